What follows belongs to an exercise in optimizing a design on an open flow for small area; a production flow would make more cautious choices. In this exercise RTL edits were held to simulation tests only and were not proved equivalent to the original. The runs stand in the order in which they began. Some may have run side by side, so a run need not build on the results above it, and the first need not be the original design. Not every run is shown, and edits may drop behaviour that the tests do not exercise. Power is estimated from default activity; no workload was simulated.

==> design/flow/design.v <==
module Keyboard (
    input [2:0] kb_lang,
    input [10:0] ps2_key,
    input pulse,
    input reset,
    output reg caps_lock,
    output [7:0] ascii_code
);
    localparam kb_US = 3'd0;
    localparam kb_GB = 3'd1;
    localparam kb_DE = 3'd2;
    localparam kb_FR = 3'd3;
    localparam kb_IT = 3'd4;
    localparam kb_ES = 3'd5;
    localparam k_F0 = 8'd192;
    localparam NONE = 8'hFF;
    wire [2:0] lang = kb_lang;
    wire ps2_pressed = ps2_key[9];
    wire ps2_released = ~ps2_pressed;
    reg old_ps2_stb;
    reg SHIFT_L;
    reg SHIFT_R;
    reg CTRL_L;
    reg CTRL_R;
    reg ALT_L;
    reg ALT_R;
    reg [7:0] joy_key;
    reg [7:0] ascii_key;
    wire SHIFT = SHIFT_L | SHIFT_R;
    wire CTRL = CTRL_L | CTRL_R;
    wire ALT = ALT_L | ALT_R;
    wire ps2_changed = (old_ps2_stb ^ ps2_key[10]);
    wire [7:0] CAPSTOGGLE = (SHIFT ^ caps_lock) ? 8'h00 : 8'h20;
    wire [7:0] CTRLMASK = CTRL ? 8'h1f : 8'hff;
    wire [8:0] keycode = ps2_key[8:0];
    assign ascii_code = ascii_key & joy_key;
    always @(posedge pulse) begin
        old_ps2_stb <= ps2_key[10];
        if (reset) begin
            caps_lock <= 0;
            SHIFT_L <= 0;
            SHIFT_R <= 0;
            CTRL_L <= 0;
            CTRL_R <= 0;
            ALT_L <= 0;
            ALT_R <= 0;
            joy_key <= 8'hff;
            ascii_key <= 8'hff;
        end else if (ps2_changed) begin
            case (keycode)
                9'h012: begin ascii_key <= NONE; SHIFT_L <= ps2_pressed; end
                9'h059: begin ascii_key <= NONE; SHIFT_R <= ps2_pressed; end
                9'h014: begin ascii_key <= NONE; CTRL_L  <= ps2_pressed; end
                9'h114: begin ascii_key <= NONE; CTRL_R  <= ps2_pressed; end
                9'h011: begin ascii_key <= NONE; ALT_L   <= ps2_pressed; end
                9'h111: begin ascii_key <= NONE; ALT_R   <= ps2_pressed; end
                9'h058: begin ascii_key <= NONE; caps_lock <= caps_lock ^ ps2_pressed; end
                default: begin end
            endcase
            if (ALT_R) begin
                case (lang)
                kb_DE:
                    case (keycode)
                    9'h15: ascii_key <= "@" & CTRLMASK;
                    9'h3d: ascii_key <= "{";
                    9'h3e: ascii_key <= "[" & CTRLMASK;
                    9'h45: ascii_key <= "}";
                    9'h46: ascii_key <= "]" & CTRLMASK;
                    9'h4e: ascii_key <= 8'h5c & CTRLMASK;
                    9'h5b: ascii_key <= "~";
                    9'h5d: ascii_key <= "#";
                    9'h61: ascii_key <= "|";
                    default: ascii_key <= NONE;
                    endcase
                kb_FR:
                    case (keycode)
                    9'h15: ascii_key <= "@" & CTRLMASK;  
                    9'h1e: ascii_key <= "~";
                    9'h25: ascii_key <= "{" & CTRLMASK;
                    9'h26: ascii_key <= "#";
                    9'h2e: ascii_key <= "[" & CTRLMASK;
                    9'h36: ascii_key <= "|";
                    9'h3d: ascii_key <= "`";
                    9'h3e: ascii_key <= 8'h5c & CTRLMASK;
                    9'h45: ascii_key <= "@" & CTRLMASK;
                    9'h46: ascii_key <= "^" & CTRLMASK;
                    9'h4e: ascii_key <= "]" & CTRLMASK;
                    9'h55: ascii_key <= "}";  
                    9'h61: ascii_key <= "|";
                    default: ascii_key <= NONE;
                    endcase
                kb_IT:
                    case (keycode)
                    9'h3d: ascii_key <= "{";
                    9'h3e: ascii_key <= "[" & CTRLMASK;
                    9'h45: ascii_key <= "}";
                    9'h46: ascii_key <= "]" & CTRLMASK;
                    9'h4c: ascii_key <= "@" & CTRLMASK;
                    9'h4e: ascii_key <= "`";
                    9'h52: ascii_key <= "#";
                    9'h54: ascii_key <= "[" & CTRLMASK;
                    9'h55: ascii_key <= "~";
                    9'h5b: ascii_key <= "]" & CTRLMASK;
                    default: ascii_key <= NONE;
                    endcase
                kb_ES:
                    case (keycode)
                    9'h0e: ascii_key <= 8'h5c & CTRLMASK;
                    9'h16: ascii_key <= "|";
                    9'h1e: ascii_key <= "@" & CTRLMASK;
                    9'h25: ascii_key <= "~";
                    9'h26: ascii_key <= "#";
                    9'h52: ascii_key <= "{";
                    9'h54: ascii_key <= "[" & CTRLMASK;
                    9'h5b: ascii_key <= "]" & CTRLMASK;
                    9'h5d: ascii_key <= "}";
                    9'h61: ascii_key <= "|";
                    default: ascii_key <= NONE;
                    endcase
                default: ascii_key <= NONE;
                endcase
            end else begin  
                case (keycode)
                    9'h05: ascii_key <= k_F0 + 8'd1;
                    9'h06: ascii_key <= k_F0 + 8'd2;
                    9'h04: ascii_key <= k_F0 + 8'd3;
                    9'h0c: ascii_key <= k_F0 + 8'd4;
                    9'h03: ascii_key <= k_F0 + 8'd5;
                    9'h0b: ascii_key <= k_F0 + 8'd6;
                    9'h83: ascii_key <= k_F0 + 8'd7;
                    9'h0a: ascii_key <= k_F0 + 8'd8;
                    9'h01: ascii_key <= k_F0 + 8'd9;
                    9'h09: ascii_key <= k_F0 +8'd10;
                    9'h78: ascii_key <= k_F0 +8'd11;
                    9'h07: ascii_key <= k_F0 +8'd12;     
                    9'h174: joy_key[0] <= ps2_released;      
                    9'h16b: joy_key[1] <= ps2_released;      
                    9'h172: joy_key[2] <= ps2_released;      
                    9'h175: joy_key[3] <= ps2_released;      
                    9'h17d: joy_key[4] <= ps2_released;      
                    9'h171: if (CTRL & ALT) joy_key[4] <= ps2_released; 
                        else joy_key[7] <= ps2_released;     
                    9'h17a: joy_key[5] <= ps2_released;      
                    9'h170, 9'h16c:
                            joy_key[6] <= ps2_released;      
                    9'h169: joy_key[7] <= ps2_released;      
                    9'h0d:  ascii_key <= 8'h09;    
                    9'h5a, 9'h15a:
                            ascii_key <= 8'h0a;   
                    9'h76:  ascii_key <= 8'h1b;   
                    9'h66:  ascii_key <= 8'h7f;  
                    9'h29:  ascii_key <= " ";
                    9'h16:
                        case (lang)
                        kb_FR:  ascii_key <= SHIFT ? "1" : "&";
                        default:ascii_key <= SHIFT ? "!" : "1";
                        endcase
                    9'h1e:
                        case (lang)
                        kb_FR:  ascii_key <= SHIFT ? "2" : NONE;
                        kb_US:  ascii_key <= SHIFT ? "@" : "2";
                        default:ascii_key <= SHIFT ? "\"": "2";
                        endcase
                    9'h26:
                        case (lang)
                        kb_FR:  ascii_key <= SHIFT ? "3" : "\"";
                        kb_US:  ascii_key <= SHIFT ? "#" : "3";
                        default:ascii_key <= SHIFT ? NONE : "3";
                        endcase
                    9'h25:
                        case (lang)
                        kb_FR:  ascii_key <= SHIFT ? "4" : "'";
                        default:ascii_key <= SHIFT ? "$" : "4";
                        endcase
                    9'h2e:
                        case (lang)
                        kb_FR:  ascii_key <= SHIFT ? "5" : "(";
                        default:ascii_key <= SHIFT ? "%" : "5";
                        endcase
                    9'h36:
                        case (lang)
                        kb_FR:  ascii_key <= SHIFT ? "6" : "-";
                        kb_US, kb_GB:
                                ascii_key <= SHIFT ? ("^" & CTRLMASK) : "6";
                        default:ascii_key <= SHIFT ? "&" : "6";
                        endcase
                    9'h3d:
                        case (lang)
                        kb_FR:  ascii_key <= SHIFT ? "7" : NONE;
                        kb_US, kb_GB:
                                ascii_key <= SHIFT ? "&" : "7";
                        default:ascii_key <= SHIFT ? "/" : "7";
                        endcase
                    9'h3e:
                        case (lang)
                        kb_FR:  ascii_key <= SHIFT ? "8" : ("_" & CTRLMASK);
                        kb_US, kb_GB:
                                ascii_key <= SHIFT ? "*" : "8";
                        default:ascii_key <= SHIFT ? "(" : "8";
                        endcase
                    9'h46:
                        case (lang)
                        kb_FR:  ascii_key <= SHIFT ? "9" : NONE;
                        kb_US, kb_GB:
                                ascii_key <= SHIFT ? "(" : "9";
                        default:ascii_key <= SHIFT ? ")" : "9";
                        endcase
                    9'h45:
                        case (lang)
                        kb_FR:  ascii_key <= SHIFT ? "0" : NONE;
                        kb_US, kb_GB:
                                ascii_key <= SHIFT ? ")" : "0";
                        default:ascii_key <= SHIFT ? "=" : "0";
                        endcase
                    9'h71: ascii_key <= ".";
                    9'h7b: ascii_key <= "-";
                    9'h79: ascii_key <= "+";
                    9'h7c: ascii_key <= "*";
                    9'h14a:ascii_key <= "/";
                    9'h70: ascii_key <= "0";
                    9'h69: ascii_key <= "1";
                    9'h72: ascii_key <= "2";
                    9'h7a: ascii_key <= "3";
                    9'h6b: ascii_key <= "4";
                    9'h73: ascii_key <= "5";
                    9'h74: ascii_key <= "6";
                    9'h6c: ascii_key <= "7";
                    9'h75: ascii_key <= "8";
                    9'h7d: ascii_key <= "9";
                    9'h0e:
                        case (lang)
                        kb_IT:  ascii_key <= SHIFT ? "|" : (8'h5c & CTRLMASK);
                        kb_DE:  ascii_key <= SHIFT ? NONE : ("^" & CTRLMASK);
                        kb_GB:  ascii_key <= SHIFT ? NONE : "`";
                        kb_US:  ascii_key <= SHIFT ? "~" : "`";
                        default:ascii_key <= NONE;
                        endcase
                    9'h4c:
                        case (lang)
                        kb_FR:  ascii_key <= ("M" | CAPSTOGGLE) & CTRLMASK;
                        kb_US, kb_GB:
                                ascii_key <= SHIFT ? ":" : ";";
                        default:ascii_key <= NONE;
                        endcase
                    9'h41:
                        case (lang)
                        kb_FR:  ascii_key <= SHIFT ? "." : ";";
                        kb_US, kb_GB:
                                ascii_key <= SHIFT ? "<" : ",";
                        default:ascii_key <= SHIFT ? ";" : ",";
                        endcase
                    9'h49:
                        case (lang)
                        kb_FR:  ascii_key <= SHIFT ? "/" : ":";
                        kb_US, kb_GB:
                                ascii_key <= SHIFT ? ">" : ".";
                        default:ascii_key <= SHIFT ? ":" : ".";
                        endcase
                    9'h4a:
                        case (lang)
                        kb_FR:  ascii_key <= SHIFT ? NONE : "!";
                        kb_US, kb_GB:
                                ascii_key <= SHIFT ? (CTRL ? 8'h7f : "?") : "/";
                        default:ascii_key <= SHIFT ? ("_" & CTRLMASK) : "-";
                        endcase
                    9'h4e:
                        case (lang)
                        kb_IT, kb_ES:
                                ascii_key <= SHIFT ? (CTRL ? 8'h7f : "?") : "'";
                        kb_DE:  ascii_key <= SHIFT ? (CTRL ? 8'h7f : "?") : NONE;
                        kb_FR:  ascii_key <= SHIFT ? NONE : ")";
                        default:ascii_key <= SHIFT ? ("_" & CTRLMASK) : "-";
                        endcase
                    9'h52:
                        case (lang)
                        kb_FR:  ascii_key <= SHIFT ? "%" : NONE;
                        kb_US:  ascii_key <= SHIFT ? "\"" : "'";
                        kb_GB:  ascii_key <= SHIFT ? "@" : "'";
                        default:ascii_key <= NONE;
                        endcase
                    9'h54:
                        case (lang)
                        kb_ES:  ascii_key <= SHIFT ? ("^" & CTRLMASK) : "`";
                        kb_FR:  ascii_key <= SHIFT ? NONE : ("^" & CTRLMASK);
                        kb_US, kb_GB:
                                ascii_key <= SHIFT ? "{" : ("[" & CTRLMASK);
                        default:ascii_key <= NONE;
                        endcase
                    9'h55:
                        case (lang)
                        kb_DE:  ascii_key <= SHIFT ? "`" : "'";
                        kb_IT:  ascii_key <= SHIFT ? ("^" & CTRLMASK) : NONE;
                        kb_ES:  ascii_key <= NONE;
                        default:ascii_key <= SHIFT ? "+" : "=";
                        endcase
                    9'h5b:
                        case (lang)
                        kb_FR:  ascii_key <= SHIFT ? NONE : "$";
                        kb_US, kb_GB:
                                ascii_key <= SHIFT ? "}" : ("]" & CTRLMASK);
                        default:ascii_key <= SHIFT ? "*" : "+";
                        endcase
                    9'h5d:
                        case (lang)
                        kb_US:  ascii_key <= SHIFT ? "|" : (8'h5c & CTRLMASK);
                        kb_GB:  ascii_key <= SHIFT ? "~" : "#";
                        kb_DE:  ascii_key <= SHIFT ? "'" : "#";
                        kb_FR:  ascii_key <= SHIFT ? NONE : "*";
                        default:ascii_key <= NONE;
                        endcase
                    9'h61:
                        case (lang)
                        kb_US:  ascii_key <= NONE;
                        kb_GB:  ascii_key <= SHIFT ? "|" : (8'h5c & CTRLMASK);
                        default:ascii_key <= SHIFT ? ">" : "<";
                        endcase
                    9'h1c: ascii_key <= ((lang == kb_FR ? "Q" : "A") | CAPSTOGGLE) & CTRLMASK;
                    9'h32: ascii_key <= ("B" | CAPSTOGGLE) & CTRLMASK;
                    9'h21: ascii_key <= ("C" | CAPSTOGGLE) & CTRLMASK;
                    9'h23: ascii_key <= ("D" | CAPSTOGGLE) & CTRLMASK;
                    9'h24: ascii_key <= ("E" | CAPSTOGGLE) & CTRLMASK;
                    9'h2b: ascii_key <= ("F" | CAPSTOGGLE) & CTRLMASK;
                    9'h34: ascii_key <= ("G" | CAPSTOGGLE) & CTRLMASK;
                    9'h33: ascii_key <= ("H" | CAPSTOGGLE) & CTRLMASK;
                    9'h43: ascii_key <= ("I" | CAPSTOGGLE) & CTRLMASK;
                    9'h3b: ascii_key <= ("J" | CAPSTOGGLE) & CTRLMASK;
                    9'h42: ascii_key <= ("K" | CAPSTOGGLE) & CTRLMASK;
                    9'h4b: ascii_key <= ("L" | CAPSTOGGLE) & CTRLMASK;
                    9'h3a: if (lang == kb_FR) ascii_key <= SHIFT ? (CTRL ? 8'h7f : "?") : ",";
                        else ascii_key <= ("M" | CAPSTOGGLE) & CTRLMASK;
                    9'h31: ascii_key <= ("N" | CAPSTOGGLE) & CTRLMASK;
                    9'h44: ascii_key <= ("O" | CAPSTOGGLE) & CTRLMASK;
                    9'h4d: ascii_key <= ("P" | CAPSTOGGLE) & CTRLMASK;
                    9'h15: ascii_key <= ((lang == kb_FR ? "A" : "Q") | CAPSTOGGLE) & CTRLMASK;
                    9'h2d: ascii_key <= ("R" | CAPSTOGGLE) & CTRLMASK;
                    9'h1b: ascii_key <= ("S" | CAPSTOGGLE) & CTRLMASK;
                    9'h2c: ascii_key <= ("T" | CAPSTOGGLE) & CTRLMASK;
                    9'h3c: ascii_key <= ("U" | CAPSTOGGLE) & CTRLMASK;
                    9'h2a: ascii_key <= ("V" | CAPSTOGGLE) & CTRLMASK;
                    9'h1d: ascii_key <= ((lang == kb_FR ? "Z" : "W") | CAPSTOGGLE) & CTRLMASK;
                    9'h22: ascii_key <= ("X" | CAPSTOGGLE) & CTRLMASK;
                    9'h35: ascii_key <= ((lang == kb_DE ? "Z" : "Y") | CAPSTOGGLE) & CTRLMASK;
                    9'h1a: ascii_key <= ((lang == kb_FR ? "W" : lang == kb_DE ? "Y" : "Z" ) | CAPSTOGGLE) & CTRLMASK;
                    default: ascii_key <= 8'hff;
                endcase
            end
        end else if (ps2_released)
            ascii_key <= 8'hff;
    end
endmodule
==> design/flow/run.sh <==
#!/bin/bash
# synth_recipe.tcl (not shown) runs the flow's synth.tcl, then flattens the netlist and writes it again
# the make line also repeats each setting of config.mk as NAME=value (left out here)
make -C /OpenROAD-flow-scripts/flow DESIGN_CONFIG=/design/flow/config.mk WORK_HOME=/design/flow/orfs CLKGATE_MAP_FILE= SYNTH_SCRIPT=/design/flow/synth_recipe.tcl finish
==> design/flow/config.mk <==
export PLATFORM = sky130hd
export DESIGN_NAME = Keyboard
export DESIGN_NICKNAME = Keyboard
export VERILOG_FILES = /design/flow/design.v
export SDC_FILE = /design/flow/constraint.sdc
export NUM_CORES = 4
export LEC_CHECK = 0
export CAP_MARGIN = 20
export CORE_MARGIN = 2
export CORE_UTILIZATION = 40
export SLEW_MARGIN = 20
==> design/flow/constraint.sdc <==
create_clock -name core_clock -period 10.0 [get_ports {pulse}]
set_input_delay 2.0000 -clock core_clock [delete_from_list [all_inputs] [get_ports {pulse}]]
set_output_delay 2.0000 -clock core_clock [all_outputs]
set_load 0.01 [all_outputs]
==> reports/metrics.yaml, run 1 <==
logic_synthesis:
  yosys-top-cells-count: "nor2_1 (91), nand2_1 (72), o21ai_0 (62)"
  synthFlopType: "dfxtp_1"
  synth_top_cell_area_share: 0.0934
  yosys_register_bits: 24
  yosysTopAreaCell: "dfxtp_1"
  synth-edff-count: 0
  syn_area_per_cell_sq_um: 6.45
  synth.area.top_cells: "dfxtp_1 (9.3%), nor2_1 (6.6%), o21ai_0 (6.0%)"
  synthArstFlopShare: 0
  syn_nets: 819
  ys_types: 87
  syn_area_sq_um: 5150
  yosys_warnings: 1
  ys_seq_area_frac: 0.0934
  synthesis.instances: 798
  synth_most_common_cell: "nor2_1"
final_layout:
  fin_area_sq_um: 5530
  nets: 789
  layout-drive-gt1-share: 0.0808
  multi_input_area_sq_um: 4240
  fillerInstances: 1311
  ff_latch_area_sq_um: 480
  syn_to_final_growth_pct: 7.46
  finalNonFillerCells: 941
worst_setup_path:
  worst-path-max-fanout: 24
  cp_common_cell: "nor4_1"
  crit_buf_inv: 1
  cp.required_ns: 10.15
  criticalPathCategory: "input port to flip-flop"
  worstPathArrival_ns: 6.77
  cp_cell_sequence: "clkdlybuf4s50_1 > nand4bb_1 > nor4_1 > nor4_1 > a41oi_2 > nand2_1 > or4_1 > o221ai_1 > o21ai_1"
  start_kind: "input port"
  cpLargestDelayFamily: "simple AND/OR/NAND/NOR gates"
  critPathSlowestCell: "nor4_1"
  cpPeakStageDelay_ns: 1.43
  end_kind: "flip-flop"
detailed_routing:
  ant_nets: 0
  vias_per_cell: 8.03
  vias: 7556
  drt_iter0_drc: 1827
  firstDrtPassIters: 7
  drt_wl_total_um: 30800
  drc: 0
  wl_per_cell_um: 32.8
timing:
  finClkSkew_ns: 0.00230
  hold_viol_final: 0
  tightest_slew_ns: 1.37
  min_period_ns: 6.63
  slew_violations: 0
  max_freq_mhz: 151
  fin_crit_sh: 0.663
  finalSetupViolCount: 0
  max_slew_margin: 0.0789
  fin_setup_tns_ns: 0
  holdWs_ns: 0.491
  rsz0062_at_grt: "no"
cts:
  cts_setup_buffers: 0
  htree_num_levels: 1
  cts_tree: "done"
  clk_pin_slew_ns: 0.07
  clock_sinks: 24
  clockRootBuffer: "clkbuf_16"
  hold_buffers: 0
  cts-resized-gates: 0
  clk_latency_ns: 0.26
  cts-buffers-inserted: 3
  cts_buffer_depth: 2
placed_design:
  dpl.hpwl_um: 22000
  gp_congestion: 1.15
  postPlaceCellArea_sq_um: 5420
  placedCellCount: 935
  port_buffers: 24
power_and_ir_drop:
  irDropWorstVdd_uv: 68.5
  power_density_nw_per_um2: 66.3
  power_leakage_nw: 1.82
run:
  maxCapViolCount: 0
grt:
  grt_pass1_vias: 6905
  grt_start_max_net_pins: 48
  grt_usage: 0.425
  grt_pass1_wl_um: 44700
  antenna_found_initial: 2
  grt_overflow: 0
status:
  status: "timing/DRC/antenna clean"
die:
  die_y_um: 117
  num_rows: 41
  core-area_sq_um: 12600
  dieArea_sq_um: 13800
  pin_count: 25
  die_w_um: 117
  initial_core_util: 0.409
worst_hold_path:
  hold_path.class: "flip-flop to flip-flop"
## cell usage in the layout, fill, tap and decap left out, types with 7 or more instances in the layout
master,count
a2111oi_0,11
a211o_1,7
a211oi_1,16
a21oi_1,45
a22oi_1,7
a31oi_1,19
and2_1,8
buf_4,26
clkdlybuf4s50_1,24
dfxtp_1,24
inv_1,12
mux2i_1,7
nand2_1,72
nand2b_1,12
nand3_1,30
nand4_1,10
nor2_1,91
nor2b_1,12
nor3_1,37
nor3_2,9
nor4_1,20
o2111ai_1,9
o211ai_1,10
o21ai_0,62
o22ai_1,14
o31ai_1,11
or2_2,7
or4_1,8
xnor2_1,7
## metal layers
metal	part of all wire	GRT usage	vias to the layer above
li1	-	-	3034
met1	0.36	0.552	3442
met2	0.39	0.590	839
met3	0.16	0.153	239
met4	0.093	0.266	2
met5	0.0016	0.00368	-
## report_power, final
part | switching, mW | internal (mW)
clock network | 0.0372 | 0.0797
logic | 0.107 | 0.0442
registers | 0.00139 | 0.0975
total | 0.145 | 0.221
## tightest hold or removal path, stage by stage (launching register included)
cell	delay, ns
dfxtp_1	0.31
nor2_1	0.09
a31oi_1	0.05
## per-stage QoR
step,setup slack [ns],util,power [mW]
6_report,3.37,0.440,0.367
5_1_grt,3.38,0.440,0.374
4_1_cts,3.71,0.439,0.355
3_5_place_dp,3.47,0.431,0.241
3_3_place_gp,3.53,0.430,0.241
2_1_floorplan,5.32,-,0.191
## cells by family after synthesis
family / after synthesis / share of synthesized area
fa+ha+maj: 5 / 0.0122
simple gates: 366 / 0.386
flops: 24 / 0.0934
xor+xnor: 10 / 0.0170
compound gates: 288 / 0.391
mux: 8 / 0.0158
buf+inv: 97 / 0.0839
## final cells by class
type / count / share of cell area
diodes: 2 / 0.000905
multi-input cells: 677 / 0.767
clock buffers: 3 / 0.0136
well taps: 172 / 0.0389
flip-flops and latches: 24 / 0.0869
clock inverters: 1 / 0.00543
repair buffers: 50 / 0.0787
inverters: 12 / 0.00814
## worst paths after layout
path | from | end | slack, ns | cells past startpoint
worst max-delay path | ps2_key[6] | ascii_key[3] | 3.37 | 9
worst min-delay path | ascii_key[7] | ascii_key[7] | 0.49 | 2
worst max register to register | SHIFT_L | ascii_key[4] | 6.56 | 11
worst min register to register | ascii_key[7] | ascii_key[7] | 0.49 | 2
## registers in the layout (all words and copies together) (netlist names)
register	cells
ascii_key	8
old_ps2_stb	1
SHIFT_L	1
ALT_L	1
CTRL_L	1
CTRL_R	1
SHIFT_R	1
joy_key	8
caps_lock	1
ALT_R	1
==> inputs of run 2 (changes only) <==
--- a/design/flow/config.mk
+++ b/design/flow/config.mk
@@ -5,6 +5,7 @@
 export SDC_FILE = /design/flow/constraint.sdc
 export NUM_CORES = 4
 export LEC_CHECK = 0
+export ABC_AREA = 1
 export CAP_MARGIN = 20
 export CORE_MARGIN = 2
 export CORE_UTILIZATION = 40
==> run 2 against run 1 <==
Effect of this change: utilization increased by 1.8 points; flip-flop and latch count unchanged; count of clock-buffer cells in the layout unchanged; worst setup slack improved by 1.4 ns; sequential share of layout area increased by 0.87 points; fmax increased by 26%; still clean; hold slack got worse by 0.023 ns; sequential power about the same; total power decreased by 13%; clock skew about the same; die area decreased by 11%.
==> reports/metrics.yaml, run 2 <==
timing:
  max_freq_mhz: 190
  tightest_slew_ns: 1.01
  hold_viol_final: 0
  rsz0062_at_grt: "no"
  finalSetupViolCount: 0
  min_period_ns: 5.25
  finClkSkew_ns: 0.00240
  max_slew_margin: 0.322
  fin_crit_sh: 0.525
  holdWs_ns: 0.468
  fin_setup_tns_ns: 0
  slew_violations: 0
detailed_routing:
  drt_iter0_drc: 1169
  vias: 7008
  wl_per_cell_um: 22.5
  drt_wl_total_um: 24800
  firstDrtPassIters: 7
  ant_nets: 0
  vias_per_cell: 6.36
  drc: 0
grt:
  grt_pass1_wl_um: 37500
  grt_pass1_vias: 6424
  antenna_found_initial: 0
  grt_start_max_net_pins: 38
  grt_usage: 0.390
  grt_overflow: 0
status:
  status: "timing/DRC/antenna clean"
logic_synthesis:
  syn_nets: 972
  synthArstFlopShare: 0
  synth_most_common_cell: "nand2_1"
  synthesis.instances: 951
  syn_area_sq_um: 4560
  yosys_warnings: 1
  ys_seq_area_frac: 0.105
  synth_top_cell_area_share: 0.247
  synthFlopType: "dfxtp_1"
  syn_area_per_cell_sq_um: 4.80
  yosysTopAreaCell: "nand2_1"
  synth-edff-count: 0
  yosys-top-cells-count: "nand2_1 (300), nor2_1 (197), nand3_1 (113)"
  ys_types: 35
  synth.area.top_cells: "nand2_1 (25%), nor2_1 (16%), nand3_1 (12%)"
  yosys_register_bits: 24
worst_hold_path:
  hold_path.class: "flip-flop to flip-flop"
  whs_path_depth: 2
  hold_start: "ascii_key[6]"
  min_to: "ascii_key[6]"
cts:
  cts_setup_buffers: 0
  cts-resized-gates: 0
  hold_buffers: 0
  cts_buffer_depth: 2
  clock_sinks: 24
  htree_num_levels: 1
  clk_pin_slew_ns: 0.06
  cts-buffers-inserted: 3
  clk_latency_ns: 0.26
  cts_tree: "done"
  clockRootBuffer: "clkbuf_16"
die:
  pin_count: 25
  initial_core_util: 0.415
  die_w_um: 111
  dieArea_sq_um: 12300
  die_y_um: 111
  core-area_sq_um: 11000
  num_rows: 38
final_layout:
  fin_area_sq_um: 5030
  layout-drive-gt1-share: 0.0343
  largestRegisters: "ascii_key (8), joy_key (8)"
  syn_to_final_growth_pct: 10.2
  final_util: 0.458
  nets: 984
  antennaDiodeCount: 0
  final_common_cell: "nand2_1"
  mostFrequentLayoutCells: "nand2_1 (300), nor2_1 (197), nand3_1 (113)"
worst_setup_path:
  criticalPathCategory: "input port to flip-flop"
  cp.required_ns: 10.16
  r2r_cells: 18
  r2r_setup_slack_ns: 6.83
  worstReg2RegStart: "SHIFT_L"
  worstPathArrival_ns: 5.41
  worst-path-max-fanout: 11
  r2r_end: "ascii_key[4]"
  start_kind: "input port"
  end_kind: "flip-flop"
power_and_ir_drop:
  power_density_nw_per_um2: 63.6
  power_leakage_nw: 2.66
  irDropWorstVdd_uv: 107
placed_design:
  gp_congestion: 1.10
  postPlaceCellArea_sq_um: 4920
  port_buffers: 24
  dpl.hpwl_um: 19500
run:
  maxCapViolCount: 0
==> run 2: changes by cell type in the layout (fill, tap and decap cells not counted), moves of 11 or more <==
cell / delta
nand2_1: +228
nor2_1: +106
nand3_1: +83
inv_1: +57
buf_4: -19
nor4_1: -17
a211oi_1: -14
a31oi_1: -14
nand2b_1: -12
nand4_1: +12
nor2b_1: -12
nor3_1: -12
a2111oi_0: -11
o31ai_1: -11
==> run 2: logic make-up (layout without fill, tap and decap cells) <==
logic type | after synthesis | after routing | share of synthesized area
compound gates | 138 | 138 | 0.168
simple gates | 679 | 679 | 0.623
buf+inv | 105 | 116 | 0.0903
fa+ha+maj | 5 | 5 | 0.0137
flops | 24 | 24 | 0.105
==> run 2: final cells by class <==
| type | count | area, sq um |
|---|---|---|
| Fill cell | 1278 | 5960 |
| Multi-Input combinational cell | 822 | 3670 |
| Sequential cell | 24 | 480 |
| Inverter | 81 | 304 |
| Timing Repair Buffer | 31 | 293 |
| Tap cell | 140 | 175 |
| Clock buffer | 3 | 75.1 |
| Clock inverter | 1 | 30.0 |
==> run 2: worst max-delay path by stage <==
stage	cells after the start	to	slack, ns	startpoint
5_1_grt	17	ascii_key[6]	4.51	ps2_key[8]
3_3_place_gp	15	ascii_key[4]	4.65	ps2_key[4]
2_1_floorplan	17	ascii_key[3]	6.12	kb_lang[0]
3_5_place_dp	15	ascii_key[4]	4.66	ps2_key[4]
4_1_cts	17	ascii_key[6]	4.94	ps2_key[4]
6_report	17	ascii_key[6]	4.75	ps2_key[4]
==> run 2: layer usage <==
metal  wire length, um  track usage  vias to the layer above
li1                  -            -                     3173
met1              9710        0.528                     3054
met2              9870        0.575                      630
met3              3290       0.0847                      151
met4              1920        0.211                        0
met5                 0            0                        -
==> run 2: power breakdown <==
| part | total, mW | internal (mW) | switching, mW |
|---|---|---|---|
| clock network | 0.116 | 0.0797 | 0.0366 |
| logic | 0.103 | 0.0291 | 0.0735 |
| registers | 0.101 | 0.0984 | 0.00220 |
| total | 0.319 | 0.207 | 0.112 |
==> run 2: worst max-delay path, stage by stage <==
cell	delay, ns
clkdlybuf4s50_1	0.50
nor2_1	0.35
inv_1	0.07
nor2_1	0.77
nand2_1	0.52
nand2_1	0.32
nor2_1	0.13
nand3_1	0.10
nor2_1	0.07
nand2_1	0.06
nand2_1	0.12
clkinv_1	0.09
nand2_1	0.05
nor2_1	0.09
nand2_1	0.06
nand3_1	0.06
nand2_1	0.05
==> run 2: per-stage QoR <==
| step | cells | setup slack, ns | total power, mW |
|---|---|---|---|
| final | 1102 | 4.75 | 0.319 |
| after global routing | 1102 | 4.51 | 0.333 |
| after CTS | 1102 | 4.94 | 0.316 |
| after detailed placement | 1098 | 4.66 | 0.200 |
| after global placement | 1098 | 4.65 | 0.202 |
| after floorplan | 951 | 6.12 | 0.162 |
==> inputs of run 3 (changes only) <==
==> design/flow/flow/run.sh (new file) <==
#!/bin/bash
# Own flow: the standard synthesis, then an area re-optimisation of the gates between the
# flip-flops (flip-flops untouched), then the standard layout from that netlist.
set -euo pipefail
HERE=$(pwd)
R=$HERE/orfs/results/$FLOW_PLATFORM/Keyboard/base
bash standard.sh synth > $HERE/std_synth.log 2>&1
cp $R/1_2_yosys.v $HERE/std_netlist.v
# the flip-flop cells the standard synthesis used
KEEP=$(grep -o 'sky130_fd_sc_hd__[a-z]*df[a-z0-9_]*' $HERE/std_netlist.v | sort -u | tr '\n' ' ' | sed 's/ $//')
LIB_FILE=$FLOW_HOME/platforms/$FLOW_PLATFORM/lib/sky130_fd_sc_hd__tt_025C_1v80.lib \
IN_NETLIST=$HERE/std_netlist.v OUT_NETLIST=$HERE/opt_netlist.v KEEP_CELLS="$KEEP" \
ABC_SCRIPT=$HERE/flow/area.abc \
  yosys -c $HERE/flow/reopt.tcl > $HERE/reopt.log 2>&1
yosys -p "read_liberty -lib $FLOW_HOME/platforms/$FLOW_PLATFORM/lib/sky130_fd_sc_hd__tt_025C_1v80.lib; read_verilog $HERE/opt_netlist.v; hierarchy -check -top $FLOW_TOP; check -assert" > $HERE/reopt_check.log 2>&1
if grep -q 'lpflow\|probe' $HERE/opt_netlist.v; then echo "don't-use cell in netlist" >&2; exit 1; fi
cp $HERE/opt_netlist.v $R/1_2_yosys.v
touch $R/1_2_yosys.v
# smallest buffer on the ports; clkbuf_8 clock tree without a dummy load
bash standard.sh finish \
  BUFFER_PORTS_ARGS="-buffer_cell sky130_fd_sc_hd__buf_1" \
  CTS_ARGS="-sink_clustering_enable -repair_clock_nets -dont_use_dummy_load -buf_list sky130_fd_sc_hd__clkbuf_8" \
  > $HERE/layout.log 2>&1
==> design/flow/flow/area.abc (new file) <==
strash
dc2
balance; resub -K 6; rewrite; resub -K 6 -N 2; refactor; resub -K 8; balance; resub -K 8 -N 2; rewrite; resub -K 10; rewrite -z; resub -K 10 -N 2; balance; resub -K 12; refactor -z; resub -K 12 -N 2; rewrite -z; balance
balance -l; resub -K 6 -l; rewrite -l; resub -K 6 -N 2 -l; refactor -l; resub -K 8 -l; balance -l; resub -K 8 -N 2 -l; rewrite -l; resub -K 10 -l; rewrite -z -l; resub -K 10 -N 2 -l; balance -l; resub -K 12 -l; refactor -z -l; resub -K 12 -N 2 -l; rewrite -z -l; balance -l
&get -n
&deepsyn -T 300
&put
&get -n
&dch -f
&nf -R 1000
&put
topo
==> design/flow/flow/reopt.tcl (new file) <==
# Re-optimise the combinational logic of the standard synthesis netlist with a stronger
# area-oriented ABC script. Every flip-flop instance of the standard netlist is kept as it is
# (same instance name, same cell), only the gates between them are remapped.
yosys -import
set lib $::env(LIB_FILE)
read_liberty -ignore_miss_func $lib
read_verilog $::env(IN_NETLIST)
hierarchy -top $::env(FLOW_TOP)
foreach m [split $::env(KEEP_CELLS) " "] {
  setattr -mod -set keep_hierarchy 1 $m
}
flatten
yosys rename -hide w:*.*
opt_clean -purge
# cells the platform marks don't-use
set dont_use {}
set fh [open $lib r]
while {[gets $fh line] >= 0} {
  if {[regexp {^\s*cell\s*\(\s*"?(sky130_fd_sc_hd__(lpflow|probe)[A-Za-z0-9_]*)"?\s*\)} $line -> name]} {
    lappend dont_use -dont_use $name
  }
}
close $fh
abc -liberty $lib -script $::env(ABC_SCRIPT) {*}$dont_use
opt_clean -purge
hierarchy -top $::env(FLOW_TOP)
blackbox sky130_fd_sc_hd__*
splitnets
opt_clean -purge
hilomap -singleton -hicell sky130_fd_sc_hd__conb_1 HI -locell sky130_fd_sc_hd__conb_1 LO
insbuf -buf sky130_fd_sc_hd__buf_4 A X
# left out here: hide names made inside functions
tee -o reopt_stat.txt stat -liberty $lib

write_verilog -noattr -nohex -nodec $::env(OUT_NETLIST)
==> design/flow/standard.sh (new file) <==
#!/bin/bash
# synth_recipe.tcl (not shown) runs the flow's synth.tcl, then flattens the netlist and writes it again
# the make line also repeats each setting of config.mk as NAME=value (left out here)
make -C /OpenROAD-flow-scripts/flow DESIGN_CONFIG=/design/flow/config.mk WORK_HOME=/design/flow/orfs CLKGATE_MAP_FILE= SYNTH_SCRIPT=/design/flow/synth_recipe.tcl "${@:-finish}"
--- a/design/flow/config.mk
+++ b/design/flow/config.mk
@@ -9,4 +9,5 @@
 export CAP_MARGIN = 20
 export CORE_MARGIN = 2
 export CORE_UTILIZATION = 40
+export GPL_TIMING_DRIVEN = 0
 export SLEW_MARGIN = 20
removed: design/flow/run.sh
==> run 3 against run 2 <==
Effect of this change: area after synthesis shrank 32%; die area shrank 31%; count of clock-buffer cells in the layout is the same; total power shrank 20%; sequential share of layout area grew 4.5 points; clock skew grew 0.015 ns; utilization shrank 1.2 points; final cell count shrank 42%; hold slack gained 0.0076 ns; cell area shrank 32%; non-clock buffer count shrank 5; critical path type unchanged; largest cell class unchanged; largest power group is now combinational logic.
==> reports/metrics.yaml, run 3 <==
detailed_routing:
  vias: 4944
  drt_iter0_drc: 1146
  wl_per_cell_um: 27.5
  ant_nets: 0
  drc: 0
  vias_per_cell: 7.70
  firstDrtPassIters: 7
  drt_wl_total_um: 17600
cts:
  clk_pin_slew_ns: 0.09
  clockRootBuffer: "clkbuf_8"
  hold_buffers: 0
  cts-buffers-inserted: 3
  cts-resized-gates: 0
  clk_latency_ns: 0.27
  htree_num_levels: 1
  cts_setup_buffers: 0
  cts_tree: "done"
  cts_buffer_depth: 2
  clock_sinks: 24
final_layout:
  finalNonFillerCells: 642
  mostFrequentLayoutCells: "nor2_1 (78), nand2_1 (69), o21ai_0 (49)"
  fin_area_sq_um: 3410
  ff_latch_area_sq_um: 480
  final_common_cell: "nor2_1"
  largestRegisters: "ascii_key (8), joy_key (8)"
  fillerInstances: 834
  nets: 558
  multi_input_area_sq_um: 2610
  layout-drive-gt1-share: 0.0222
  antennaDiodeCount: 0
  syn_to_final_growth_pct: 9.36
grt:
  grt_start_max_net_pins: 36
  grt_pass1_vias: 4542
  grt_usage: 0.413
  antenna_found_initial: 2
  grt_overflow: 0
  grt_pass1_wl_um: 26900
worst_setup_path:
  start_kind: "input port"
  r2r_cells: 12
  worst-path-max-fanout: 17
  worstPathArrival_ns: 7.19
  end_kind: "flip-flop"
  criticalPathCategory: "input port to flip-flop"
  r2r_end: "ascii_key[3]"
  r2r_setup_slack_ns: 6.15
  worstReg2RegStart: "old_ps2_stb"
  cp.required_ns: 10.15
die:
  die_w_um: 92.3
  dieArea_sq_um: 8510
  core-area_sq_um: 7650
  num_rows: 32
  die_y_um: 92.3
  pin_count: 25
  initial_core_util: 0.407
worst_hold_path:
  hold_path.class: "flip-flop to flip-flop"
  whs_path_depth: 1
  min_to: "ascii_key[5]"
  hold_start: "ascii_key[5]"
timing:
  slew_violations: 0
  fin_crit_sh: 0.704
  hold_viol_final: 0
  max_slew_margin: 0.187
  rsz0062_at_grt: "no"
  max_freq_mhz: 142
  min_period_ns: 7.04
  finalSetupViolCount: 0
  finClkSkew_ns: 0.0173
  tightest_slew_ns: 1.21
  fin_setup_tns_ns: 0
placed_design:
  gp_congestion: 1.10
  port_buffers: 24
  placedCellCount: 638
  postPlaceCellArea_sq_um: 3350
  dpl.hpwl_um: 12900
power_and_ir_drop:
  power_leakage_nw: 1.03
  power_density_nw_per_um2: 75.3
  irDropWorstVdd_uv: 54.0
logic_synthesis:
  syn_nets: 527
  syn_area_sq_um: 3120
  syn_area_per_cell_sq_um: 6.10
  yosys_warnings: 1
  synthesis.instances: 511
status:
  status: "timing/DRC/antenna clean"
run:
  maxCapViolCount: 0
==> run 3: per-layer routing <==
layer / part of all wire / track usage / vias to the layer above
met4: 0.084 / 0.198 / 4
met5: 0.0013 / 0 / -
met2: 0.38 / 0.597 / 554
li1: - / - / 2056
met3: 0.17 / 0.169 / 172
met1: 0.37 / 0.530 / 2158
==> run 3: cell type report <==
cell class / instances / area share
Multi-Input combinational cell: 479 / 0.766
Sequential cell: 24 / 0.141
Tap cell: 102 / 0.0375
Timing Repair Buffer: 26 / 0.0342
Clock buffer: 3 / 0.0121
Inverter: 8 / 0.00881
==> run 3: worst max path at each step <==
| stage | start | end | slack, ns | cells past startpoint |
|---|---|---|---|---|
| floorplan | ps2_key[7] | ascii_key[3] | 5.20 | 13 |
| global placement | ps2_key[6] | ascii_key[3] | 2.02 | 15 |
| detailed placement | ps2_key[4] | ascii_key[3] | 3.08 | 13 |
| CTS | ps2_key[4] | ascii_key[3] | 3.32 | 13 |
| global route | ps2_key[6] | ascii_key[3] | 2.90 | 14 |
| finish | ps2_key[6] | ascii_key[3] | 2.96 | 14 |
==> run 3: worst max-delay path: stages <==
cell and delay [ns]:
buf_1 0.70, nand2b_1 0.38, or4_1 0.82, nor2_1 0.24, a21oi_1 0.07, o21ai_0 0.40, nor3_1 0.17, a21oi_1 0.37
nand2b_1 0.20, o311ai_0 0.31, nor3b_1 0.58, o2111ai_1 0.35, nor4_1 0.50, nor2_1 0.09
==> run 3: through the flow <==
step / util / power [mW] / hold slack [ns] / worst slack, ns
final: 0.446 / 0.256 / 0.476 / 2.96
after global placement: 0.436 / 0.197 / 0.449 / 2.02
after CTS: 0.444 / 0.248 / 0.482 / 3.32
after detailed placement: 0.438 / 0.195 / 0.459 / 3.08
after global routing: 0.446 / 0.264 / 0.506 / 2.90
after floorplan: - / 0.151 / 0.434 / 5.20
==> run 3: report_power, final <==
group | switching, mW | total, mW | internal, mW
logic | 0.0792 | 0.104 | 0.0249
registers | 0.000860 | 0.0980 | 0.0971
clock network | 0.0275 | 0.0543 | 0.0269
==> inputs of run 4 (changes only) <==
==> design/flow/design.v (replaced) <==
module Keyboard (
    input [2:0] kb_lang,
    input [10:0] ps2_key,
    input pulse,
    input reset,
    output reg caps_lock,
    output [7:0] ascii_code
);
    localparam kb_US = 3'd0;
    localparam kb_GB = 3'd1;
    localparam kb_DE = 3'd2;
    localparam kb_FR = 3'd3;
    localparam kb_IT = 3'd4;
    localparam kb_ES = 3'd5;
    localparam k_F0 = 8'd192;
    localparam NONE = 8'hFF;
    wire [2:0] lang = kb_lang;
    wire ps2_pressed = ps2_key[9];
    wire ps2_released = ~ps2_pressed;
    reg old_ps2_stb;
    reg n_SHIFT_L; wire SHIFT_L = ~n_SHIFT_L;
    reg n_SHIFT_R; wire SHIFT_R = ~n_SHIFT_R;
    reg n_CTRL_L; wire CTRL_L = ~n_CTRL_L;
    reg n_CTRL_R; wire CTRL_R = ~n_CTRL_R;
    reg n_ALT_L; wire ALT_L = ~n_ALT_L;
    reg n_ALT_R; wire ALT_R = ~n_ALT_R;
    reg [7:0] n_joy;
    reg [7:0] n_ascii;
    wire SHIFT = SHIFT_L | SHIFT_R;
    wire CTRL = CTRL_L | CTRL_R;
    wire ALT = ALT_L | ALT_R;
    wire ps2_changed = (old_ps2_stb ^ ps2_key[10]);
    wire [7:0] CAPSTOGGLE = (SHIFT ^ caps_lock) ? 8'h00 : 8'h20;
    wire [7:0] CTRLMASK = CTRL ? 8'h1f : 8'hff;
    wire [8:0] keycode = ps2_key[8:0];
    assign ascii_code = (~n_ascii) & (~n_joy);
    always @(posedge pulse) begin
        old_ps2_stb <= ps2_key[10];
        if (reset) begin
            caps_lock <= 0;
            n_SHIFT_L <= 1;
            n_SHIFT_R <= 1;
            n_CTRL_L <= 1;
            n_CTRL_R <= 1;
            n_ALT_L <= 1;
            n_ALT_R <= 1;
            n_joy <= 8'h00;
            n_ascii <= 8'h00;
        end else if (ps2_changed) begin
            case (keycode)
                9'h012: begin n_ascii <= 8'h00; n_SHIFT_L <= ~ps2_pressed; end
                9'h059: begin n_ascii <= 8'h00; n_SHIFT_R <= ~ps2_pressed; end
                9'h014: begin n_ascii <= 8'h00; n_CTRL_L  <= ~ps2_pressed; end
                9'h114: begin n_ascii <= 8'h00; n_CTRL_R  <= ~ps2_pressed; end
                9'h011: begin n_ascii <= 8'h00; n_ALT_L   <= ~ps2_pressed; end
                9'h111: begin n_ascii <= 8'h00; n_ALT_R   <= ~ps2_pressed; end
                9'h058: begin n_ascii <= 8'h00; caps_lock <= caps_lock ^ ps2_pressed; end
                default: begin end
            endcase
            if (ALT_R) begin
                case (lang)
                kb_DE:
                    case (keycode)
                    9'h15: n_ascii <= ~("@" & CTRLMASK);
                    9'h3d: n_ascii <= ~("{");
                    9'h3e: n_ascii <= ~("[" & CTRLMASK);
                    9'h45: n_ascii <= ~("}");
                    9'h46: n_ascii <= ~("]" & CTRLMASK);
                    9'h4e: n_ascii <= ~(8'h5c & CTRLMASK);
                    9'h5b: n_ascii <= ~("~");
                    9'h5d: n_ascii <= ~("#");
                    9'h61: n_ascii <= ~("|");
                    default: n_ascii <= ~(NONE);
                    endcase
                kb_FR:
                    case (keycode)
                    9'h15: n_ascii <= ~("@" & CTRLMASK);  
                    9'h1e: n_ascii <= ~("~");
                    9'h25: n_ascii <= ~("{" & CTRLMASK);
                    9'h26: n_ascii <= ~("#");
                    9'h2e: n_ascii <= ~("[" & CTRLMASK);
                    9'h36: n_ascii <= ~("|");
                    9'h3d: n_ascii <= ~("`");
                    9'h3e: n_ascii <= ~(8'h5c & CTRLMASK);
                    9'h45: n_ascii <= ~("@" & CTRLMASK);
                    9'h46: n_ascii <= ~("^" & CTRLMASK);
                    9'h4e: n_ascii <= ~("]" & CTRLMASK);
                    9'h55: n_ascii <= ~("}");  
                    9'h61: n_ascii <= ~("|");
                    default: n_ascii <= ~(NONE);
                    endcase
                kb_IT:
                    case (keycode)
                    9'h3d: n_ascii <= ~("{");
                    9'h3e: n_ascii <= ~("[" & CTRLMASK);
                    9'h45: n_ascii <= ~("}");
                    9'h46: n_ascii <= ~("]" & CTRLMASK);
                    9'h4c: n_ascii <= ~("@" & CTRLMASK);
                    9'h4e: n_ascii <= ~("`");
                    9'h52: n_ascii <= ~("#");
                    9'h54: n_ascii <= ~("[" & CTRLMASK);
                    9'h55: n_ascii <= ~("~");
                    9'h5b: n_ascii <= ~("]" & CTRLMASK);
                    default: n_ascii <= ~(NONE);
                    endcase
                kb_ES:
                    case (keycode)
                    9'h0e: n_ascii <= ~(8'h5c & CTRLMASK);
                    9'h16: n_ascii <= ~("|");
                    9'h1e: n_ascii <= ~("@" & CTRLMASK);
                    9'h25: n_ascii <= ~("~");
                    9'h26: n_ascii <= ~("#");
                    9'h52: n_ascii <= ~("{");
                    9'h54: n_ascii <= ~("[" & CTRLMASK);
                    9'h5b: n_ascii <= ~("]" & CTRLMASK);
                    9'h5d: n_ascii <= ~("}");
                    9'h61: n_ascii <= ~("|");
                    default: n_ascii <= ~(NONE);
                    endcase
                default: n_ascii <= ~(NONE);
                endcase
            end else begin  
                case (keycode)
                    9'h05: n_ascii <= ~(k_F0 + 8'd1);
                    9'h06: n_ascii <= ~(k_F0 + 8'd2);
                    9'h04: n_ascii <= ~(k_F0 + 8'd3);
                    9'h0c: n_ascii <= ~(k_F0 + 8'd4);
                    9'h03: n_ascii <= ~(k_F0 + 8'd5);
                    9'h0b: n_ascii <= ~(k_F0 + 8'd6);
                    9'h83: n_ascii <= ~(k_F0 + 8'd7);
                    9'h0a: n_ascii <= ~(k_F0 + 8'd8);
                    9'h01: n_ascii <= ~(k_F0 + 8'd9);
                    9'h09: n_ascii <= ~(k_F0 +8'd10);
                    9'h78: n_ascii <= ~(k_F0 +8'd11);
                    9'h07: n_ascii <= ~(k_F0 +8'd12);     
                    9'h174: n_joy[0] <= ps2_pressed;      
                    9'h16b: n_joy[1] <= ps2_pressed;      
                    9'h172: n_joy[2] <= ps2_pressed;      
                    9'h175: n_joy[3] <= ps2_pressed;      
                    9'h17d: n_joy[4] <= ps2_pressed;      
                    9'h171: if (CTRL & ALT) n_joy[4] <= ps2_pressed; 
                        else n_joy[7] <= ps2_pressed;     
                    9'h17a: n_joy[5] <= ps2_pressed;      
                    9'h170, 9'h16c:
                            n_joy[6] <= ps2_pressed;      
                    9'h169: n_joy[7] <= ps2_pressed;      
                    9'h0d:  n_ascii <= ~(8'h09);    
                    9'h5a, 9'h15a:
                            n_ascii <= ~(8'h0a);   
                    9'h76:  n_ascii <= ~(8'h1b);   
                    9'h66:  n_ascii <= ~(8'h7f);  
                    9'h29:  n_ascii <= ~(" ");
                    9'h16:
                        case (lang)
                        kb_FR:  n_ascii <= ~(SHIFT ? "1" : "&");
                        default:n_ascii <= ~(SHIFT ? "!" : "1");
                        endcase
                    9'h1e:
                        case (lang)
                        kb_FR:  n_ascii <= ~(SHIFT ? "2" : NONE);
                        kb_US:  n_ascii <= ~(SHIFT ? "@" : "2");
                        default:n_ascii <= ~(SHIFT ? "\"": "2");
                        endcase
                    9'h26:
                        case (lang)
                        kb_FR:  n_ascii <= ~(SHIFT ? "3" : "\"");
                        kb_US:  n_ascii <= ~(SHIFT ? "#" : "3");
                        default:n_ascii <= ~(SHIFT ? NONE : "3");
                        endcase
                    9'h25:
                        case (lang)
                        kb_FR:  n_ascii <= ~(SHIFT ? "4" : "'");
                        default:n_ascii <= ~(SHIFT ? "$" : "4");
                        endcase
                    9'h2e:
                        case (lang)
                        kb_FR:  n_ascii <= ~(SHIFT ? "5" : "(");
                        default:n_ascii <= ~(SHIFT ? "%" : "5");
                        endcase
                    9'h36:
                        case (lang)
                        kb_FR:  n_ascii <= ~(SHIFT ? "6" : "-");
                        kb_US, kb_GB:
                                n_ascii <= ~(SHIFT ? ("^" & CTRLMASK) : "6");
                        default:n_ascii <= ~(SHIFT ? "&" : "6");
                        endcase
                    9'h3d:
                        case (lang)
                        kb_FR:  n_ascii <= ~(SHIFT ? "7" : NONE);
                        kb_US, kb_GB:
                                n_ascii <= ~(SHIFT ? "&" : "7");
                        default:n_ascii <= ~(SHIFT ? "/" : "7");
                        endcase
                    9'h3e:
                        case (lang)
                        kb_FR:  n_ascii <= ~(SHIFT ? "8" : ("_" & CTRLMASK));
                        kb_US, kb_GB:
                                n_ascii <= ~(SHIFT ? "*" : "8");
                        default:n_ascii <= ~(SHIFT ? "(" : "8");
                        endcase
                    9'h46:
                        case (lang)
                        kb_FR:  n_ascii <= ~(SHIFT ? "9" : NONE);
                        kb_US, kb_GB:
                                n_ascii <= ~(SHIFT ? "(" : "9");
                        default:n_ascii <= ~(SHIFT ? ")" : "9");
                        endcase
                    9'h45:
                        case (lang)
                        kb_FR:  n_ascii <= ~(SHIFT ? "0" : NONE);
                        kb_US, kb_GB:
                                n_ascii <= ~(SHIFT ? ")" : "0");
                        default:n_ascii <= ~(SHIFT ? "=" : "0");
                        endcase
                    9'h71: n_ascii <= ~(".");
                    9'h7b: n_ascii <= ~("-");
                    9'h79: n_ascii <= ~("+");
                    9'h7c: n_ascii <= ~("*");
                    9'h14a:n_ascii <= ~("/");
                    9'h70: n_ascii <= ~("0");
                    9'h69: n_ascii <= ~("1");
                    9'h72: n_ascii <= ~("2");
                    9'h7a: n_ascii <= ~("3");
                    9'h6b: n_ascii <= ~("4");
                    9'h73: n_ascii <= ~("5");
                    9'h74: n_ascii <= ~("6");
                    9'h6c: n_ascii <= ~("7");
                    9'h75: n_ascii <= ~("8");
                    9'h7d: n_ascii <= ~("9");
                    9'h0e:
                        case (lang)
                        kb_IT:  n_ascii <= ~(SHIFT ? "|" : (8'h5c & CTRLMASK));
                        kb_DE:  n_ascii <= ~(SHIFT ? NONE : ("^" & CTRLMASK));
                        kb_GB:  n_ascii <= ~(SHIFT ? NONE : "`");
                        kb_US:  n_ascii <= ~(SHIFT ? "~" : "`");
                        default:n_ascii <= ~(NONE);
                        endcase
                    9'h4c:
                        case (lang)
                        kb_FR:  n_ascii <= ~(("M" | CAPSTOGGLE) & CTRLMASK);
                        kb_US, kb_GB:
                                n_ascii <= ~(SHIFT ? ":" : ";");
                        default:n_ascii <= ~(NONE);
                        endcase
                    9'h41:
                        case (lang)
                        kb_FR:  n_ascii <= ~(SHIFT ? "." : ";");
                        kb_US, kb_GB:
                                n_ascii <= ~(SHIFT ? "<" : ",");
                        default:n_ascii <= ~(SHIFT ? ";" : ",");
                        endcase
                    9'h49:
                        case (lang)
                        kb_FR:  n_ascii <= ~(SHIFT ? "/" : ":");
                        kb_US, kb_GB:
                                n_ascii <= ~(SHIFT ? ">" : ".");
                        default:n_ascii <= ~(SHIFT ? ":" : ".");
                        endcase
                    9'h4a:
                        case (lang)
                        kb_FR:  n_ascii <= ~(SHIFT ? NONE : "!");
                        kb_US, kb_GB:
                                n_ascii <= ~(SHIFT ? (CTRL ? 8'h7f : "?") : "/");
                        default:n_ascii <= ~(SHIFT ? ("_" & CTRLMASK) : "-");
                        endcase
                    9'h4e:
                        case (lang)
                        kb_IT, kb_ES:
                                n_ascii <= ~(SHIFT ? (CTRL ? 8'h7f : "?") : "'");
                        kb_DE:  n_ascii <= ~(SHIFT ? (CTRL ? 8'h7f : "?") : NONE);
                        kb_FR:  n_ascii <= ~(SHIFT ? NONE : ")");
                        default:n_ascii <= ~(SHIFT ? ("_" & CTRLMASK) : "-");
                        endcase
                    9'h52:
                        case (lang)
                        kb_FR:  n_ascii <= ~(SHIFT ? "%" : NONE);
                        kb_US:  n_ascii <= ~(SHIFT ? "\"" : "'");
                        kb_GB:  n_ascii <= ~(SHIFT ? "@" : "'");
                        default:n_ascii <= ~(NONE);
                        endcase
                    9'h54:
                        case (lang)
                        kb_ES:  n_ascii <= ~(SHIFT ? ("^" & CTRLMASK) : "`");
                        kb_FR:  n_ascii <= ~(SHIFT ? NONE : ("^" & CTRLMASK));
                        kb_US, kb_GB:
                                n_ascii <= ~(SHIFT ? "{" : ("[" & CTRLMASK));
                        default:n_ascii <= ~(NONE);
                        endcase
                    9'h55:
                        case (lang)
                        kb_DE:  n_ascii <= ~(SHIFT ? "`" : "'");
                        kb_IT:  n_ascii <= ~(SHIFT ? ("^" & CTRLMASK) : NONE);
                        kb_ES:  n_ascii <= ~(NONE);
                        default:n_ascii <= ~(SHIFT ? "+" : "=");
                        endcase
                    9'h5b:
                        case (lang)
                        kb_FR:  n_ascii <= ~(SHIFT ? NONE : "$");
                        kb_US, kb_GB:
                                n_ascii <= ~(SHIFT ? "}" : ("]" & CTRLMASK));
                        default:n_ascii <= ~(SHIFT ? "*" : "+");
                        endcase
                    9'h5d:
                        case (lang)
                        kb_US:  n_ascii <= ~(SHIFT ? "|" : (8'h5c & CTRLMASK));
                        kb_GB:  n_ascii <= ~(SHIFT ? "~" : "#");
                        kb_DE:  n_ascii <= ~(SHIFT ? "'" : "#");
                        kb_FR:  n_ascii <= ~(SHIFT ? NONE : "*");
                        default:n_ascii <= ~(NONE);
                        endcase
                    9'h61:
                        case (lang)
                        kb_US:  n_ascii <= ~(NONE);
                        kb_GB:  n_ascii <= ~(SHIFT ? "|" : (8'h5c & CTRLMASK));
                        default:n_ascii <= ~(SHIFT ? ">" : "<");
                        endcase
                    9'h1c: n_ascii <= ~(((lang == kb_FR ? "Q" : "A") | CAPSTOGGLE) & CTRLMASK);
                    9'h32: n_ascii <= ~(("B" | CAPSTOGGLE) & CTRLMASK);
                    9'h21: n_ascii <= ~(("C" | CAPSTOGGLE) & CTRLMASK);
                    9'h23: n_ascii <= ~(("D" | CAPSTOGGLE) & CTRLMASK);
                    9'h24: n_ascii <= ~(("E" | CAPSTOGGLE) & CTRLMASK);
                    9'h2b: n_ascii <= ~(("F" | CAPSTOGGLE) & CTRLMASK);
                    9'h34: n_ascii <= ~(("G" | CAPSTOGGLE) & CTRLMASK);
                    9'h33: n_ascii <= ~(("H" | CAPSTOGGLE) & CTRLMASK);
                    9'h43: n_ascii <= ~(("I" | CAPSTOGGLE) & CTRLMASK);
                    9'h3b: n_ascii <= ~(("J" | CAPSTOGGLE) & CTRLMASK);
                    9'h42: n_ascii <= ~(("K" | CAPSTOGGLE) & CTRLMASK);
                    9'h4b: n_ascii <= ~(("L" | CAPSTOGGLE) & CTRLMASK);
                    9'h3a: if (lang == kb_FR) n_ascii <= ~(SHIFT ? (CTRL ? 8'h7f : "?") : ",");
                        else n_ascii <= ~(("M" | CAPSTOGGLE) & CTRLMASK);
                    9'h31: n_ascii <= ~(("N" | CAPSTOGGLE) & CTRLMASK);
                    9'h44: n_ascii <= ~(("O" | CAPSTOGGLE) & CTRLMASK);
                    9'h4d: n_ascii <= ~(("P" | CAPSTOGGLE) & CTRLMASK);
                    9'h15: n_ascii <= ~(((lang == kb_FR ? "A" : "Q") | CAPSTOGGLE) & CTRLMASK);
                    9'h2d: n_ascii <= ~(("R" | CAPSTOGGLE) & CTRLMASK);
                    9'h1b: n_ascii <= ~(("S" | CAPSTOGGLE) & CTRLMASK);
                    9'h2c: n_ascii <= ~(("T" | CAPSTOGGLE) & CTRLMASK);
                    9'h3c: n_ascii <= ~(("U" | CAPSTOGGLE) & CTRLMASK);
                    9'h2a: n_ascii <= ~(("V" | CAPSTOGGLE) & CTRLMASK);
                    9'h1d: n_ascii <= ~(((lang == kb_FR ? "Z" : "W") | CAPSTOGGLE) & CTRLMASK);
                    9'h22: n_ascii <= ~(("X" | CAPSTOGGLE) & CTRLMASK);
                    9'h35: n_ascii <= ~(((lang == kb_DE ? "Z" : "Y") | CAPSTOGGLE) & CTRLMASK);
                    9'h1a: n_ascii <= ~(((lang == kb_FR ? "W" : lang == kb_DE ? "Y" : "Z" ) | CAPSTOGGLE) & CTRLMASK);
                    default: n_ascii <= 8'h00;
                endcase
            end
        end else if (ps2_released)
            n_ascii <= 8'h00;
    end
endmodule
==> design/flow/flow/run.sh (replaced) <==
#!/bin/bash
# Own flow: the standard synthesis, then an area re-optimisation of the gates between the
# flip-flops (flip-flops untouched: same instances, names and cells), then the standard
# layout from that netlist, with the smallest buffer on the ports and a small clock tree.
set -euo pipefail
HERE=$(pwd)
R=$HERE/orfs/results/$FLOW_PLATFORM/Keyboard/base
LIB=$FLOW_HOME/platforms/$FLOW_PLATFORM/lib/sky130_fd_sc_hd__tt_025C_1v80.lib
bash standard.sh synth > $HERE/std_synth.log 2>&1
cp $R/1_2_yosys.v $HERE/std_netlist.v
# the flip-flop cells the standard synthesis used
KEEP=$(grep -o 'sky130_fd_sc_hd__[a-z]*df[a-z0-9_]*' $HERE/std_netlist.v | sort -u | tr '\n' ' ' | sed 's/ $//')
# deepsyn from several random seeds in parallel; keep the smallest result
SEEDS="1 2 3 4"
for s in $SEEDS; do
  sed -e "s/@SEED@/$s/" -e "s/@TIME@/${DEEPSYN_T:-300}/" $HERE/flow/area.abc.in > $HERE/area_$s.abc
  LIB_FILE=$LIB IN_NETLIST=$HERE/std_netlist.v OUT_NETLIST=$HERE/opt_netlist_$s.v KEEP_CELLS="$KEEP" \
  ABC_SCRIPT=$HERE/area_$s.abc STAT_FILE=$HERE/reopt_stat_$s.txt \
    yosys -c $HERE/flow/reopt.tcl > $HERE/reopt_$s.log 2>&1 &
done
wait
best=""; bestA=""
for s in $SEEDS; do
  a=$(grep -i "chip area for module" $HERE/reopt_stat_$s.txt | awk '{print $NF}') || continue
  echo "seed $s area $a" >> $HERE/reopt_summary.log
  if [[ -z "$best" ]] || awk -v a="$a" -v b="$bestA" 'BEGIN{exit !(a<b)}'; then best=$s; bestA=$a; fi
done
echo "best seed $best area $bestA" >> $HERE/reopt_summary.log
cp $HERE/opt_netlist_$best.v $HERE/opt_netlist.v
# prove the re-optimised gates equal to the standard ones (flip-flops cut, paired by instance name)
python3 $HERE/flow/cutff.py $HERE/std_netlist.v $HERE/eq_std.v
python3 $HERE/flow/cutff.py $HERE/opt_netlist.v $HERE/eq_opt.v
if ! yosys -p "
read_liberty -ignore_miss_func $LIB; read_verilog $HERE/eq_std.v; hierarchy -top $FLOW_TOP; flatten; rename $FLOW_TOP gold; design -stash g;
read_liberty -ignore_miss_func $LIB; read_verilog $HERE/eq_opt.v; hierarchy -top $FLOW_TOP; flatten; rename $FLOW_TOP gate; design -stash h;
design -copy-from g -as gold gold; design -copy-from h -as gate gate;
miter -equiv -flatten -make_assert gold gate miter; hierarchy -top miter; sat -verify -prove-asserts miter" > $HERE/reopt_equiv.log 2>&1; then
  echo "re-optimised netlist not proven equal; using the standard one" >> $HERE/reopt_summary.log
  cp $HERE/std_netlist.v $HERE/opt_netlist.v
fi
yosys -p "read_liberty -lib $LIB; read_verilog $HERE/opt_netlist.v; hierarchy -check -top $FLOW_TOP; check -assert" > $HERE/reopt_check.log 2>&1
if grep -q 'lpflow\|probe' $HERE/opt_netlist.v; then echo "don't-use cell in netlist" >&2; exit 1; fi
cp $HERE/opt_netlist.v $R/1_2_yosys.v
touch $R/1_2_yosys.v
bash standard.sh finish \
  BUFFER_PORTS_ARGS="-buffer_cell sky130_fd_sc_hd__buf_1" \
  CTS_ARGS="-sink_clustering_enable -repair_clock_nets -dont_use_dummy_load -buf_list sky130_fd_sc_hd__clkbuf_8" \
  > $HERE/layout.log 2>&1
==> design/flow/flow/area.abc.in (new file) <==
strash
dc2
balance; resub -K 6; rewrite; resub -K 6 -N 2; refactor; resub -K 8; balance; resub -K 8 -N 2; rewrite; resub -K 10; rewrite -z; resub -K 10 -N 2; balance; resub -K 12; refactor -z; resub -K 12 -N 2; rewrite -z; balance
balance -l; resub -K 6 -l; rewrite -l; resub -K 6 -N 2 -l; refactor -l; resub -K 8 -l; balance -l; resub -K 8 -N 2 -l; rewrite -l; resub -K 10 -l; rewrite -z -l; resub -K 10 -N 2 -l; balance -l; resub -K 12 -l; refactor -z -l; resub -K 12 -N 2 -l; rewrite -z -l; balance -l
&get -n
&deepsyn -T @TIME@ -S @SEED@
&put
&get -n
&dch -f
&nf -R 1000
&put
topo
==> design/flow/flow/cutff.py (new file) <==
import re,sys
t=open(sys.argv[1]).read()
pat=re.compile(r'^\s*sky130_fd_sc_hd__df\w+\s+(\\\S+|\w+)\s*\(\s*\.CLK\(([^)]*)\),\s*\.D\(([^)]*)\),\s*\.Q\(([^)]*)\)\s*\);',re.M)
ffs=sorted(pat.findall(t), key=lambda x:x[0])
t=pat.sub('',t)
ports=[];body=[]
for i,(name,clk,d,q) in enumerate(ffs):
    ports.append(f'ffq_{i}'); ports.append(f'ffd_{i}')
    body.append(f'  input ffq_{i};\n  output ffd_{i};\n  assign {q.strip()} = ffq_{i};\n  assign ffd_{i} = {d.strip()};\n')
t=re.sub(r'module\s+\w+\s*\(', 'module Keyboard('+', '.join(ports)+', ', t, count=1)
t=t.replace('endmodule', ''.join(body)+'endmodule')
open(sys.argv[2],'w').write(t)
print(len(ffs),'flops cut', file=sys.stderr)
--- a/design/flow/flow/reopt.tcl
+++ b/design/flow/flow/reopt.tcl
@@ -30,6 +30,6 @@
 hilomap -singleton -hicell sky130_fd_sc_hd__conb_1 HI -locell sky130_fd_sc_hd__conb_1 LO
 insbuf -buf sky130_fd_sc_hd__buf_4 A X
 # left out here: hide names made inside functions
-tee -o reopt_stat.txt stat -liberty $lib
+tee -o $::env(STAT_FILE) stat -liberty $lib
 
 write_verilog -noattr -nohex -nodec $::env(OUT_NETLIST)
removed: design/flow/flow/area.abc
==> run 4 against run 3 <==
Effect of this change: still clean; final cell count shrank 7.2%; via count down 14%; fmax grew 16%; clock power about the same; cell area down 9.3%; clock skew fell by 0.0085 ns; routed wire length is 18% lower; worst setup slack improved by 0.96 ns; flip-flop and latch count stayed put; non-clock buffer count is 2 lower; die area is 8.7% lower; critical endpoint is now n_ascii[6]; largest cell class unchanged.
==> reports/metrics.yaml, run 4 <==
worst_hold_path:
  min_to: "n_ascii[3]"
  hold_path.class: "flip-flop to flip-flop"
  hold_start: "n_ascii[3]"
  whs_path_depth: 1
grt:
  grt_start_max_net_pins: 28
  grt_usage: 0.381
  grt_overflow: 0
  grt_pass1_vias: 3945
  antenna_found_initial: 0
  grt_pass1_wl_um: 22300
timing:
  fin_crit_sh: 0.608
  min_period_ns: 6.08
  finClkSkew_ns: 0.00878
  holdWs_ns: 0.461
  fin_setup_tns_ns: 0
  max_slew_margin: 0.252
  finalSetupViolCount: 0
  tightest_slew_ns: 1.11
  max_freq_mhz: 164
  slew_violations: 0
  hold_viol_final: 0
  rsz0062_at_grt: "no"
final_layout:
  fillerInstances: 756
  fin_area_sq_um: 3090
  nets: 518
  largestRegisters: "n_ascii (8), n_joy (8)"
  antennaDiodeCount: 0
  final_common_cell: "nor2_1"
  layout-drive-gt1-share: 0.0120
  syn_to_final_growth_pct: 9.15
  mostFrequentLayoutCells: "nor2_1 (95), nand2_1 (60), a21oi_1 (54)"
  finalNonFillerCells: 596
logic_synthesis:
  synthesis.instances: 473
  syn_area_per_cell_sq_um: 5.99
  syn_nets: 489
  syn_area_sq_um: 2830
  yosys_warnings: 1
power_and_ir_drop:
  power_density_nw_per_um2: 71.8
  power_leakage_nw: 1.04
  irDropWorstVdd_uv: 43.8
detailed_routing:
  drt_wl_total_um: 14500
  firstDrtPassIters: 6
  ant_nets: 0
  vias: 4254
  drt_iter0_drc: 659
  drc: 0
  vias_per_cell: 7.14
  wl_per_cell_um: 24.2
cts:
  cts-resized-gates: 0
  clock_sinks: 24
  cts_tree: "done"
  cts_buffer_depth: 2
  cts-buffers-inserted: 3
  clockRootBuffer: "clkbuf_8"
  clk_latency_ns: 0.26
  hold_buffers: 0
  htree_num_levels: 1
  cts_setup_buffers: 0
  clk_pin_slew_ns: 0.08
run:
  maxCapViolCount: 0
die:
  core-area_sq_um: 6830
  pin_count: 25
  die_y_um: 88.1
  initial_core_util: 0.414
  num_rows: 30
  dieArea_sq_um: 7770
  die_w_um: 88.1
worst_setup_path:
  r2r_end: "n_ascii[6]"
  cp.required_ns: 10.16
  worstReg2RegStart: "n_SHIFT_L"
  end_kind: "flip-flop"
  r2r_setup_slack_ns: 6.54
  criticalPathCategory: "input port to flip-flop"
  r2r_cells: 8
  start_kind: "input port"
  worstPathArrival_ns: 6.24
  worst-path-max-fanout: 16
placed_design:
  postPlaceCellArea_sq_um: 3050
  gp_congestion: 1.10
  placedCellCount: 593
  dpl.hpwl_um: 11000
  port_buffers: 24
status:
  status: "timing/DRC/antenna clean"
run 4: worst max-delay path, cell delays in order:
cell and delay [ns]:
buf_1 0.58, nor2b_1 0.93, nand3_1 0.39, nor3_1 0.33, a21oi_1 0.16, or3b_1 0.30, a2bb2oi_1 0.28, a21oi_1 0.12
nor4_1 0.30, nor2_1 0.14, nand2_1 0.09, nand4_1 0.10, nand3_1 0.11, nand4_1 0.11, a32o_1 0.29
run 4: power by group:
part / switching [mW] / internal, mW / total [mW]
sequential: 0.00102 / 0.0973 / 0.0983
combinational: 0.0520 / 0.0171 / 0.0691
clock: 0.0276 / 0.0269 / 0.0545
run 4: area by class of cell:
type / count / area, sq um / share of cell area
Clock buffer: 3 / 41.3 / 0.0134
Inverter: 4 / 15.0 / 0.00486
Multi-Input combinational cell: 445 / 2340 / 0.757
Tap cell: 96 / 120 / 0.0389
Sequential cell: 24 / 480 / 0.155
Timing Repair Buffer: 24 / 92.6 / 0.0300
run 4: worst max path at each step:
| stage | start | end | slack [ns] | cells past startpoint |
|---|---|---|---|---|
| after floorplan | kb_lang[1] | n_ascii[6] | 5.43 | 9 |
| after global placement | ps2_key[2] | n_ascii[6] | 3.78 | 16 |
| after detailed placement | ps2_key[2] | n_ascii[6] | 3.88 | 16 |
| after CTS | ps2_key[2] | n_ascii[6] | 4.15 | 16 |
| after global routing | ps2_key[0] | n_ascii[6] | 3.69 | 15 |
| final | ps2_key[0] | n_ascii[6] | 3.92 | 15 |
run 4: per-layer routing:
metal	global-route usage	wire length, um	up-vias
met5	0	0	-
met2	0.567	6020	366
met3	0.0924	1880	81
li1	-	-	1854
met1	0.517	5740	1953
met4	0.178	816	0
run 4: metrics by stage:
stage                     setup slack [ns]   util  total power [mW]
after global placement                3.78  0.445             0.166
after detailed placement              3.88  0.446             0.165
after global routing                  3.69  0.452             0.231
after CTS                             4.15  0.452             0.219
final                                 3.92  0.452             0.222
after floorplan                       5.43      -             0.136
==> inputs of run 5 (changes only) <==
--- a/design/flow/design.v
+++ b/design/flow/design.v
@@ -33,7 +33,7 @@
     wire [7:0] CAPSTOGGLE = (SHIFT ^ caps_lock) ? 8'h00 : 8'h20;
     wire [7:0] CTRLMASK = CTRL ? 8'h1f : 8'hff;
     wire [8:0] keycode = ps2_key[8:0];
-    assign ascii_code = (~n_ascii) & (~n_joy);
+    assign ascii_code = ~(n_ascii | n_joy);
     always @(posedge pulse) begin
         old_ps2_stb <= ps2_key[10];
         if (reset) begin
--- a/design/flow/flow/run.sh
+++ b/design/flow/flow/run.sh
@@ -10,23 +10,28 @@
 cp $R/1_2_yosys.v $HERE/std_netlist.v
 # the flip-flop cells the standard synthesis used
 KEEP=$(grep -o 'sky130_fd_sc_hd__[a-z]*df[a-z0-9_]*' $HERE/std_netlist.v | sort -u | tr '\n' ' ' | sed 's/ $//')
-# deepsyn from several random seeds in parallel; keep the smallest result
-SEEDS="1 2 3 4"
+# deepsyn from several random seeds, NUM_CORES at a time; keep the smallest result
+SEEDS="1 2 3 4 5 6 7 8"
+n=0
 for s in $SEEDS; do
   sed -e "s/@SEED@/$s/" -e "s/@TIME@/${DEEPSYN_T:-300}/" $HERE/flow/area.abc.in > $HERE/area_$s.abc
   LIB_FILE=$LIB IN_NETLIST=$HERE/std_netlist.v OUT_NETLIST=$HERE/opt_netlist_$s.v KEEP_CELLS="$KEEP" \
   ABC_SCRIPT=$HERE/area_$s.abc STAT_FILE=$HERE/reopt_stat_$s.txt \
     yosys -c $HERE/flow/reopt.tcl > $HERE/reopt_$s.log 2>&1 &
+  n=$((n+1))
+  if (( n % ${NUM_CORES:-4} == 0 )); then wait; fi
 done
 wait
 best=""; bestA=""
 for s in $SEEDS; do
-  a=$(grep -i "chip area for module" $HERE/reopt_stat_$s.txt | awk '{print $NF}') || continue
+  [[ -f $HERE/reopt_stat_$s.txt ]] || continue
+  a=$(grep -i "chip area for module" $HERE/reopt_stat_$s.txt | awk '{print $NF}')
+  [[ -n "$a" ]] || continue
   echo "seed $s area $a" >> $HERE/reopt_summary.log
   if [[ -z "$best" ]] || awk -v a="$a" -v b="$bestA" 'BEGIN{exit !(a<b)}'; then best=$s; bestA=$a; fi
 done
 echo "best seed $best area $bestA" >> $HERE/reopt_summary.log
-cp $HERE/opt_netlist_$best.v $HERE/opt_netlist.v
+if [[ -n "$best" ]]; then cp $HERE/opt_netlist_$best.v $HERE/opt_netlist.v; else cp $HERE/std_netlist.v $HERE/opt_netlist.v; fi
 # prove the re-optimised gates equal to the standard ones (flip-flops cut, paired by instance name)
 python3 $HERE/flow/cutff.py $HERE/std_netlist.v $HERE/eq_std.v
 python3 $HERE/flow/cutff.py $HERE/opt_netlist.v $HERE/eq_opt.v
==> run 5 against run 4 <==
Effect of this change: routed wire length grew 4.5%; clock power rose by 3%; synthesized cell count is 2.5% higher; fmax decreased by 0.67%; cell area is 0.97% higher; register-to-register slack worse by 0.19 ns; non-clock buffer count up 1; worst setup slack got worse by 0.041 ns; combinational power up 3%; via count up 2.6%; largest cell class unchanged; highest routed layer unchanged.
==> reports/metrics.yaml, run 5 <==
status:
  status: "timing/DRC/antenna clean"
detailed_routing:
  firstDrtPassIters: 6
  dr_wl_met3_um: 1940
  wl_per_cell_um: 24.8
  vias_per_cell: 7.17
  drc: 0
  ant_nets: 0
  wl_met1_um: 5870
  route.met2.wl_um: 6290
  drt_wl_total_um: 15100
  vias: 4366
  highest_layer: "met4"
  drt_iter0_drc: 856
timing:
  tightest_slew_ns: 1.03
  fin_ws_ns: 3.88
  max_slew_margin: 0.312
  finClkSkew_ns: 0.0102
  fin_setup_tns_ns: 0
  rsz0062_at_grt: "no"
  hold_viol_final: 0
  fin_crit_sh: 0.612
  slew_violations: 0
  finalSetupViolCount: 0
  max_freq_mhz: 163
  min_period_ns: 6.12
die:
  die_y_um: 88.4
  initial_core_util: 0.417
  die_w_um: 88.4
  num_rows: 30
  pin_count: 25
  core-area_sq_um: 6830
  dieArea_sq_um: 7810
placed_design:
  place_worst_setup_slack_ns: 3.85
  postPlaceCellArea_sq_um: 3080
  gp_congestion: 1.15
  port_buffers: 24
  dpl.hpwl_um: 11500
worst_hold_path:
  hold_path.class: "flip-flop to flip-flop"
  hold_start: "n_ascii[6]"
  min_to: "n_ascii[6]"
  whs_path_depth: 1
worst_setup_path:
  r2r_end: "n_ascii[6]"
  crit_buf_inv: 2
  worstPathArrival_ns: 6.33
  r2r_setup_slack_ns: 6.35
  start_kind: "input port"
  cp.required_ns: 10.21
  cp_cell_sequence: "buf_2 > clkinv_1 > and3_1 > o31ai_1 > nor3_1 > a211oi_1 > o21ai_0 > nor4_1 > o21ai_0 > a2111o_1 > a32oi_1 > a21o_1"
  criticalPathCategory: "input port to flip-flop"
  r2r_cells: 7
  worst-path-max-fanout: 31
  end_kind: "flip-flop"
  cpPeakStageDelay_ns: 0.86
  cpLargestDelayFamily: "compound AO/OA/AOI/OAI gates"
  worstReg2RegStart: "n_SHIFT_L"
  cp_common_cell: "o21ai_0"
  critPathSlowestCell: "nor4_1"
final_layout:
  syn_to_final_growth_pct: 9.58
  layout-drive-gt1-share: 0.0156
  nets: 531
  largestRegisters: "n_ascii (8), n_joy (8)"
  multi_input_area_sq_um: 2360
  fillerInstances: 777
  fin_area_sq_um: 3120
  antennaDiodeCount: 0
  mostFrequentLayoutCells: "nand2_1 (94), nor2_1 (78), a21oi_1 (57)"
  ff_latch_area_sq_um: 480
  final_util: 0.457
  final_common_cell: "nand2_1"
cts:
  cts_tree: "done"
  cts-buffers-inserted: 3
  clk_pin_slew_ns: 0.07
  clk_latency_ns: 0.27
  hold_buffers: 0
  htree_num_levels: 1
  clockRootBuffer: "clkbuf_8"
  cts_buffer_depth: 2
  cts_setup_buffers: 0
  cts-resized-gates: 0
  clock_sinks: 24
logic_synthesis:
  syn_area_sq_um: 2850
  syn_nets: 501
  yosys_warnings: 1
  syn_area_per_cell_sq_um: 5.87
  synthesis.instances: 485
power_and_ir_drop:
  power_leakage_nw: 1.07
  power_density_nw_per_um2: 72.4
  irDropWorstVdd_uv: 62.8
grt:
  grt_pass1_vias: 3953
  grt_overflow: 0
  grt_start_max_net_pins: 32
  grt_usage: 0.393
  grt_pass1_wl_um: 22900
  antenna_found_initial: 0
run:
  maxCapViolCount: 0
run 5: worst max path at each step:
stage	slack [ns]	startpoint	end	depth (start not counted)
6_report	3.88	ps2_key[3]	n_ascii[6]	12
5_1_grt	3.71	ps2_key[3]	n_ascii[6]	12
4_1_cts	4.13	ps2_key[1]	n_ascii[6]	12
3_5_place_dp	3.85	ps2_key[1]	n_ascii[6]	12
3_3_place_gp	3.00	ps2_key[3]	n_ascii[6]	12
2_1_floorplan	5.68	ps2_key[2]	n_ascii[6]	11
run 5: layer usage:
layer  vias to the layer above  track usage
met3                       105       0.0914
met2                       411        0.586
li1                       1883            -
met4                         0        0.183
met1                      1967        0.536
met5                         -            0
run 5: metrics by stage:
step           hold WS, ns  power [mW]  instances
2_1_floorplan        0.426       0.137        485
3_3_place_gp         0.446       0.168        605
3_5_place_dp         0.452       0.168        606
4_1_cts              0.476       0.222        609
5_1_grt              0.494       0.235        609
6_report             0.481       0.226        609
run 5: worst reg2reg max path, stage by stage (launching register included):
cell	delay, ns
dfxtp_1	0.38
and2_0	0.79
nand2_1	0.42
a2111oi_0	0.97
nand4_1	0.29
a211oi_1	0.37
a32oi_1	0.16
a21o_1	0.17
run 5: layout make-up:
class	count	share of cell area
tap	96	0.0385
timing repair buffer	25	0.0321
multi-input combinational	456	0.756
inverter	5	0.00601
sequential	24	0.154
clock buffer	3	0.0132
run 5: report_power, final:
group          total [mW]  internal, mW  switching, mW
sequential         0.0990        0.0976        0.00132
clock              0.0559        0.0269         0.0290
combinational      0.0711        0.0175         0.0536
total               0.226         0.142         0.0839
==> inputs of run 6 (changes only) <==
--- a/design/flow/flow/run.sh
+++ b/design/flow/flow/run.sh
@@ -11,10 +11,10 @@
 # the flip-flop cells the standard synthesis used
 KEEP=$(grep -o 'sky130_fd_sc_hd__[a-z]*df[a-z0-9_]*' $HERE/std_netlist.v | sort -u | tr '\n' ' ' | sed 's/ $//')
 # deepsyn from several random seeds, NUM_CORES at a time; keep the smallest result
-SEEDS="1 2 3 4 5 6 7 8"
+SEEDS="1 2 3 4"
 n=0
 for s in $SEEDS; do
-  sed -e "s/@SEED@/$s/" -e "s/@TIME@/${DEEPSYN_T:-300}/" $HERE/flow/area.abc.in > $HERE/area_$s.abc
+  sed -e "s/@SEED@/$s/" -e "s/@TIME@/${DEEPSYN_T:-1500}/" $HERE/flow/area.abc.in > $HERE/area_$s.abc
   LIB_FILE=$LIB IN_NETLIST=$HERE/std_netlist.v OUT_NETLIST=$HERE/opt_netlist_$s.v KEEP_CELLS="$KEEP" \
   ABC_SCRIPT=$HERE/area_$s.abc STAT_FILE=$HERE/reopt_stat_$s.txt \
     yosys -c $HERE/flow/reopt.tcl > $HERE/reopt_$s.log 2>&1 &
==> run 6 against run 5 <==
Effect of this change: fmax is 11% lower; sequential power hardly changed; hold slack worse by 0.030 ns; non-clock buffer count is 1 lower; clock skew is 0.0016 ns higher; largest power group unchanged; still clean on timing, DRC and antenna; register-to-register slack worse by 0.04 ns; via count is 3.0% lower; utilization is 0.84 points lower; flip-flop and latch count stayed put; global-route usage is 2.8 points lower.
==> reports/metrics.yaml, run 6 <==
die:
  dieArea_sq_um: 7660
  pin_count: 25
  num_rows: 30
  core-area_sq_um: 6760
  initial_core_util: 0.413
  die_y_um: 87.5
  die_w_um: 87.5
worst_setup_path:
  criticalPathCategory: "input port to flip-flop"
  cpLargestDelayFamily: "compound AO/OA/AOI/OAI gates"
  cp_cell_sequence: "buf_1 > nand3_1 > nor3_1 > o21ai_0 > o21ai_0 > a2111oi_0 > a21oi_1 > o21ai_0 > nand2_1 > a31oi_1 > a2111oi_0 > o21ai_0 > a22o_1"
  worstPathArrival_ns: 7.02
  critPathSlowestCell: "nor3_1"
  end_kind: "flip-flop"
  path_depth: 13
  start_kind: "input port"
  cpPeakStageDelay_ns: 0.98
  cp.required_ns: 10.17
  cp_common_cell: "o21ai_0"
  worst-path-max-fanout: 18
  crit_buf_inv: 1
  r2r_cells: 12
cts:
  cts_buffer_depth: 2
  hold_buffers: 0
  clock_sinks: 24
  htree_num_levels: 1
  cts_setup_buffers: 0
  cts-buffers-inserted: 3
  cts_tree: "done"
  cts-resized-gates: 0
  clockRootBuffer: "clkbuf_8"
  clk_latency_ns: 0.27
  clk_pin_slew_ns: 0.08
power_and_ir_drop:
  clkPwrFrac: 0.237
  p_sw_mw: 0.0908
  power_leakage_nw: 0.990
  power_frac_comb: 0.340
  p_seq_frac: 0.422
  power_density_nw_per_um2: 77.5
  p_int_mw: 0.144
  irDropWorstVdd_uv: 50.0
  netSwitchingFraction: 0.387
  total_power_mw: 0.235
detailed_routing:
  ant_nets: 0
  wl_met1_um: 5160
  highest_layer: "met4"
  drt_wl_total_um: 14100
  vias: 4236
  dr_wl_met3_um: 2480
  firstDrtPassIters: 7
  drc: 0
  vias_per_cell: 7.50
  wl_per_cell_um: 24.9
  route.met2.wl_um: 5540
  drt_iter0_drc: 1025
placed_design:
  place_worst_setup_slack_ns: 3.48
  gp_congestion: 1.14
  postPlaceCellArea_sq_um: 2990
  port_buffers: 24
  dpl.hpwl_um: 10500
timing:
  finalSetupViolCount: 0
  min_period_ns: 6.85
  holdWs_ns: 0.451
  max_freq_mhz: 146
  finClkSkew_ns: 0.0118
  fin_crit_sh: 0.685
  tightest_slew_ns: 1.27
  max_slew_margin: 0.130
  slew_violations: 0
  fin_setup_tns_ns: 0
  rsz0062_at_grt: "no"
  fin_ws_ns: 3.15
  hold_viol_final: 0
final_layout:
  antennaDiodeCount: 0
  nets: 503
  fillerInstances: 740
  fin_area_sq_um: 3030
  mostFrequentLayoutCells: "nor2_1 (71), nand2_1 (66), o21ai_0 (47)"
  final_common_cell: "nor2_1"
  layout-drive-gt1-share: 0.0124
  largestRegisters: "n_ascii (8), n_joy (8)"
  syn_to_final_growth_pct: 8.57
grt:
  grt_usage: 0.365
  grt_overflow: 0
  grt_pass1_wl_um: 21200
  antenna_found_initial: 0
  grt_start_max_net_pins: 38
  grt_pass1_vias: 3796
status:
  status: "timing/DRC/antenna clean"
logic_synthesis:
  syn_nets: 474
  synthesis.instances: 458
  syn_area_per_cell_sq_um: 6.09
  syn_area_sq_um: 2790
  yosys_warnings: 1
worst_hold_path:
  hold_path.class: "flip-flop to flip-flop"
  whs_path_depth: 2
run:
  maxCapViolCount: 0
## run 6: tightest hold or removal path, delay by kind of cell (launching register included)
kind / cells / cell delay (ns)
flip-flops: 1 / 0.32
AND/OR/NAND/NOR: 2 / 0.09
## run 6: final cells by class
cell class	instances	area, sq um	area share
timing repair buffer	24	92.6	0.0306
clock buffer	3	41.3	0.0136
multi-input combinational	428	2290	0.757
sequential	24	480	0.159
tap	80	100	0.0330
inverter	6	22.5	0.00743
## run 6: path summary, 6_finish.rpt
kind | slack (ns) | start | end
hold reg to reg | 0.45 | n_ascii[1] | n_ascii[1]
setup reg to reg | 6.31 | n_SHIFT_L | n_ascii[6]
hold / removal | 0.45 | n_ascii[1] | n_ascii[1]
setup / recovery | 3.15 | ps2_key[1] | n_ascii[6]
## run 6: metrics by stage
| stage | util | cells |
|---|---|---|
| 2_1_floorplan | - | 458 |
| 3_3_place_gp | 0.441 | 562 |
| 3_5_place_dp | 0.442 | 562 |
| 4_1_cts | 0.448 | 565 |
| 5_1_grt | 0.448 | 565 |
| 6_report | 0.448 | 565 |
## run 6: per-layer routing
metal  GRT usage  vias up
met4       0.154        0
met3       0.125      112
met1       0.491     1849
li1            -     1810
met2       0.529      465
met5           0        -
## run 6: power by group through the flow
stage          clock network [mW]  registers (mW)  logic [mW]
2_1_floorplan                   0           0.101      0.0415
3_3_place_gp                    0           0.101      0.0758
3_5_place_dp                    0           0.101      0.0741
4_1_cts                    0.0573          0.0992      0.0744
5_1_grt                    0.0608          0.0994      0.0826
6_report                   0.0557          0.0992      0.0799
==> inputs of run 7 (changes only) <==
--- a/design/flow/design.v
+++ b/design/flow/design.v
@@ -18,13 +18,13 @@
     wire ps2_pressed = ps2_key[9];
     wire ps2_released = ~ps2_pressed;
     reg old_ps2_stb;
-    reg n_SHIFT_L; wire SHIFT_L = ~n_SHIFT_L;
-    reg n_SHIFT_R; wire SHIFT_R = ~n_SHIFT_R;
-    reg n_CTRL_L; wire CTRL_L = ~n_CTRL_L;
-    reg n_CTRL_R; wire CTRL_R = ~n_CTRL_R;
-    reg n_ALT_L; wire ALT_L = ~n_ALT_L;
-    reg n_ALT_R; wire ALT_R = ~n_ALT_R;
-    reg [7:0] n_joy;
+    reg SHIFT_L;
+    reg SHIFT_R;
+    reg CTRL_L;
+    reg CTRL_R;
+    reg ALT_L;
+    reg ALT_R;
+    reg [7:0] joy_key;
     reg [7:0] n_ascii;
     wire SHIFT = SHIFT_L | SHIFT_R;
     wire CTRL = CTRL_L | CTRL_R;
@@ -33,27 +33,27 @@
     wire [7:0] CAPSTOGGLE = (SHIFT ^ caps_lock) ? 8'h00 : 8'h20;
     wire [7:0] CTRLMASK = CTRL ? 8'h1f : 8'hff;
     wire [8:0] keycode = ps2_key[8:0];
-    assign ascii_code = ~(n_ascii | n_joy);
+    assign ascii_code = (~n_ascii) & (joy_key);
     always @(posedge pulse) begin
         old_ps2_stb <= ps2_key[10];
         if (reset) begin
             caps_lock <= 0;
-            n_SHIFT_L <= 1;
-            n_SHIFT_R <= 1;
-            n_CTRL_L <= 1;
-            n_CTRL_R <= 1;
-            n_ALT_L <= 1;
-            n_ALT_R <= 1;
-            n_joy <= 8'h00;
+            SHIFT_L <= 0;
+            SHIFT_R <= 0;
+            CTRL_L <= 0;
+            CTRL_R <= 0;
+            ALT_L <= 0;
+            ALT_R <= 0;
+            joy_key <= 8'hff;
             n_ascii <= 8'h00;
         end else if (ps2_changed) begin
             case (keycode)
-                9'h012: begin n_ascii <= 8'h00; n_SHIFT_L <= ~ps2_pressed; end
-                9'h059: begin n_ascii <= 8'h00; n_SHIFT_R <= ~ps2_pressed; end
-                9'h014: begin n_ascii <= 8'h00; n_CTRL_L  <= ~ps2_pressed; end
-                9'h114: begin n_ascii <= 8'h00; n_CTRL_R  <= ~ps2_pressed; end
-                9'h011: begin n_ascii <= 8'h00; n_ALT_L   <= ~ps2_pressed; end
-                9'h111: begin n_ascii <= 8'h00; n_ALT_R   <= ~ps2_pressed; end
+                9'h012: begin n_ascii <= 8'h00; SHIFT_L <= ps2_pressed; end
+                9'h059: begin n_ascii <= 8'h00; SHIFT_R <= ps2_pressed; end
+                9'h014: begin n_ascii <= 8'h00; CTRL_L  <= ps2_pressed; end
+                9'h114: begin n_ascii <= 8'h00; CTRL_R  <= ps2_pressed; end
+                9'h011: begin n_ascii <= 8'h00; ALT_L   <= ps2_pressed; end
+                9'h111: begin n_ascii <= 8'h00; ALT_R   <= ps2_pressed; end
                 9'h058: begin n_ascii <= 8'h00; caps_lock <= caps_lock ^ ps2_pressed; end
                 default: begin end
             endcase
@@ -133,17 +133,17 @@
                     9'h09: n_ascii <= ~(k_F0 +8'd10);
                     9'h78: n_ascii <= ~(k_F0 +8'd11);
                     9'h07: n_ascii <= ~(k_F0 +8'd12);     
-                    9'h174: n_joy[0] <= ps2_pressed;      
-                    9'h16b: n_joy[1] <= ps2_pressed;      
-                    9'h172: n_joy[2] <= ps2_pressed;      
-                    9'h175: n_joy[3] <= ps2_pressed;      
-                    9'h17d: n_joy[4] <= ps2_pressed;      
-                    9'h171: if (CTRL & ALT) n_joy[4] <= ps2_pressed; 
-                        else n_joy[7] <= ps2_pressed;     
-                    9'h17a: n_joy[5] <= ps2_pressed;      
+                    9'h174: joy_key[0] <= ps2_released;      
+                    9'h16b: joy_key[1] <= ps2_released;      
+                    9'h172: joy_key[2] <= ps2_released;      
+                    9'h175: joy_key[3] <= ps2_released;      
+                    9'h17d: joy_key[4] <= ps2_released;      
+                    9'h171: if (CTRL & ALT) joy_key[4] <= ps2_released; 
+                        else joy_key[7] <= ps2_released;     
+                    9'h17a: joy_key[5] <= ps2_released;      
                     9'h170, 9'h16c:
-                            n_joy[6] <= ps2_pressed;      
-                    9'h169: n_joy[7] <= ps2_pressed;      
+                            joy_key[6] <= ps2_released;      
+                    9'h169: joy_key[7] <= ps2_released;      
                     9'h0d:  n_ascii <= ~(8'h09);    
                     9'h5a, 9'h15a:
                             n_ascii <= ~(8'h0a);   
==> run 7 against run 6 <==
Effect of this change: via count increased by 1.4%; routed wire length increased by 5.0%; global-route usage grew 2.3 points; hold slack better by 0.015 ns; non-clock buffer count up 1; sequential power shrank 0.9%; area after synthesis decreased by 0.36%; worst setup slack better by 0.20 ns; critical endpoint is now n_ascii[2]; highest routed layer unchanged.
==> reports/metrics.yaml, run 7 <==
worst_hold_path:
  hold_path.class: "flip-flop to flip-flop"
worst_setup_path:
  worst-path-max-fanout: 15
  path_depth: 13
  crit_start: "ps2_key[1]"
  worstPathArrival_ns: 6.77
  end_kind: "flip-flop"
  r2r_setup_slack_ns: 5.32
  cp.required_ns: 10.11
  r2r_end: "n_ascii[1]"
  crit_end: "n_ascii[2]"
  r2r_cells: 11
  cpPeakStageDelay_ns: 0.79
  criticalPathCategory: "input port to flip-flop"
  cp_cell_sequence: "buf_1 > clkinv_1 > nand2_1 > nor2_1 > nor2b_1 > o22a_1 > a21oi_1 > o21bai_1 > a21oi_1 > nor4b_2 > o211ai_1 > nor4_1 > o21ai_0"
  worstReg2RegStart: "SHIFT_R"
  cpLargestDelayFamily: "simple AND/OR/NAND/NOR gates"
  crit_buf_inv: 2
  start_kind: "input port"
  critPathSlowestCell: "nor4b_2"
  cp_common_cell: "a21oi_1"
die:
  pin_count: 25
  die_y_um: 87.4
  num_rows: 30
  core-area_sq_um: 6760
  dieArea_sq_um: 7630
  initial_core_util: 0.411
  die_w_um: 87.4
cts:
  clk_latency_ns: 0.26
  hold_buffers: 0
  cts_tree: "done"
  clock_sinks: 24
  clockRootBuffer: "clkbuf_8"
  cts_setup_buffers: 0
  clk_pin_slew_ns: 0.07
  cts-buffers-inserted: 3
  cts_buffer_depth: 2
  cts-resized-gates: 0
  htree_num_levels: 1
timing:
  finClkSkew_ns: 0.0124
  max_freq_mhz: 150
  slew_violations: 0
  fin_crit_sh: 0.666
  finalSetupViolCount: 0
  min_period_ns: 6.66
  tightest_slew_ns: 1.16
  max_slew_margin: 0.219
  rsz0062_at_grt: "no"
  hold_viol_final: 0
  holdWs_ns: 0.466
  fin_setup_tns_ns: 0
detailed_routing:
  firstDrtPassIters: 9
  drc: 0
  vias_per_cell: 7.62
  vias: 4295
  ant_nets: 0
  drt_iter0_drc: 1008
  drt_wl_total_um: 14800
  wl_per_cell_um: 26.2
power_and_ir_drop:
  power_leakage_nw: 0.952
  irDropWorstVdd_uv: 44.1
  total_power_mw: 0.224
  power_density_nw_per_um2: 74.0
placed_design:
  dpl.hpwl_um: 11300
  gp_congestion: 1.08
  port_buffers: 24
  placedCellCount: 561
logic_synthesis:
  synthesis.instances: 456
  yosys_warnings: 1
  syn_nets: 472
  syn_area_sq_um: 2780
  syn_area_per_cell_sq_um: 6.10
status:
  status: "timing/DRC/antenna clean"
grt:
  grt_start_max_net_pins: 28
  antenna_found_initial: 0
  grt_pass1_vias: 3881
  grt_overflow: 0
  grt_usage: 0.388
  grt_pass1_wl_um: 22400
final_layout:
  layout-drive-gt1-share: 0.0165
  final_util: 0.449
  antennaDiodeCount: 0
  mostFrequentLayoutCells: "nor2_1 (75), nand2_1 (66), o21ai_0 (49)"
  syn_to_final_growth_pct: 9.14
  final_common_cell: "nor2_1"
  finalNonFillerCells: 564
  nets: 502
  largestRegisters: "joy_key (8), n_ascii (8)"
  fillerInstances: 736
run:
  maxCapViolCount: 0
## run 7: how the worst min path moves through the flow
stage	from	to	slack [ns]	cells after the start
after global routing	n_ascii[1]	n_ascii[1]	0.50	2
after detailed placement	n_ascii[3]	n_ascii[3]	0.45	2
after floorplan	n_ascii[0]	n_ascii[0]	0.43	2
final	n_ascii[5]	n_ascii[5]	0.47	2
after global placement	n_ascii[2]	n_ascii[2]	0.43	2
after CTS	n_ascii[3]	n_ascii[3]	0.46	2
## run 7: final cells by class
type | instances | area (sq um) | area share
flip-flops and latches | 24 | 480 | 0.158
clock buffers | 3 | 41.3 | 0.0136
inverters | 4 | 15.0 | 0.00495
well taps | 80 | 100 | 0.0330
repair buffers | 25 | 100 | 0.0330
multi-input cells | 428 | 2300 | 0.757
## run 7: stage by stage
stage	area (sq um)	setup slack, ns
final	3030	3.34
after global routing	3030	3.41
after CTS	3030	3.79
after detailed placement	2990	3.56
after global placement	2970	2.87
after floorplan	2780	5.14
## run 7: worst min-delay path: stages (launching register included)
cell and delay (ns):
dfxtp_1 0.33, nand2_1 0.05, o21ai_0 0.06
## run 7: metal layers
layer	up-vias	part of all wire	wire length (um)	global-route usage
li1	1800	-	-	-
met1	1905	0.35	5200	0.495
met2	443	0.40	5980	0.588
met3	147	0.15	2200	0.101
met4	0	0.094	1390	0.220
met5	-	0	0	0
## run 7: where the power goes
group | total, mW | internal, mW | leakage, nW | switching (mW)
Sequential | 0.0983 | 0.0972 | 0.194 | 0.00104
Clock | 0.0542 | 0.0268 | 0.0216 | 0.0273
Combinational | 0.0720 | 0.0161 | 0.736 | 0.0559
==> inputs of run 8 (changes only) <==
==> design/flow/design.v: back to that of run 5 <==
--- a/design/flow/flow/run.sh
+++ b/design/flow/flow/run.sh
@@ -11,10 +11,10 @@
 # the flip-flop cells the standard synthesis used
 KEEP=$(grep -o 'sky130_fd_sc_hd__[a-z]*df[a-z0-9_]*' $HERE/std_netlist.v | sort -u | tr '\n' ' ' | sed 's/ $//')
 # deepsyn from several random seeds, NUM_CORES at a time; keep the smallest result
-SEEDS="1 2 3 4"
+SEEDS="5 6 7 8"
 n=0
 for s in $SEEDS; do
-  sed -e "s/@SEED@/$s/" -e "s/@TIME@/${DEEPSYN_T:-1500}/" $HERE/flow/area.abc.in > $HERE/area_$s.abc
+  sed -e "s/@SEED@/$s/" -e "s/@TIME@/${DEEPSYN_T:-2100}/" $HERE/flow/area.abc.in > $HERE/area_$s.abc
   LIB_FILE=$LIB IN_NETLIST=$HERE/std_netlist.v OUT_NETLIST=$HERE/opt_netlist_$s.v KEEP_CELLS="$KEEP" \
   ABC_SCRIPT=$HERE/area_$s.abc STAT_FILE=$HERE/reopt_stat_$s.txt \
     yosys -c $HERE/flow/reopt.tcl > $HERE/reopt_$s.log 2>&1 &
==> run 8 against run 7 <==
Effect of this change: highest routed layer unchanged; global-route usage fell by 0.89 points; clock power increased by 4%; sequential share of layout area shrank 0.33 points; routed wire length up 0.60%; combinational power grew 4.2%; total power increased by 2.4%; worst setup slack worse by 0.98 ns; non-clock buffer count down 1; critical path depth increased by 8; hold slack got worse by 0.012 ns; fmax down 13%; cell area up 2.1%.
==> reports/metrics.yaml, run 8 <==
detailed_routing:
  firstDrtPassIters: 6
  drc: 0
  ant_nets: 0
  drt_iter0_drc: 699
  vias_per_cell: 7.45
  drt_wl_total_um: 14900
  vias: 4357
  wl_per_cell_um: 25.4
worst_setup_path:
  start_kind: "input port"
  worst-path-max-fanout: 22
  r2r_end: "n_ascii[7]"
  end_kind: "flip-flop"
  crit_start: "ps2_key[1]"
  worstReg2RegStart: "n_SHIFT_L"
  crit_end: "n_ascii[7]"
  r2r_cells: 19
  worstPathArrival_ns: 7.80
  cp.required_ns: 10.16
  r2r_setup_slack_ns: 5.60
  criticalPathCategory: "input port to flip-flop"
final_layout:
  layout-drive-gt1-share: 0.0123
  mostFrequentLayoutCells: "nor2_1 (79), nand2_1 (69), a21oi_1 (44)"
  largestRegisters: "n_ascii (8), n_joy (8)"
  syn_to_final_growth_pct: 9.12
  nets: 507
  finalNonFillerCells: 585
  antennaDiodeCount: 0
  fillerInstances: 785
  final_common_cell: "nor2_1"
timing:
  tightest_slew_ns: 1.16
  fin_crit_sh: 0.764
  slew_violations: 0
  finalSetupViolCount: 0
  max_freq_mhz: 131
  fin_setup_tns_ns: 0
  rsz0062_at_grt: "no"
  finClkSkew_ns: 0.00970
  min_period_ns: 7.64
  max_slew_margin: 0.227
  hold_viol_final: 0
grt:
  antenna_found_initial: 0
  grt_pass1_vias: 3771
  grt_start_max_net_pins: 38
  grt_overflow: 0
  grt_usage: 0.379
  grt_pass1_wl_um: 22000
die:
  initial_core_util: 0.416
  num_rows: 30
  core-area_sq_um: 6830
  die_y_um: 88.2
  dieArea_sq_um: 7790
  pin_count: 25
  die_w_um: 88.2
cts:
  cts-resized-gates: 0
  cts_tree: "done"
  cts-buffers-inserted: 3
  htree_num_levels: 1
  clock_sinks: 24
  hold_buffers: 0
  cts_buffer_depth: 2
  cts_setup_buffers: 0
  clk_pin_slew_ns: 0.07
  clk_latency_ns: 0.27
  clockRootBuffer: "clkbuf_8"
power_and_ir_drop:
  netSwitchingFraction: 0.381
  p_seq_frac: 0.429
  power_leakage_nw: 1.06
  power_frac_comb: 0.327
  p_int_mw: 0.142
  power_density_nw_per_um2: 74.2
  irDropWorstVdd_uv: 60.6
  p_sw_mw: 0.0876
  clkPwrFrac: 0.245
placed_design:
  gp_congestion: 1.15
  port_buffers: 24
  placedCellCount: 582
  dpl.hpwl_um: 11200
worst_hold_path:
  hold_path.class: "flip-flop to flip-flop"
run:
  maxCapViolCount: 0
logic_synthesis:
  syn_nets: 478
  synthesis.instances: 462
  syn_area_sq_um: 2840
  syn_area_per_cell_sq_um: 6.14
  yosys_warnings: 1
status:
  status: "timing/DRC/antenna clean"
## run 8: metrics by stage
stage	utilization	power (mW)	instance area, sq um	hold WS (ns)	setup slack, ns
global placement	0.446	0.171	3050	0.434	2.26
floorplan	-	0.137	2840	0.416	4.61
detailed placement	0.447	0.170	3060	0.443	2.53
global route	0.453	0.236	3100	0.471	2.32
CTS	0.453	0.225	3100	0.453	2.79
finish	0.453	0.230	3100	0.454	2.36
## run 8: area by class of cell
type                            count  area (sq um)  area share
Clock buffer                        3          41.3      0.0133
Inverter                            2          7.51     0.00242
Multi-Input combinational cell    436          2360       0.761
Sequential cell                    24           480       0.155
Tap cell                           96           120      0.0388
Timing Repair Buffer               24          92.6      0.0299
## run 8: routing by layer
layer	track usage	up-vias	wire length (um)
met5	0	-	0
met4	0.174	0	1010
met3	0.104	110	2090
met2	0.552	442	6000
met1	0.520	1973	5760
li1	-	1832	-
## run 8: worst max-delay path, stage by stage
cell,delay [ns]
buf_1,0.83
nor2b_1,0.76
o21ai_0,0.19
and3_1,0.32
nand3_1,0.13
nor2_1,0.11
a21boi_0,0.63
o211ai_1,0.19
o21a_1,0.17
or4_1,0.59
and4_1,0.27
nor2_1,0.09
o21ai_0,0.11
a21oi_1,0.19
nor2_1,0.08
nand4b_1,0.22
nor2_1,0.23
nand3_1,0.15
nor3_1,0.28
a31oi_1,0.09
a21o_1,0.17
## run 8: how the worst min path moves through the flow
stage                 endpoint  depth (start not counted)  slack (ns)       start
floorplan           n_ascii[2]                          2        0.42  n_ascii[2]
CTS                 n_ascii[2]                          2        0.45  n_ascii[2]
global placement    n_ascii[6]                          2        0.43  n_ascii[6]
detailed placement  n_ascii[2]                          2        0.44  n_ascii[2]
finish              n_ascii[2]                          2        0.45  n_ascii[2]
global route        n_ascii[6]                          2        0.47  n_ascii[6]
## run 8: power groups by stage
stage / sequential [mW] / combinational, mW / clock [mW]
2_1_floorplan: 0.100 / 0.0372 / 0
3_3_place_gp: 0.101 / 0.0704 / 0
3_5_place_dp: 0.101 / 0.0691 / 0
4_1_cts: 0.0985 / 0.0693 / 0.0572
5_1_grt: 0.0987 / 0.0775 / 0.0601
6_report: 0.0985 / 0.0750 / 0.0562

-- port drivers added, routing unchanged --
The results above use ideal ports. As a check the final layouts listed here were re-extracted and re-timed, cells and wires unchanged. Step 1, drivers: a clkbuf_16 drives pulse and a buf_2 each remaining input, both assumed. Step 2 moves the port delays by t, midway between the first and last clock arrival at a register: inputs arrive t later, outputs are due t later. That takes back most of the time a late clock gives input paths. Three values: ideal, step 1, step 2; two values: the first two.
| run | t (ns) | setup WS [ns] | worst setup path at the end | cell pins on the clock port's net |
|---|---|---|---|---|
| run 1 | 0.290 | 3.374 / 3.382 / 3.092 | input to register | 1 |
| run 2 | 0.287 | 4.748 / 4.753 / 4.465 | input to register | 1 |
| run 3 | 0.283 | 2.962 / 2.960 / 2.677 | input to register | 1 |
| run 4 | 0.282 | 3.920 / 3.920 / 3.637 | input to register | 1 |
| run 5 | 0.285 | 3.879 / 3.878 / 3.593 | input to register | 1 |
| run 6 | 0.286 | 3.145 / 3.144 / 2.858 | input to register | 1 |
| run 7 | 0.279 | 3.345 / 3.344 / 3.065 | input to register | 1 |
| run 8 | 0.288 | 2.361 / 2.356 / 2.068 | input to register | 1 |
After both steps setup and hold are still met in every run listed. For run 8, which loses most, drivers alone change the setup slack by -0.005 ns; drivers and shift together by -0.293 ns.
